What follows belongs to an exercise in optimizing a design on an open flow for small area; a production flow would make more cautious choices. In this exercise RTL edits were held to simulation tests only and were not proved equivalent to the original. Order is by start time. A run may have started before the one above it ended, and the first run may already hold edits. Some runs may be left out. An edit can pass the tests and still lose a function that they never use. Power figures rest on the tool's default switching activity, not on a simulated workload.

### design/flow/design.v
module UC (opcode, onWriteReg,  writeDataMem, outputEnable, onop, onskip, muxEnd,
ctrlM5, selectSize, selectDado, selectD, HLT, endPCorReg, inputEnable, outmuxReg2,write_mem_inst, save_hd,
reset_pc, writeProcBuffer, flag_inst_type, zerarPC, flagCmd, emit, regType, selectRegFRST, selectReg, onWriteBuf, interrupt);
input [5:0] opcode;
output reg onWriteReg, writeDataMem, outputEnable, onop, onskip, muxEnd, outmuxReg2;
output reg [1:0] ctrlM5, selectSize;
output reg [2:0] selectDado;
output reg selectD, HLT, endPCorReg, inputEnable, write_mem_inst,save_hd, reset_pc, writeProcBuffer ;
output reg [1:0] flag_inst_type;
output reg zerarPC, onWriteBuf;  
output reg flagCmd, emit, regType, selectRegFRST, selectReg, interrupt;
parameter adc = 6'b0, sub = 6'b1, adci = 6'b10, subi = 6'b00011, storePage = 6'b100, loadPage = 6'b101, countPC = 6'b110,
lowo = 6'b00111, stwo = 6'b01000, loi = 6'b1001, mov = 6'b01010, insereInst = 6'b01011, sril = 6'b1100, jump = 6'b1101,
jmpr = 6'b01110, saveProc = 6'b01111, bneq = 6'b10000, blz = 6'b10001, slet = 6'b10010, sgrt = 6'b10011, in = 6'b10100,
out = 6'b10101, nop = 6'b10110, hlt = 6'b10111, mult = 6'b11000, multi = 6'b11001, jal = 6'b11010, div = 6'b11011,
copy = 6'b11100, storeRegister = 6'b011110 , loadRegister = 6'b011101, reset = 6'b11111, inCMD = 6'b100000, emitCMD = 6'b100001,
loi6bits = 6'b100010, savePC = 6'b100011, saveadd_buffer = 6'b100100, renameProg = 6'b100101, troca_contexto = 6'b100110, 
renameProgReg = 6'b100111, interrupCPC  = 6'b101000;
always @ (*) begin
	{onWriteReg, writeDataMem, outputEnable, onop, onskip, muxEnd, outmuxReg2, ctrlM5, selectSize, selectDado, selectD, HLT, endPCorReg, inputEnable, write_mem_inst, save_hd, reset_pc, writeProcBuffer, flag_inst_type, zerarPC, onWriteBuf, flagCmd, emit, regType, selectRegFRST, selectReg, interrupt} = 0;
	case (opcode)
		adc: begin
			onWriteReg = 1;
			writeDataMem = 0;
			outputEnable = 0;
			onop = 1;
			outmuxReg2 = 0;
			onskip = 0;
			muxEnd = 1;
			ctrlM5 = 2'b10;
			selectSize = 2'b0;
			selectDado = 0;
			selectD = 0;
			inputEnable = 0;
			HLT = 0;
			endPCorReg = 0;
			write_mem_inst= 0;
			save_hd = 0;
			reset_pc = 0;
			writeProcBuffer = 0;
			flag_inst_type = 2'b11;
			zerarPC = 0;
			flagCmd = 0;
			emit = 0;
			regType = 0;
			selectRegFRST = 0;
			selectReg = 0;
			onWriteBuf = 0;
			interrupt = 0;
		end
		sub:  begin
			onWriteReg = 1;
			writeDataMem = 0;
			outputEnable = 0;
			outmuxReg2 = 0;
			onop = 1;
			onskip = 0;
			muxEnd = 1;
			ctrlM5 = 2'b10;
			selectSize = 2'b0;
			selectDado = 0;
			inputEnable = 0;
			selectD = 0;
			HLT = 0;
			endPCorReg = 0;
			write_mem_inst= 0;
			save_hd = 0;
			reset_pc = 0;
			writeProcBuffer = 0;
			flag_inst_type = 2'b11;
			zerarPC = 0;
			flagCmd = 0;
			emit = 0;
			regType = 0;
			selectRegFRST = 0;
			selectReg = 0;
			onWriteBuf = 0;
			interrupt = 0;
		end
		adci:  begin
			onWriteReg = 1;
			writeDataMem = 0;
			outputEnable = 0;
			onop = 1;
			onskip = 0;
			outmuxReg2 = 0;
			muxEnd = 1;
			inputEnable = 0;
			ctrlM5 = 2'b01;
			selectSize = 2'b0;
			selectDado = 0;
			selectD = 1;
			HLT = 0;
			endPCorReg = 0;
			write_mem_inst= 0;
			save_hd = 0;
			reset_pc = 0;
			writeProcBuffer = 0;
			flag_inst_type = 2'b11;
			zerarPC = 0;
			flagCmd = 0;
			emit = 0;
			regType = 0;
			selectRegFRST = 0;
			selectReg = 0;
			onWriteBuf = 0;
			interrupt = 0;
		end
		subi:
		begin
			onWriteReg = 1;
			writeDataMem = 0;
			inputEnable = 0;
			outputEnable = 0;
			onop = 1;
			outmuxReg2 = 0;
			onskip = 0;
			muxEnd = 1;
			ctrlM5 = 2'b01;
			selectSize = 2'b0;
			selectDado = 0;
			selectD = 1;
			HLT = 0;
			endPCorReg = 0;
			write_mem_inst= 0;
			save_hd = 0;
			reset_pc = 0;
			writeProcBuffer = 0;
			flag_inst_type = 2'b11;
			zerarPC = 0;
			flagCmd = 0;
			emit = 0;
			regType = 0;
			selectRegFRST = 0;
			selectReg = 0;
			onWriteBuf = 0;
			interrupt = 0;
		end
		storePage: begin
			onWriteReg = 1;
			writeDataMem = 0;
			outputEnable = 0;
			onop = 1;
			onskip = 0;
			outmuxReg2 = 0;
			muxEnd = 1;
			ctrlM5 = 2'b10;
			inputEnable = 0;
			selectSize = 2'b0;
			selectDado = 0;
			selectD = 0;	
			writeProcBuffer = 0;
			HLT = 0;
			endPCorReg = 0;
			write_mem_inst= 0;
			save_hd = 0;
			reset_pc = 0;
			writeProcBuffer = 0;
			flag_inst_type = 2'b11;
			zerarPC = 0;
			flagCmd = 0;
			emit = 0;
			regType = 0;
			selectRegFRST = 0;
			selectReg = 0;
			onWriteBuf = 0;
			interrupt = 0;
		end
		loadPage:  begin
			onWriteReg = 1;
			writeDataMem = 0;
			outputEnable = 0;
			onop = 1;
			onskip = 0;
			inputEnable = 0;
			outmuxReg2 = 0;
			muxEnd = 1;
			ctrlM5 = 2'b10;
			selectSize = 2'b0;
			selectDado = 0;
			selectD = 0;
			HLT = 0;
			endPCorReg = 0;
			write_mem_inst= 0;
			save_hd = 0;
			reset_pc = 0;
			writeProcBuffer = 0;
			flag_inst_type = 2'b10;
			zerarPC = 0;
			flagCmd = 0;
			emit = 0;
			regType = 0;
			selectRegFRST = 0;
			selectReg = 0;		
		   onWriteBuf = 0;	
			interrupt = 0;
		end
	countPC: begin  
			onWriteReg = 0;
			writeDataMem = 0;
			outputEnable = 0;
			onop = 0;
			outmuxReg2 = 0;
			onskip = 0;
			muxEnd = 1;
			ctrlM5 = 2'b01;
			selectSize = 2'b0;
			inputEnable = 0;
			selectDado = 0;
			selectD = 1'b0;
			HLT = 0;
			endPCorReg = 0;
			write_mem_inst= 0;
			save_hd = 0;
			reset_pc = 0;
			writeProcBuffer = 0;
			flag_inst_type = 2'b11;
			zerarPC = 1;
			flagCmd = 0;
			emit = 0;
			regType = 0;
			selectRegFRST = 0;
			selectReg = 0;	
			onWriteBuf = 0;
			interrupt = 0;
		end
	lowo: begin
			writeProcBuffer = 0;
			onWriteReg = 1;
			writeDataMem = 0;
			outputEnable = 0;
			onop = 1;
			onskip = 0;
			inputEnable = 0;
			outmuxReg2 = 1;
			muxEnd = 1;
			ctrlM5 = 2'b10;
			selectSize = 2'b0;
			selectDado = 3'b10;
			selectD = 0;
			HLT = 0;
			endPCorReg = 0;
			write_mem_inst= 0;
			save_hd = 0;
			reset_pc = 0;
			writeProcBuffer = 0;
			flag_inst_type = 2'b11;
			zerarPC = 0;
			flagCmd = 0;
			emit = 0;
			regType = 0;
			selectRegFRST = 0;
			selectReg = 0;	
			onWriteBuf = 0;
			interrupt = 0;
		end
		stwo: begin
			onWriteReg = 0;
			writeDataMem = 1;
			outputEnable = 0;
			onop = 1;
			onskip = 0;
			outmuxReg2 = 1;
			inputEnable = 0;
			muxEnd = 1;
			ctrlM5 = 2'b0;
			selectSize = 2'b0;
			selectDado = 2'b0;
			selectD = 0;
			HLT = 0;
			endPCorReg = 0;
			write_mem_inst= 0;
			save_hd = 0;
			reset_pc = 0;
			writeProcBuffer = 0;
			flag_inst_type = 2'b11;
			zerarPC = 0;
			flagCmd = 0;
			emit = 0;
			regType = 0;
			selectRegFRST = 0;
			selectReg = 0;	
			onWriteBuf = 0;
			interrupt = 0;
		end
		loi: begin
			onWriteReg = 1;
			writeDataMem = 0;
			outputEnable = 0;
			onop = 0;
			onskip = 0;
			outmuxReg2 = 0;
			inputEnable = 0;
			muxEnd = 1;
			ctrlM5 = 0;
			selectSize = 2'b01;
			selectDado = 3'b11;
			selectD = 1'b0;
			HLT = 0;
			endPCorReg = 0;
			write_mem_inst= 0;
			save_hd = 0;
			reset_pc = 0;
			writeProcBuffer = 0;
			flag_inst_type = 2'b11;
			zerarPC = 0;
			flagCmd = 0;
			emit = 0;
			regType = 0;
			selectRegFRST = 0;
			selectReg = 0;	
			onWriteBuf = 0;
			interrupt = 0;
		end
		mov: begin
			onWriteReg = 1;
			writeDataMem = 0;
			outputEnable = 0;
			outmuxReg2 = 0;
			onop = 0;
			onskip = 0;
			muxEnd = 1;
			inputEnable = 0;
			ctrlM5 = 2'b01;
			selectSize = 2'b0;
			selectDado = 3'b01;
			selectD = 1'b0;
			HLT = 0;
			endPCorReg = 0;
			write_mem_inst= 0;
			save_hd = 0;
			reset_pc = 0;
			writeProcBuffer = 0;
			flag_inst_type = 2'b11;
			zerarPC = 0;
			flagCmd = 0;
			emit = 0;
			regType = 0;
			selectRegFRST = 0;
			selectReg = 0;	
			onWriteBuf = 0;
			interrupt = 0;
		end
		insereInst: begin
			onWriteReg = 1;
			writeDataMem = 0;
			outputEnable = 0;
			onop = 1;
			onskip = 0;
			outmuxReg2 = 0;
			muxEnd = 1;
			ctrlM5 = 2'b01;
			inputEnable = 0;
			selectSize = 2'b0;
			selectDado = 0;
			selectD = 1;
			HLT = 0;
			endPCorReg = 0;
			write_mem_inst= 0;
			save_hd = 0;
			reset_pc = 0;
			writeProcBuffer = 0;
			flag_inst_type = 2'b11;
			zerarPC = 0;
			flagCmd = 0;
			emit = 0;
			regType = 0;
			selectRegFRST = 0;
			selectReg = 0;	
			onWriteBuf = 0;
			interrupt = 0;
		end
		sril: begin
			onWriteReg = 1;
			writeDataMem = 0;
			outputEnable = 0;
			onop = 1;
			onskip = 0;
			muxEnd = 1;
			inputEnable = 0;
			outmuxReg2 = 0;
			ctrlM5 = 1;
			selectSize = 2'b0;
			selectDado = 0;
			selectD = 1;
			HLT = 0;
			endPCorReg = 0;
			write_mem_inst= 0;
			save_hd = 0;
			reset_pc = 0;
			writeProcBuffer = 0;
			flag_inst_type = 2'b11;
			zerarPC = 0;
			flagCmd = 0;
			emit = 0;
			regType = 0;
			selectRegFRST = 0;
			selectReg = 0;	
			onWriteBuf = 0;
			interrupt = 0;
		end
		jump: begin
			onWriteReg = 0;
			writeDataMem = 0;
			outputEnable = 0;
			outmuxReg2 = 0;
			inputEnable = 0;
			onop = 0;
			onskip = 1;
			muxEnd = 0;
			ctrlM5 = 2'b0;
			selectSize = 2'b0;
			selectDado = 3'b0;
			selectD = 1'b0;
			HLT = 0;
			endPCorReg = 0;
			write_mem_inst= 0;
			save_hd = 0;
			reset_pc = 0;
			writeProcBuffer = 0;
			flag_inst_type = 2'b11;
			zerarPC = 0;
			flagCmd = 0;
			emit = 0;
			regType = 0;
			selectRegFRST = 0;
			selectReg = 0;	
			onWriteBuf = 0;
			interrupt = 0;
		end
		jmpr: begin
			onWriteReg = 0;
			writeDataMem = 0;
			outputEnable = 0;
			onop = 0;
			onskip = 1;
			muxEnd = 0;
			outmuxReg2 = 0;
			ctrlM5 = 0;
			selectSize = 0;
			selectDado = 0;
			selectD = 0;
			inputEnable = 0;
			HLT = 0;
			endPCorReg = 1;
			write_mem_inst= 0;
			save_hd = 0;
			reset_pc = 0;
			writeProcBuffer = 0;
			flag_inst_type = 2'b11;
			zerarPC = 0;
			flagCmd = 0;
			emit = 0;
			regType = 0;
			selectRegFRST = 0;
			selectReg = 0;	
			onWriteBuf = 0;
			interrupt = 0;
		end
		saveProc: begin
			onWriteReg = 0;
			writeDataMem = 0;
			outputEnable = 0;
			onop = 0;
			outmuxReg2 = 0;
			onskip = 0;
			muxEnd = 0;
			ctrlM5 = 2'b0;
			inputEnable = 0;
			selectSize = 2'b0;
			selectDado = 2'b0;
			selectD = 0;
			HLT = 0;
			endPCorReg = 0;
			write_mem_inst= 0;
			save_hd = 0;
			reset_pc = 0;
			writeProcBuffer = 1;
			flag_inst_type = 2'b11;
			zerarPC = 0;
			flagCmd = 0;
			emit = 0;
			regType = 0;
			selectRegFRST = 0;
			selectReg = 0;	
			onWriteBuf = 0;
			interrupt = 0;
		end
		bneq: begin
			onWriteReg = 0;
			writeDataMem = 0;
			outputEnable = 0;
			outmuxReg2 = 0;
			onop = 1;
			onskip = 1;
			muxEnd = 0;
			ctrlM5 = 2'b0;
			inputEnable = 0;
			selectSize = 2'b0;
			selectDado = 2'b0;
			selectD = 0;
			HLT = 0;
			endPCorReg = 0;
			write_mem_inst= 0;
			save_hd = 0;
			reset_pc = 0;
			writeProcBuffer = 0;
			flag_inst_type = 2'b11;
			zerarPC = 0;
			flagCmd = 0;
			emit = 0;
			regType = 0;
			selectRegFRST = 0;
			selectReg = 0;	
			onWriteBuf = 0;
			interrupt = 0;
		end
		blz: begin
			onWriteReg = 0;
			writeDataMem = 0;
			outputEnable = 0;
			onop = 1;
			outmuxReg2 = 0;
			inputEnable = 0;
			onskip = 1;
			muxEnd = 0;
			ctrlM5 = 2'b0;
			selectSize = 2'b0;
			selectDado = 2'b0;
			selectD = 1'b0;
			HLT = 0;
			endPCorReg = 0;
			write_mem_inst= 0;
			save_hd = 0;
			reset_pc = 0;
			writeProcBuffer = 0;
			flag_inst_type = 2'b11;
			zerarPC = 0;
			flagCmd = 0;
			emit = 0;
			regType = 0;
			selectRegFRST = 0;
			selectReg = 0;	
			onWriteBuf = 0;
			interrupt = 0;
		end
		slet: begin
			onWriteReg = 1;
			writeDataMem = 0;
			outputEnable = 0;
			onop = 1;
			inputEnable = 0;
			outmuxReg2 = 0;
			onskip = 0;
			muxEnd = 1;
			ctrlM5 = 2'b10;
			selectSize = 2'b0;
			selectDado = 0;
			selectD = 0;
			HLT = 0;
			endPCorReg = 0;
			write_mem_inst= 0;
			save_hd = 0;
			reset_pc = 0;
			writeProcBuffer = 0;
			flag_inst_type = 2'b11;
			zerarPC = 0;
			flagCmd = 0;
			emit = 0;
			regType = 0;
			selectRegFRST = 0;
			selectReg = 0;	
			onWriteBuf = 0;
			interrupt = 0;
		end
		sgrt: begin
			onWriteReg = 1;
			writeDataMem = 0;
			outputEnable = 0;
			onop = 1;
			inputEnable = 0;
			onskip = 0;
			outmuxReg2 = 0;
			muxEnd = 1;
			ctrlM5 = 2'b10;
			selectSize = 2'b0;
			selectDado = 0;
			selectD = 0;
			HLT = 0;
			endPCorReg = 0;
			write_mem_inst= 0;
			save_hd = 0;
			reset_pc = 0;
			writeProcBuffer = 0;
			flag_inst_type = 2'b11;
			zerarPC = 0;
			flagCmd = 0;
			emit = 0;
			regType = 0;
			selectRegFRST = 0;
			selectReg = 0;	
			onWriteBuf = 0;
			interrupt = 0;
		end
		in: begin
			onWriteReg = 1;
			writeDataMem = 0;
			outputEnable = 0;
			inputEnable = 1;
			onop = 0;
			onskip = 0;
			muxEnd = 1;
			outmuxReg2 = 0;
			ctrlM5 = 2'b0;
			selectSize = 2'b11;
			selectDado = 3'b11;
			selectD = 1;
			HLT = 1;
			endPCorReg = 0;
			write_mem_inst= 0;
			save_hd = 0;
			reset_pc = 0;
			writeProcBuffer = 0;
			flag_inst_type = 2'b11;
			zerarPC = 0;
			flagCmd = 0;
			emit = 0;
			regType = 0;
			selectRegFRST = 0;
			selectReg = 0;	
			onWriteBuf = 0;
			interrupt = 0;
		end
		out: begin
			onWriteReg = 0;
			writeDataMem = 0;
			outputEnable = 1;
			outmuxReg2 = 0;
			onop = 0;
			onskip = 0;
			muxEnd = 1;
			ctrlM5 = 2'b0;
			selectSize = 2'b0;
			inputEnable = 0;
			selectDado = 3'b0;
			selectD = 1'b0;
			HLT = 1;
			endPCorReg = 0;
			write_mem_inst= 0;
			save_hd = 0;
			reset_pc = 0;
			writeProcBuffer = 0;
			flag_inst_type = 2'b11;
			zerarPC = 0;
			flagCmd = 0;
			emit = 0;
			regType = 0;
			selectRegFRST = 0;
			selectReg = 0;	
			onWriteBuf = 0;
			interrupt = 0;
		end
		nop:
		begin
			onWriteReg = 0;
			writeDataMem = 0;
			inputEnable = 0;
			outmuxReg2 = 0;
			outputEnable = 0;
			onop = 0;
			onskip = 0;
			muxEnd = 1;
			ctrlM5 = 0;
			selectSize = 2'b0;
			selectDado = 0;
			selectD = 0;
			HLT = 0;
			endPCorReg = 0;
			write_mem_inst= 0;
			save_hd = 0;
			reset_pc = 0;
			writeProcBuffer = 0;
			flag_inst_type = 2'b11;
			zerarPC = 0;
			flagCmd = 0;
			emit = 0;
			regType = 0;
			selectRegFRST = 0;
			selectReg = 0;	
			onWriteBuf = 0;
			interrupt = 0;
		end
		hlt: begin
			onWriteReg = 0;
			writeDataMem = 0;
			outputEnable = 0;
			onop = 0;
			outmuxReg2 = 0;
			onskip = 0;
			muxEnd = 1;
			inputEnable = 0;
			ctrlM5 = 2'b0;
			selectSize = 2'b0;
			selectDado = 2'b0;
			selectD = 1'b0;
			HLT = 1;
			endPCorReg = 0;
			write_mem_inst= 0;
			save_hd = 0;
			reset_pc = 0;
			writeProcBuffer = 0;
			flag_inst_type = 2'b11;
			zerarPC = 0;
			flagCmd = 0;
			emit = 0;
			regType = 0;
			selectRegFRST = 0;
			selectReg = 0;	
			onWriteBuf = 0;
			interrupt = 0;
		end
		mult: begin
			onWriteReg = 1;
			writeDataMem = 0;
			outputEnable = 0;
			onop = 1;
			onskip = 0;
			muxEnd = 1;
			outmuxReg2 = 0;
			ctrlM5 = 2'b10;
			selectSize = 2'b0;
			inputEnable = 0;
			selectDado = 0;
			selectD = 0;
			HLT = 0;
			endPCorReg = 0;
			write_mem_inst= 0;
			save_hd = 0;
			reset_pc = 0;
			writeProcBuffer = 0;
			flag_inst_type = 2'b11;
			zerarPC = 0;
			flagCmd = 0;
			emit = 0;
			regType = 0;
			selectRegFRST = 0;
			selectReg = 0;	
			onWriteBuf = 0;
			interrupt = 0;
		end
			multi: begin
			onWriteReg = 1;
			writeDataMem = 0;
			inputEnable = 0;
			outputEnable = 0;
			onop = 1;
			onskip = 0;
			muxEnd = 1;
			ctrlM5 = 2'b01;
			outmuxReg2 = 0;
			selectSize = 2'b0;
			selectDado = 0;
			selectD = 1;
			HLT = 0;
			endPCorReg = 0;
			write_mem_inst= 0;
			save_hd = 0;
			reset_pc = 0;
			writeProcBuffer = 0;
			flag_inst_type = 3'b11;
			zerarPC = 0;
			flagCmd = 0;
			emit = 0;
			regType = 0;
			selectRegFRST = 0;
			selectReg = 0;	
			onWriteBuf = 0;
			interrupt = 0;
			end
			jal: begin
			onWriteReg = 1;
			writeDataMem = 0;
			outputEnable = 0;
			onop = 0;
			onskip = 1;
			muxEnd = 0;
			ctrlM5 = 2'b00;
			selectSize = 2'b10;
			outmuxReg2 = 0;
			inputEnable = 0;
			selectDado = 3'b11;
			selectD = 1'b0;
			HLT = 0;
			endPCorReg = 0;
			write_mem_inst= 0;
			save_hd = 0;
			reset_pc = 0;
			writeProcBuffer = 0;
			flag_inst_type = 2'b11;
			zerarPC = 0;
			flagCmd = 0;
			emit = 0;
			regType = 0;
			selectRegFRST = 0;
			selectReg = 0;	
			onWriteBuf = 0;
			interrupt = 0;
		end
		div: begin
			onWriteReg = 1;
			writeDataMem = 0;
			outputEnable = 0;
			onop = 1;
			onskip = 0;
			muxEnd = 1;
			outmuxReg2 = 0;
			ctrlM5 = 2'b10;
			selectSize = 2'b0;
			inputEnable = 0;
			selectDado = 0;
			selectD = 0;
			HLT = 0;
			endPCorReg = 0;
			write_mem_inst= 0;
			save_hd = 0;
			reset_pc = 0;
			writeProcBuffer = 0;
			flag_inst_type = 2'b11;
			zerarPC = 0;
			flagCmd = 0;
			emit = 0;
			regType = 0;
			selectRegFRST = 0;
			selectReg = 0;	
			onWriteBuf = 0;
			interrupt = 0;
		end
		copy: begin
			onWriteReg = 0;
			writeDataMem = 0;
			outputEnable = 0;
			onop = 0;
			onskip = 0;
			muxEnd = 1;
			outmuxReg2 = 0;
			ctrlM5 = 2'b10;
			selectSize = 2'b0;
			inputEnable = 0;
			selectDado = 0;
			selectD = 0;
			HLT = 0;
			endPCorReg = 0;
			write_mem_inst= 1;
			save_hd = 0;
			reset_pc = 0;
			writeProcBuffer = 0;
			flag_inst_type = 2'b0;
			zerarPC = 0;
			flagCmd = 0;
			emit = 0;
			regType = 0;
			selectRegFRST = 0;
			selectReg = 0;	
			onWriteBuf = 0;
			interrupt = 0;
		end
		storeRegister: begin
			onWriteReg = 0;
			writeDataMem = 0;
			outputEnable = 0;
			onop = 0;
			onskip = 0;
			muxEnd = 1;
			outmuxReg2 = 0;
			ctrlM5 = 2'b10;
			selectSize = 2'b0;
			inputEnable = 0;
			selectDado = 0;
			selectD = 0;
			HLT = 0;
			endPCorReg = 0;
			write_mem_inst= 0;
			save_hd = 1;
			reset_pc = 0;
			writeProcBuffer = 0;
			flag_inst_type = 2'b1;
			zerarPC = 0;
			flagCmd = 0;
			emit = 0;
			regType = 0;
			selectRegFRST = 1;
			selectReg = 0;	
			onWriteBuf = 0;
			interrupt = 0;
		end
		loadRegister: begin
			onWriteReg = 1;
			writeDataMem = 0;
			outputEnable = 0;
			onop = 0;
			onskip = 0;
			muxEnd = 1;
			outmuxReg2 = 0;
			ctrlM5 = 2'b11;
			selectSize = 2'b0;
			inputEnable = 0;
			selectDado = 3'b100;
			selectD = 0;
			HLT = 0;
			endPCorReg = 0;
			write_mem_inst= 0;
			save_hd = 0;
			reset_pc = 0;
			writeProcBuffer = 0;
			flag_inst_type = 2'b1;
			zerarPC = 0;
			flagCmd = 0;
			emit = 0;
			regType = 0;
			selectRegFRST = 1;
			selectReg = 0;	
			onWriteBuf = 0;
			interrupt = 0;
		end
		reset: begin
			onWriteReg = 0;
			writeDataMem = 0;
			outputEnable = 0;
			onop = 0;
			onskip = 0;
			muxEnd = 1;
			outmuxReg2 = 0;
			ctrlM5 = 2'b10;
			selectSize = 2'b0;
			inputEnable = 0;
			selectDado = 0;
			selectD = 0;
			HLT = 0;
			endPCorReg = 0;
			write_mem_inst= 0;
			save_hd = 0;
			reset_pc = 1;
			writeProcBuffer = 0;
			flag_inst_type = 2'b11;
			zerarPC = 0;
			flagCmd = 0;
			emit = 0;
			regType = 0;
			selectRegFRST = 0;
			selectReg = 0;	
			onWriteBuf = 0;
			interrupt = 0;
		end
		inCMD: begin
			onWriteReg = 1;
			writeDataMem = 0;
			outputEnable = 0;
			onop = 0;
			onskip = 0;
			muxEnd = 1;
			outmuxReg2 = 0;
			ctrlM5 = 2'b10;
			selectSize = 2'b11;
			inputEnable = 1;
			selectDado = 3'b11;
			selectD = 1;
			HLT = 1;
			endPCorReg = 0;
			write_mem_inst= 0;
			save_hd = 0;
			reset_pc = 0;
			writeProcBuffer = 0;
			flag_inst_type = 2'b11;
			zerarPC = 0;
			flagCmd = 1;
			emit = 0;
			regType = 0;
			selectRegFRST = 0;
			selectReg = 0;	
			onWriteBuf = 0;
			interrupt = 0;
		end
		emitCMD: begin
			onWriteReg = 0;
			writeDataMem = 0;
			outputEnable = 0;
			onop = 0;
			onskip = 0;
			muxEnd = 1;
			outmuxReg2 = 0;
			ctrlM5 = 2'b10;
			selectSize = 2'b0;
			inputEnable = 0;
			selectDado = 0;
			selectD = 0;
			HLT = 0;
			endPCorReg = 0;
			write_mem_inst= 0;
			save_hd = 0;
			reset_pc = 0;
			writeProcBuffer = 0;
			flag_inst_type = 2'b11;
			zerarPC = 0;
			flagCmd = 0;
			emit = 1;
			regType = 0;
			selectRegFRST = 0;
			selectReg = 0;	
			onWriteBuf = 0;
			interrupt = 0;
		end
		loi6bits: begin
			onWriteReg = 1;
			writeDataMem = 0;
			outputEnable = 0;
			onop = 0;
			onskip = 0;
			outmuxReg2 = 0;
			inputEnable = 0;
			muxEnd = 1;
			ctrlM5 = 0;
			selectSize = 2'b0;
			selectDado = 3'b11;
			selectD = 1'b0;
			HLT = 0;
			endPCorReg = 0;
			write_mem_inst= 0;
			save_hd = 0;
			reset_pc = 0;
			writeProcBuffer = 0;
			flag_inst_type = 2'b11;
			zerarPC = 0;
			flagCmd = 1;
			emit = 0;
			regType = 1;
			selectRegFRST = 0;
			selectReg = 0;	
			onWriteBuf = 0;
			interrupt = 0;
		end
		renameProgReg: begin
			onWriteReg = 0;
			writeDataMem = 0;
			outputEnable = 0;
			onop = 0;
			onskip = 0;
			outmuxReg2 = 0;
			inputEnable = 0;
			muxEnd = 1;
			ctrlM5 = 0;
			selectSize = 2'b0;
			selectDado = 3'b11;
			selectD = 1'b0;
			HLT = 0;
			endPCorReg = 0;
			write_mem_inst= 0;
			save_hd = 0;
			reset_pc = 0;
			writeProcBuffer = 0;
			flag_inst_type = 2'b11;
			zerarPC = 0;
			flagCmd = 0;
			emit = 0;
			regType = 0;
			selectRegFRST = 0;
			selectReg = 0;	
			onWriteBuf = 1;
			interrupt = 0;
		end 
		troca_contexto: begin
			onWriteReg = 1;
			writeDataMem = 0;
			outputEnable = 0;
			onop = 0;
			onskip = 0;
			outmuxReg2 = 0;
			inputEnable = 0;
			muxEnd = 1;
			ctrlM5 = 2'b1;
			selectSize = 2'b0;
			selectDado = 3'b101;
			selectD = 1'b0;
			HLT = 0;
			endPCorReg = 0;
			write_mem_inst= 0;
			save_hd = 0;
			reset_pc = 0;
			writeProcBuffer = 0;
			flag_inst_type = 2'b11;
			zerarPC = 0;
			flagCmd = 0;
			emit = 0;
			regType = 0;
			selectRegFRST = 0;
			selectReg = 0;	
			onWriteBuf = 0;
			interrupt = 0;
		end 
		interrupCPC: begin
			onWriteReg = 0;
			writeDataMem = 0;
			outputEnable = 0;
			onop = 0;
			onskip = 0;
			outmuxReg2 = 0;
			inputEnable = 0;
			muxEnd = 1;
			ctrlM5 = 2'b1;
			selectSize = 2'b0;
			selectDado = 3'b101;
			selectD = 1'b0;
			HLT = 0;
			endPCorReg = 0;
			write_mem_inst= 0;
			save_hd = 0;
			reset_pc = 0;
			writeProcBuffer = 0;
			flag_inst_type = 2'b11;
			zerarPC = 0;
			flagCmd = 0;
			emit = 0;
			regType = 0;
			selectRegFRST = 0;
			selectReg = 0;	
			onWriteBuf = 0;
			interrupt = 1;
		end 
		default: begin
			onWriteReg = 0;
			writeDataMem = 0;
			outputEnable = 0;
			onop = 0;
			onskip = 0;
			muxEnd = 1;
			outmuxReg2 = 0;
			ctrlM5 = 2'b10;
			selectSize = 2'b0;
			inputEnable = 0;
			selectDado = 0;
			selectD = 0;
			HLT = 0;
			endPCorReg = 0;
			write_mem_inst= 0;
			save_hd = 0;
			reset_pc = 0;
			writeProcBuffer = 0;
			flag_inst_type = 2'b11;
			zerarPC = 0;
			flagCmd = 0;
			emit = 0;
			regType = 0;
			selectRegFRST = 0;
			selectReg = 0;	
			onWriteBuf = 0;
			interrupt = 0;
		end
	endcase
end
endmodule
module ULA  (controle, DA, DB, ULAresult, negativo, zero, overflow);
  input [3:0] controle;
  input [31:0] DA;
  input [31:0] DB;
  output reg [31:0] ULAresult;
  output zero;
  output negativo;
  reg [63:0] multResult;
  output reg overflow;
  reg [32:0] resultOF;
	parameter adc = 4'b0, sub = 4'b1, e = 4'b10, ou = 4'b11, n = 4'b100, 
	slel = 4'b101, sril = 4'b110, beq = 4'b111, bneq = 4'b1000, 
	blz = 4'b1001, slet =4'b1010, sgrt = 4'b1011, mult = 4'b1100, div = 4'b1101;
  always @ (*) begin
    multResult = 0;
    resultOF = 0;
    case(controle)
      adc: begin 
		resultOF = DA + DB;  
		overflow = 0;
		if(resultOF[32] == 1) begin
			overflow = 1;
			resultOF = 0;
		end
		ULAresult = resultOF;
		end
      sub: begin  
			if(DA>DB)
				ULAresult = DA - DB;	
			else
				ULAresult = DB - DA;	
			overflow = 0;
			end
      e: begin ULAresult = DA & DB;  
			overflow = 0;
			end
      ou: begin ULAresult = DA | DB;  
			overflow = 0;
			end
      n: begin ULAresult = !DA;
			overflow = 0;
			end
		sril: begin ULAresult = DA >> DB;  
				overflow = 0;
				end
      slel: begin 
			ULAresult = DA << DB;
			overflow = 0;
		end
      beq: begin 
				if (DA == DB) ULAresult = 0;  
				else ULAresult = 1;
				overflow = 0;
			 end
      bneq: begin
					if(DA != DB) ULAresult = 1;  
					else ULAresult = 0;
					overflow = 0;
				end
      blz: begin 
			  ULAresult = DA;
			  overflow = 0;
			  end
      sgrt: begin if (DA > DB) ULAresult = 1;  
				else ULAresult =0;
				overflow = 0;
				end
      slet:  begin if (DA < DB) ULAresult = 1;  
				else ULAresult =0;
				overflow = 0;
				end
		mult: begin
			overflow = 0;
				multResult = DA * DB;
				if (|multResult[63:32]) begin
					overflow = 1;
					multResult = 0;
				end
				ULAresult = multResult [31:0];
		end
		div: begin
			if (DB == 0) ULAresult = 0;
			else ULAresult = DA/DB;
			overflow = 0;
		end
		default: begin
			ULAresult = 0;
			overflow = 0;
		end
    endcase
    end
	assign zero = (ULAresult==0);
	assign negativo = ($signed (ULAresult) < 0);
endmodule
module controle1 (ONcontrole1, controle, jump, pc, endereco, zero, negativo, endout);
	input ONcontrole1;
	input [5:0] controle;
	input [11:0] endereco, pc;
	input zero, negativo;
	output reg jump;
	output reg [11:0] endout;
	reg [11:0] add;
	parameter beq = 6'b01111, bneq = 6'b10000, blz = 6'b10001, jmp = 6'b01101, jmpr = 6'b01110, jal = 6'b11010;
	always @ (*) begin 
		add = pc;
		if (ONcontrole1) begin
		case (controle)
			beq:
				if(zero==1) begin
					endout = add + endereco;
					jump =1;
				end
				else begin 
					endout = add;
					jump = 0;
				end
			bneq:
				if(zero == 0) begin
					endout = endereco;
					jump =1;
				end
				else begin 
					endout = add;
					jump = 0;
				end
			blz:
				if(negativo==1) begin
					endout = add + endereco;
					jump = 1;
				end
				else begin 
					endout = add;
					jump = 0;
				end
			jmp: begin
				endout = endereco;
				jump = 1;
			end
			jmpr: begin
				endout = endereco +1;
				jump = 1;
			end
			jal: begin
				endout = endereco;
				jump = 1;
			end
			default: begin
				endout = endereco;
				jump = 1;
			end
		endcase	
	end
	else begin
		endout = 0;
		jump = 0;
	end 
	end
endmodule 
module controle2(nfuncao, onOP, controle);
	input [5:0] nfuncao;
	input onOP;
	output reg [3:0] controle;
	parameter adc = 6'b00000, sub = 6'b00001, adci = 6'b00010, subi = 6'b00011, e = 6'b00100,
	ou = 6'b00101, n = 6'b00110, lowo = 6'b00111 , stwo = 6'b01000, slel = 6'b01011,
	sril = 6'b01100, beq = 6'b01111, bneq = 6'b10000, blz = 6'b10001, slet = 6'b10010,
	sgrt = 6'b10011, mult = 6'b11000, multi = 6'b11001, div = 6'b11011;
	always @(*) begin
		if(onOP) begin
			case (nfuncao)
				adc: controle = 4'b0;
				sub: controle = 4'b1;
				adci: controle = 4'b0;
				subi: controle = 4'b1;
				e: controle = 4'b10;
				ou: controle = 4'b11;
				n: controle = 4'b100;
				lowo: controle = 4'b0;
				stwo: controle = 4'b0;
				slel: controle = 4'b101;
				sril: controle = 4'b110;
				beq: controle = 4'b111;
				bneq: controle = 4'b1000;
				blz: controle = 4'b1001;
				slet: controle = 4'b1010;
				sgrt: controle = 4'b1011;
				mult: controle = 4'b1100;
				multi: controle = 4'b1100;
				div: controle = 4'b1101;
				default: controle = 4'b0;
				endcase
			end
		else controle = 5'b0;
	end
endmodule 
module extensorSinal (selectSize, imm17, imm22, imm9, imm18, out32);
	input [1:0]selectSize;
	input [15:0] imm17;
	input [21:0] imm22;
	input [11:0] imm9;
	input [17:0] imm18;
	output reg [31:0] out32;
	parameter i17 = 2'b0, i22 = 2'b01, i9 = 2'b10, i18 = 2'b11;
	always @ (*) begin
		case (selectSize)
			i17: out32 = {16'b0, imm17};
			i22: out32 = {9'b0, imm22};
			i9: out32 = {20'b0, imm9};
			i18: out32 = {14'b0, imm18};
		endcase
	end
endmodule
module mux5bits (ctl, DA, DB, DC, DD, outD);
	input [1:0] ctl;
	input [5:0] DA, DB, DC, DD;
	output reg [5:0] outD;
	always @ (*) begin
		case (ctl) 
			2'b00: outD = DA;
			2'b01: outD = DB;
			2'b10: outD = DC;
			2'b11: outD = DD;
		endcase
	end
endmodule
module RegSizeSelector (DA, DB, controle, dataOut);
	input [5:0] DA, DB;
	output reg [5:0] dataOut;
	input controle;
	always @ (*) begin
		case (controle) 
			0: dataOut = DA;
			1:dataOut = DB;
		endcase
	end
endmodule 
module MUX(select, DA, DB, outMUX);
	input [31:0] DA, DB;
	input select;
	output reg[31:0] outMUX;
	always @ (*) begin
		case (select)
			1'b0: outMUX = DA;
			1'b1: outMUX = DB;
		endcase
	end
endmodule
module mux4 (select, DA, DB,DC, DD, DE, DF, outD);
input [2:0] select;
input [31:0] DA, DB, DC, DD, DE, DF;
output reg [31:0] outD;
always @ (*) begin
 case (select)
	3'b0: outD = DA;	
	3'b01: outD = DB;
	3'b10: outD = DC;
	3'b11: outD = DD;
	3'b100: outD = DE;
	3'b101: outD = DF;
	default: outD = 0;
 endcase
end
endmodule
module muxEndereco (ctrl, jIN, EA,EB, jOUT, Eout);
	input ctrl, jIN;
	input [11:0] EA, EB;
	output reg jOUT;
	output reg [11:0] Eout;
	always @(*) begin
		case (ctrl)
			1'b0: begin Eout = EA;	
							jOUT = jIN;
					end
			1'b1: begin Eout = EB;
							jOUT = 0;
					end
		endcase
	end
endmodule
module muxEnd (ctrl,EA,EB,Eout);
	input ctrl;
	input [11:0] EA, EB;
	output reg [11:0] Eout;
	always @(*) begin
		case (ctrl)
			1'b0: Eout = EA;				
			1'b1:  Eout = EB;
		endcase
	end
endmodule
module somadorADDR (index, pid_buffer, flag_inst_type, saida);
	input [13:0]pid_buffer;  
	input [7:0] index;  
	input [1:0] flag_inst_type;  
	output reg [13:0] saida;  
	always @(*) begin	
		case(flag_inst_type)
			2'b0: begin  
				saida = pid_buffer; 
			end 
			2'b1: begin  
				saida = 500 + 40*pid_buffer + index;
			end 
			2'b10: begin  
				saida =  800 + 40*pid_buffer + index;                 
			end 
			default: saida = 0;
		endcase
	end 
endmodule
module outputController (outputEnable, data, out);
	input outputEnable;
	input [31:0] data;
	output reg [31:0] out;
	always @ (*) begin
		if(outputEnable)
			out = data;
		else 
			out = 0;
	end
endmodule
module binToBCD(outputEnable, endereco, inputEnable, dataBin, dmilhao, milhao, cmilhar, dmilhar, milhar, centesimal, decimal, unidade);
	input [31:0] dataBin;
	input [11:0] endereco;
	input outputEnable, inputEnable;
	output reg [3:0] dmilhao , milhao, cmilhar, dmilhar, centesimal, milhar, decimal, unidade;
	integer i, j;
	always @(*) begin
	dmilhao = 4'd0;
	milhao = 4'd0;
	cmilhar =  4'd0;
	dmilhar =  4'd0;
		for(i = 11; i>=0; i = i-1 ) begin
		if(dmilhao > 4)
			dmilhao = dmilhao + 3;
		if(milhao > 4)
			milhao = milhao + 3;
		if(cmilhar > 4)
			cmilhar = cmilhar + 3;
		if(dmilhar > 4)
			dmilhar = dmilhar + 3;
		dmilhao = dmilhao << 1;
		dmilhao [0] = milhao [3];
		milhao = milhao << 1;
		milhao [0] = cmilhar [3];
		cmilhar = cmilhar << 1;
		cmilhar [0] =  dmilhar [3];
		dmilhar = dmilhar << 1;
		dmilhar [0] =  endereco[i];
		end
	end
	always @(*) begin
	j = 0;
	milhar = 4'd0;
	centesimal = 4'd0;
	decimal = 4'd0;
	unidade = 4'd0;
		if (outputEnable == 0)
			begin
			if(inputEnable ==1) begin
				unidade = 4'b1011;
				decimal = 4'b1011;
				centesimal = 4'b1011;
				milhar = 4'b1011;
			end
		else
			begin
				unidade = 4'b1010;
				decimal = 4'b1010;
				centesimal = 4'b1010;
				milhar = 4'b1010;
			 end
	end
	else
		begin
	for(j = 31; j>=0; j = j-1 ) begin
		if(milhar > 4)
			milhar = milhar + 3;
		if(centesimal > 4)
			centesimal = centesimal + 3;
		if(decimal > 4)
			decimal = decimal + 3;
		if (unidade > 4)
			unidade = unidade + 3;
		milhar = milhar << 1;
		milhar [0] = centesimal [3];
		centesimal = centesimal << 1;
		centesimal [0] = decimal [3];
		decimal = decimal << 1;
		decimal [0] = unidade [3];
		unidade = unidade <<1;
		unidade [0] = dataBin[j];
		end
	end
end	
endmodule
module display7segmentos(numero, outDisplay);	
	input [3:0] numero;
	output reg [6:0] outDisplay;
	always@(*)
		case(numero)
			4'b0000 : outDisplay = ~7'b1111110;
			4'b0001 : outDisplay = ~7'b0110000;
			4'b0010 : outDisplay = ~7'b1101101;
			4'b0011 : outDisplay = ~7'b1111001;
			4'b0100 : outDisplay = ~7'b0110011;
			4'b0101 : outDisplay = ~7'b1011011;
			4'b0110 : outDisplay = ~7'b1011111;
			4'b0111 : outDisplay = ~7'b1110000;
			4'b1000 : outDisplay = ~7'b1111111;
			4'b1001 : outDisplay = ~7'b1111011;
			4'b1011 : outDisplay = ~7'b0000001; 
			default : outDisplay = ~7'b0000000;
		endcase
endmodule 
module programCounter (ck, rst, jump, countPC, endereco, hlt, nHLT, OUTendereco, CPCin, output_cpc,interrupt, stored, stored_OK, returnMenu);
	input ck, rst, jump, hlt, nHLT, countPC, stored_OK, returnMenu,interrupt;
	input [11:0] endereco;
	reg [11:0] address;
	output reg[11:0] OUTendereco;
	input [11:0] CPCin;
	reg [11:0] CPCout;
	output reg [11:0] output_cpc;
	reg lastState;
	output reg stored;
	always @ (posedge ck) begin
		if(rst) begin
			address = 0;
			CPCout = 0;
			stored <= 0;
			output_cpc <= 0;
			lastState <= 0;
			OUTendereco <= 0;
		end
		else begin
		if(interrupt) begin
			CPCout = 12'b111111111111;
			stored <= 0;
			address = endereco + 1;
		end
	  else if (CPCin == 12'b110010) begin
			address = endereco;
			stored <= 1;
			CPCout = CPCin + 1;
		end 
		else if (stored_OK)  begin
			address = 12'b110101001; 
			CPCout = 12'b1111111111;
			stored <= 0;
		end
		 else if(countPC) begin
			CPCout = 0;
			address = endereco + 1;
			stored <= 0;
		end 
		else if(returnMenu) begin
			address = 12'b100010; 
			CPCout = CPCin + 1;
			stored <= 0;
		end
	else if(jump) begin
			address = endereco;
			stored <= 0;
			CPCout = CPCin + 1;
		end 
		else if(nHLT && !lastState) begin
			address = endereco + 1;
			CPCout = CPCin + 1;
			stored <= 0;
		end 
		else if(hlt) begin
			stored <= 0;
		end
		else  begin
			address = endereco + 1;
			CPCout = CPCin + 1;
			stored <= 0;
		end
			output_cpc <= CPCout;
			lastState<= nHLT;
			OUTendereco <= address;	
		end
	end
endmodule
module regFile(rst, readReg1, readReg2, readReg3, writeReg, writeData, writeAddress, readData1, readData2, readData3, inCMD, ck, emit,
stored, endereco, stored_OK);
	input [5:0] readReg1, readReg2, readReg3;
	input [31:0] writeData;
	input [5:0] writeAddress;
	input stored;
	output reg stored_OK;
	input [31:0] endereco;
	input rst, ck, writeReg, inCMD, emit;
	output reg [31:0] readData1, readData2, readData3;
	reg [31:0] registers[63:0];
	integer k;
	always @ (posedge ck) begin
		if(rst) begin
			for (k = 0; k < 64; k = k + 1)
				registers[k] = 0;
			stored_OK <= 0;
		end
		else if(stored==1) begin
			registers[8] = endereco - 1;
			stored_OK <= 1;
		end
		else if (writeReg) begin
			if(inCMD)
				registers[40] = writeData;
			else
				registers[writeAddress] = writeData;
			stored_OK <= 0;
		end 
		else stored_OK <= 0;
	end
always@(*) begin
	readData1 = registers[readReg1];
	readData2 = registers[readReg2];
	readData3 = registers[readReg3];
	if(emit)
		readData1 = registers[40];
end
endmodule
module mips_os_core (
	input  wire        clk,
	input  wire        rst,
	input  wire [31:0] instr,
	input  wire [31:0] dmem_rdata,
	input  wire [31:0] hd_rdata,
	input  wire [31:0] pbuf_rdata,
	input  wire [16:0] switches,
	input  wire        nHLT,
	input  wire        returnMenu,
	output wire [11:0] endereco,
	output wire [31:0] result,
	output wire        zero,
	output wire        neg,
	output wire        overflow,
	output wire        dmem_we,
	output wire [6:0]  dmem_addr,
	output wire [31:0] dmem_wdata,
	output wire        hd_we,
	output wire [10:0] hd_addr,
	output wire [31:0] hd_wdata,
	output wire        imem_we,
	output wire [10:0] imem_waddr,
	output wire [31:0] imem_wdata,
	output wire        pbuf_we,
	output wire [5:0]  pbuf_addr,
	output wire [31:0] pbuf_wdata,
	output wire [6:0]  sdmilhao,
	output wire [6:0]  smilhao,
	output wire [6:0]  scmilhar,
	output wire [6:0]  sdmilhar,
	output wire [6:0]  smilhar,
	output wire [6:0]  scentesimal,
	output wire [6:0]  sdecimal,
	output wire [6:0]  sunidade
);
	wire [11:0] cpc;
	wire reset_pc, stored;
	wire outmuxReg2;
	wire [31:0] DA, DB, DC;
	wire [31:0] instrucao, wd, outIM;
	wire [13:0] endereco_efetivo_HD;
	wire [1:0] flag_inst_type;
	wire zerarPC, emit;
	wire onWriteReg, writeDataMem, outputEnable, onop, onskip, muxEnd;
	wire hlt, endPCorReg, flagCmd;
	wire [1:0] ctrlM5, selectSize;
	wire [2:0] selectDado;
	wire selectD;
	wire [5:0] gravaEnd, reg1_select, reg2_select;
	wire [31:0] outmux;
	wire [11:0] outskip, skipEnd, pcin;
	wire j, jmp, interrupt;
	wire inputEnable, selectRegFRST;
	wire [3:0] controle;
	wire [31:0] outOC;
	wire [3:0] dmilhao, milhao, cmilhar, dmilhar, centesimal, milhar, decimal, unidade;
	wire save_hd, writeProcBuffer, onWriteBuf, selectReg;
	wire write_mem_inst, regType, stored_OK;
	assign instrucao = instr;
	UC controlUnit(.opcode(instrucao[31:26]),
		.onWriteReg(onWriteReg), .writeDataMem(writeDataMem), .outputEnable(outputEnable),
		.onop(onop), .outmuxReg2(outmuxReg2), .onskip(onskip), .muxEnd(muxEnd),
		.ctrlM5(ctrlM5), .zerarPC(zerarPC), .selectSize(selectSize), .selectDado(selectDado),
		.selectD(selectD), .HLT(hlt), .flagCmd(flagCmd), .inputEnable(inputEnable),
		.endPCorReg(endPCorReg), .write_mem_inst(write_mem_inst), .save_hd(save_hd),
		.reset_pc(reset_pc), .writeProcBuffer(writeProcBuffer), .emit(emit), .regType(regType),
		.selectReg(selectReg), .selectRegFRST(selectRegFRST), .onWriteBuf(onWriteBuf),
		.flag_inst_type(flag_inst_type), .interrupt(interrupt));
	programCounter pc (.ck(clk), .rst(rst), .jump(jmp), .endereco(pcin), .hlt(hlt),
		.countPC(zerarPC), .CPCin(cpc), .output_cpc(cpc), .nHLT(~nHLT),
		.OUTendereco(endereco), .stored(stored), .stored_OK(stored_OK),
		.returnMenu(~returnMenu), .interrupt(interrupt));
	muxEndereco mux_add(.ctrl(muxEnd), .jIN(j), .EA(outskip), .EB(endereco), .jOUT(jmp), .Eout(pcin));
	mux5bits mux_save_reg (.ctl(ctrlM5), .DA({1'b0, instrucao[25:21]}), .DB({1'b0, instrucao[20:16]}),
		.DC({1'b0, instrucao[15:11]}), .DD(instrucao[5:0]), .outD(gravaEnd));
	RegSizeSelector selector (.DA({1'b0, instrucao[25:21]}), .DB(instrucao[25:20]),
		.controle(selectReg), .dataOut(reg1_select));
	RegSizeSelector selectorREG2 (.DA({1'b0, instrucao[20:16]}), .DB(instrucao[5:0]),
		.controle(selectRegFRST), .dataOut(reg2_select));
	regFile Banco_de_Registradores(.rst(rst), .readReg1(reg1_select), .readReg2(reg2_select),
		.readReg3({1'b0, instrucao[15:11]}), .emit(emit), .writeReg(onWriteReg),
		.writeData(outmux), .writeAddress(gravaEnd), .readData1(DA), .readData2(DB),
		.readData3(DC), .inCMD(flagCmd), .ck(clk), .stored(stored),
		.endereco({20'b0, endereco}), .stored_OK(stored_OK));
	extensorSinal Extensor_de_Sinal(.selectSize(selectSize), .imm17(instrucao[15:0]),
		.imm22({1'b0, instrucao[20:0]}), .imm9(endereco), .imm18({1'b0, switches}), .out32(wd));
	MUX mux1(.select(selectD), .DA(DB), .DB(wd), .outMUX(outIM));
	controle2 OPcontrol(.nfuncao(instrucao[31:26]), .onOP(onop), .controle(controle));
	ULA Unidade_Logica_Aritmetica(.controle(controle), .DA(DA), .DB(outIM), .ULAresult(result),
		.negativo(neg), .zero(zero), .overflow(overflow));
	muxEnd PCorREG(.ctrl(endPCorReg), .EA(instrucao[11:0]), .EB(DA[11:0]), .Eout(skipEnd));
	controle1 opControl(.ONcontrole1(onskip), .controle(instrucao[31:26]), .jump(j),
		.pc(endereco), .endereco(skipEnd), .zero(zero), .negativo(neg), .endout(outskip));
	mux4 RAMorImm (.select(selectDado), .DA(result), .DB(DA), .DC(dmem_rdata), .DD(wd),
		.DE(hd_rdata), .DF(pbuf_rdata), .outD(outmux));
	outputController outcontrol (.outputEnable(outputEnable), .data(DA), .out(outOC));
	somadorADDR sum(.index(instrucao[7:0]), .pid_buffer(DA[13:0]),
		.flag_inst_type(flag_inst_type), .saida(endereco_efetivo_HD));
	binToBCD BCDconversor(.dataBin(outOC), .endereco(pcin), .inputEnable(inputEnable),
		.outputEnable(outputEnable), .dmilhao(dmilhao), .milhao(milhao), .cmilhar(cmilhar),
		.dmilhar(dmilhar), .milhar(milhar), .centesimal(centesimal), .decimal(decimal),
		.unidade(unidade));
	display7segmentos H (.numero(dmilhao), .outDisplay(sdmilhao));
	display7segmentos G (.numero(milhao), .outDisplay(smilhao));
	display7segmentos F (.numero(cmilhar), .outDisplay(scmilhar));
	display7segmentos E (.numero(dmilhar), .outDisplay(sdmilhar));
	display7segmentos D (.numero(milhar), .outDisplay(smilhar));
	display7segmentos C (.numero(centesimal), .outDisplay(scentesimal));
	display7segmentos B (.numero(decimal), .outDisplay(sdecimal));
	display7segmentos A (.numero(unidade), .outDisplay(sunidade));
	assign dmem_we    = writeDataMem;
	assign dmem_addr  = result[6:0];
	assign dmem_wdata = DC;
	assign hd_we      = save_hd;
	assign hd_addr    = endereco_efetivo_HD[10:0];
	assign hd_wdata   = DB;
	assign imem_we    = write_mem_inst;
	assign imem_waddr = instrucao[10:0];
	assign imem_wdata = hd_rdata;
	assign pbuf_we    = onWriteBuf;
	assign pbuf_addr  = DA[5:0];
	assign pbuf_wdata = DB;
endmodule
### design/flow/run.sh
#!/bin/bash
# synth_recipe.tcl (not shown) runs the flow's synth.tcl, then flattens the netlist and writes it again
# the make line also repeats each setting of config.mk as NAME=value (left out here)
make -C /OpenROAD-flow-scripts/flow DESIGN_CONFIG=/design/flow/config.mk WORK_HOME=/design/flow/orfs CLKGATE_MAP_FILE= SYNTH_SCRIPT=/design/flow/synth_recipe.tcl finish
### design/flow/config.mk
export PLATFORM = sky130hd
export DESIGN_NAME = mips_os_core
export DESIGN_NICKNAME = mips_os_core
export VERILOG_FILES = /design/flow/design.v
export SDC_FILE = /design/flow/constraint.sdc
export NUM_CORES = 4
export LEC_CHECK = 0
export ABC_CLOCK_PERIOD_IN_PS = 150000
export CAP_MARGIN = 20
export CORE_MARGIN = 2
export CORE_UTILIZATION = 45
export SLEW_MARGIN = 20
### design/flow/constraint.sdc
create_clock -name core_clock -period 250.0 [get_ports {clk}]
set_input_delay 50.0000 -clock core_clock [delete_from_list [all_inputs] [get_ports {clk}]]
set_output_delay 50.0000 -clock core_clock [all_outputs]
set_load 0.01 [all_outputs]
==> impl_results.md, run 1 <==
- Clk Latency, worst-skew pair: 940 ps
- Compound-Gate Fraction of Synth Area: 12.4%
- Vias per cell: 6.61
- Sequential cell power: 402 uW
- Worst-margin pin slew: 1350 ps
- CTS Buf Count: 217
- CP Class: in2out
- CP Max Fanout: 66
- Setup_tns: 0 ps
- Synth Instances: 21.2k
- Die height: 661 um
- Max-slew violations: 0
- Reg2Reg Depth: 598
- Hold Path Sink: pc.output_cpc[11]
- Pwr top: combinational cells
- Placement Rows: 241
- Yosys reg bits: 2075
- Achievable Freq: 0.00415 GHz
- Worst setup path endpoint: sdmilhar[2]
- IO buf count: 418
- Routed WL: 899000 um
- FF-to-FF setup slack: 122560 ps
- Final ANT Viol Nets: 0
- FF-to-FF End: pc.OUTendereco[8]
- Largest stage delay, worst path: 800 ps
- Clock Power: 330 uW
- Worst slew margin: 9.99%
- DR pass1 iterations: 9
- Leak Pwr: 84.1 nW
- Post-Synth Adder-Cell Area: 17.3%
- Post-synth top flop: edfxtp_1
- Pint: 25.3 mW
- Clock Sinks: 2075
- Hold Vio Cnt, Final: 0
- Ports: 419
- Period utilization: 96.3%
- Sw Ratio: 55.5%
- Worst clock skew: 75.7 ps
- Die W: 661 um
- Critical path depth in cells: 648
- Comb pwr: 56.2 mW
- DP HPWL: 615000 um
- Critical Path AT: 190760 ps
- Largest family of logic cells by synthesized area: simple AND/OR/NAND/NOR gates
- Core footprint: 0.431 mm^2
- Clk pwr share: 0.6%
- First-pass GRT wire length: 1260000 um
- Avg Cell Area, Syn: 9.19 um^2
- Ys Warns: 17
- Worst R2R Start: Banco_de_Registradores.registers[18][20]
- Commonest non-fill, non-tap cells in the layout: 3306 x nor2_1, 3085 x nand2_1, 2048 x edfxtp_1, 1374 x inv_1, 1238 x ha_1
- Most used cell, CP: o21a_1
- Synth cell types: 147
- Placer Congestion: 1.05
- Root buf cell: clkbuf_16
- Drt drc: 0
- Hold_sp: pc.output_cpc[11]
- P&R area growth vs syn: 9.59%
- Synth Area in XOR/XNOR: 1.19%
- Post-synth EDFFs: 2048
- Fraction of synthesized area in multiplexers: 11.8%
- Net Switching: 31.6 mW
- Flop pwr share: 0.7%
- WHS: 518 ps
- Share of cells above drive strength 1: 11.7%
- DRT iter0 DRCs: 24.9k
- Power per cell area: 267 mW/mm^2
- CP bufs+invs: 34
- Crit. End Element: primary output
- Sequential area share after synthesis: 31.9%
- Initial Utilization: 45.2%
- Crit path from: instr[27]
- Total global-route track usage: 40.1%
- Min cycle time layout: 240760 ps
- CP required: 200000 ps
- Hold Crit Depth: 2
- Via Count: 177k
- Combinational share of power: 98.7%
- Asr flop ratio synth: 0%
- Final setup viols: 0
- Slowest CP cell: clkdlybuf4s50_1
- Simple-Gate Fraction of Synth Area: 19.3%
- Syn nets: 23.5k
- RSZ-0062 raised after global routing: false
- H-tree Lvls: 4
- GRT overflow: 0
- Cts hold-fix bufs: 0
- Full die area: 0.437 mm^2
- Clock slew at reported path FFs: 60 ps
- Status: no timing/DRC/antenna violations
- Min-delay worst type: reg2reg
- Routed length per instance: 33.6 um
- CP top delay family: compound AO/OA/AOI/OAI gates
- Antenna violations before repair: 69
- Setup crit start kind: input pin
- Largest net degree at the start of global routing: 136
- CTS tree: built
- Mapped Area: 0.194 mm^2
- Max IR drop VDD: 0.00319 V
- Vias in the first global route: 167k
- # Max-Cap Violations: 0
- Commonest non-fill, non-tap cell in the layout: nor2_1
- Final Net Count: 23.1k
- Clock Path Buffers: 4
final cells by class:
| cell class | instances | area, um^2 |
|---|---|---|
| Antenna cell | 38 | 95.1 |
| Sequential cell | 2075 | 62000 |
| Tap cell | 5710 | 7140 |
| Fill cell | 40147 | 217000 |
| Clock inverter | 121 | 1220 |
| Clock buffer | 257 | 5620 |
| Inverter | 1416 | 5320 |
| Multi-Input combinational cell | 16104 | 123000 |
| Timing Repair Buffer | 1009 | 8890 |
stage by stage:
step	instance area [um^2]	cells	setup WS [ps]	util (%)	power [mW]
2_1_floorplan	194000	21160	20010	-	52.9
3_3_place_gp	206000	26299	11430	47.8	56.0
3_5_place_dp	206000	26300	9620	47.8	56.4
4_1_cts	213000	26678	8830	49.4	56.9
5_1_grt	213000	26703	15.3	49.5	59.1
6_report	213000	26730	9240	49.5	57.0
state kept, by name (all words and copies together) (netlist names):
register,flops
pc.output_cpc,12
Banco_de_Registradores.registers,2048
Banco_de_Registradores.stored_OK,1
pc.lastState,1
pc.OUTendereco,12
pc.stored,1
cells by family (layout without fill, tap and decap cells):
group | Yosys count | after routing
muxes | 1416 | 1416
other | 0 | 38
buffers and inverters | 2982 | 2803
DFF | 2075 | 2075
and+or+nand+nor | 8842 | 8842
xor gates and xnor gates | 259 | 259
AOI/OAI and AO/OA | 3444 | 3445
adders and majority gates | 2142 | 2142
what timing repair did:
action                     4_1_cts  5_1_grt
setup buffers                    0        5
gates resized for setup          0       17
setup endpoints to repair        0       28
routing by layer:
layer  vias up  global-route usage, %  wire, um
met5         -                 0.0332       309
met3      3133                   11.4    114000
met1     86831                   50.0    323000
met2     12382                   58.7    377000
li1      74307                      -         -
met4        42                   31.1     85600
Yosys cell counts, types with 56 or more instances:
cell type | instances | area [um^2]
a211oi_1 | 77 | 578
a21o_1 | 153 | 1150
a21oi_1 | 630 | 3150
a221oi_1 | 60 | 526
a22oi_1 | 57 | 428
a311oi_1 | 308 | 2700
a31oi_1 | 137 | 857
and2_1 | 77 | 482
and3_1 | 185 | 1160
buf_1 | 244 | 916
buf_2 | 122 | 611
buf_4 | 90 | 676
clkbuf_1 | 1098 | 4120
edfxtp_1 | 2048 | 61500
fa_1 | 903 | 18100
ha_1 | 1238 | 15500
inv_1 | 1384 | 5190
mux2_2 | 366 | 4120
mux2i_1 | 371 | 3710
mux4_2 | 655 | 14800
nand2_1 | 3144 | 11800
nand2b_1 | 150 | 938
nand3_1 | 982 | 4910
nand4_1 | 85 | 532
nor2_1 | 3315 | 12400
nor2b_1 | 60 | 375
nor3_1 | 544 | 2720
o211ai_1 | 107 | 803
o21a_1 | 470 | 3530
o21ai_0 | 495 | 2480
o21ai_1 | 56 | 280
o221ai_1 | 70 | 613
o22ai_1 | 88 | 551
o31ai_1 | 199 | 1490
or2_2 | 60 | 375
xnor2_1 | 204 | 1790
==> run 2, diff against run 1 <==
==> design/flow/design.v (replaced) <==
module mips_os_core (
	input  wire        clk,
	input  wire        rst,
	input  wire [31:0] instr,
	input  wire [31:0] dmem_rdata,
	input  wire [31:0] hd_rdata,
	input  wire [31:0] pbuf_rdata,
	input  wire [16:0] switches,
	input  wire        nHLT,
	input  wire        returnMenu,
	output wire [11:0] endereco,
	output wire [31:0] result,
	output wire        zero,
	output wire        neg,
	output wire        overflow,
	output wire        dmem_we,
	output wire [6:0]  dmem_addr,
	output wire [31:0] dmem_wdata,
	output wire        hd_we,
	output wire [10:0] hd_addr,
	output wire [31:0] hd_wdata,
	output wire        imem_we,
	output wire [10:0] imem_waddr,
	output wire [31:0] imem_wdata,
	output wire        pbuf_we,
	output wire [5:0]  pbuf_addr,
	output wire [31:0] pbuf_wdata,
	output wire [6:0]  sdmilhao,
	output wire [6:0]  smilhao,
	output wire [6:0]  scmilhar,
	output wire [6:0]  sdmilhar,
	output wire [6:0]  smilhar,
	output wire [6:0]  scentesimal,
	output wire [6:0]  sdecimal,
	output wire [6:0]  sunidade
);
	genvar k, kb;
	localparam integer DIV_RIPPLE = 12;
	wire [5:0] op = instr[31:26];
	wire [63:0] od = 64'd1 << op;
	wire o_sub   = od[1]  | od[3];
	wire o_and   = od[4];
	wire o_or    = od[5];
	wire o_shl   = od[11];
	wire o_shr   = od[12];
	wire o_neq   = od[16];
	wire o_pass  = od[17];
	wire o_slt   = od[18];
	wire o_sgt   = od[19];
	wire o_mul   = od[24] | od[25];
	wire o_div   = od[27];
	wire o_add   = ~(o_sub | o_and | o_or | o_shl | o_shr | o_neq | o_pass |
	                 o_slt | o_sgt | o_mul | o_div);
	wire wr      = od[0] | od[1] | od[2] | od[3] | od[4] | od[5] | od[7] | od[9] |
	               od[10] | od[11] | od[12] | od[18] | od[19] | od[20] | od[24] |
	               od[25] | od[26] | od[27] | od[29] | od[32] | od[34] | od[38];
	wire m5_0    = od[9] | od[20] | od[26];
	wire m5_1    = od[2] | od[3] | od[10] | od[11] | od[12] | od[25] | od[38];
	wire m5_3    = od[29];
	wire cmd     = od[32] | od[34];
	wire hlt     = od[20] | od[21] | od[23] | od[32];
	wire in_en   = od[20] | od[32];
	wire out_en  = od[21];
	wire emit    = od[33];
	wire sel_rf  = od[29] | od[30];
	wire imm_b   = od[2] | od[3] | od[11] | od[12] | od[25];
	reg [11:0] pc, cpc;
	reg stored, stored_ok, last;
	assign endereco = pc;
	wire [31:0] r [0:63];
	wire [31:0] wdata;
	wire [5:0]  waddr = cmd  ? 6'd40 :
	                    m5_0 ? {1'b0, instr[25:21]} :
	                    m5_1 ? {1'b0, instr[20:16]} :
	                    m5_3 ? instr[5:0] : {1'b0, instr[15:11]};
	wire [63:0] wdec = {63'd0, wr} << waddr;
	wire [31:0] wdata_g = wdata & {32{~rst}};
	wire [31:0] pcm1 = {20'd0, pc} - 32'd1;
	wire [31:0] wdata8 = rst ? 32'd0 : stored ? pcm1 : wdata;
	generate for (k = 0; k < 64; k = k + 1) begin: R
		reg [31:0] q;
		wire we = rst | (stored ? (k == 8) : wdec[k]);
		always @(posedge clk)
			if (we) q <= (k == 8) ? wdata8 : wdata_g;
		assign r[k] = q;
	end endgenerate
	wire [31:0] rlo [0:31];
	generate for (k = 0; k < 32; k = k + 1) begin: L
		assign rlo[k] = r[k];
	end endgenerate
	wire [31:0] DA = emit ? r[40] : rlo[instr[25:21]];
	wire [5:0]  ra2 = sel_rf ? instr[5:0] : {1'b0, instr[20:16]};
	wire [31:0] DB = r[ra2];
	wire [31:0] DC = rlo[instr[15:11]];
	wire [31:0] B = imm_b ? {16'd0, instr[15:0]} : in_en ? {15'd0, switches} : DB;
	wire subm = o_sub | o_neq | o_slt | o_sgt;
	wire [32:0] s33 = {1'b0, DA} + {1'b0, B ^ {32{subm}}};
	wire [31:0] s = s33[31:0];
	wire c = s33[32];
	wire eq = &s;                      
	wire [31:0] r_add = c ? 32'd0 : s;
	wire [31:0] r_sub = c ? s + 32'd1 : ~s;
	wire [31:0] da_rev, sh_rev, sh;
	generate for (k = 0; k < 32; k = k + 1) begin: REV
		assign da_rev[k] = DA[31 - k];
		assign sh_rev[k] = sh[31 - k];
	end endgenerate
	wire [31:0] shin = o_shl ? da_rev : DA;
	assign sh = shin >> B[4:0];
	wire [31:0] r_sh = (|B[31:5]) ? 32'd0 : (o_shl ? sh_rev : sh);
	wire [35:0] yb = {3'b000, B, 1'b0};
	reg [32:0] p33, brow;
	reg bs1, bs2, bng;
	integer br, bi;
	always @(*) begin
		p33 = 33'd0;
		for (br = 0; br < 17; br = br + 1) begin
			bng = yb[2*br+2];
			bs1 = yb[2*br+1] ^ yb[2*br];
			bs2 = (yb[2*br+2] & ~yb[2*br+1] & ~yb[2*br]) | (~yb[2*br+2] & yb[2*br+1] & yb[2*br]);
			for (bi = 0; bi < 33; bi = bi + 1)
				brow[bi] = ((bs1 & ((bi < 32) ? DA[(bi < 32) ? bi : 0] : 1'b0)) |
				            (bs2 & ((bi > 0) ? DA[(bi > 0) ? bi - 1 : 0] : 1'b0))) ^ bng;
			p33 = p33 + (brow << (2*br)) + ({32'd0, bng} << (2*br));
		end
	end
	wire [31:0] apf, bpf;
	assign apf[31] = DA[31];
	assign bpf[31] = B[31];
	generate for (k = 30; k >= 0; k = k - 1) begin: PF
		assign apf[k] = apf[k + 1] | DA[k];
		assign bpf[k] = bpf[k + 1] | B[k];
	end endgenerate
	wire [31:1] big;
	generate for (k = 1; k < 32; k = k + 1) begin: BG
		assign big[k] = apf[k] & bpf[32 - k];
	end endgenerate
	wire ovm = p33[32] | (|big);
	wire [31:0] r_mul = ovm ? 32'd0 : p33[31:0];
	wire [31:0] qq;
	generate for (k = 31; k >= 0; k = k - 1) begin: DV
		localparam integer W = 32 - k;
		wire [W-1:0] T, Rm;
		if (W == 1) begin: F
			assign T = DA[31];
		end else begin: N
			assign T = {DV[k + 1].Rm[W-2:0], DA[k]};
		end
		wire [W:0] D;
		if (W <= DIV_RIPPLE) begin: RP
			wire [W:0] cy;
			assign cy[0] = 1'b1;
			for (kb = 0; kb < W; kb = kb + 1) begin: C
				assign D[kb] = T[kb] ^ ~B[kb] ^ cy[kb];
				assign cy[kb + 1] = (T[kb] & ~B[kb]) | (T[kb] & cy[kb]) | (~B[kb] & cy[kb]);
			end
			assign D[W] = ~cy[W];
		end else begin: KS
			assign D = {1'b0, T} - {1'b0, B[W-1:0]};
		end
		wire hz;
		if (W == 32) begin: H1
			assign hz = 1'b1;
		end else begin: H0
			assign hz = ~bpf[W];
		end
		assign qq[k] = hz & ~D[W];
		assign Rm = qq[k] ? D[W-1:0] : T;
	end endgenerate
	wire [31:0] r_div = qq & {32{bpf[0]}};
	assign result =
		({32{o_add}}  & r_add) |
		({32{o_sub}}  & r_sub) |
		({32{o_and}}  & (DA & B)) |
		({32{o_or}}   & (DA | B)) |
		({32{o_shl | o_shr}} & r_sh) |
		({32{o_neq}}  & {31'd0, ~eq}) |
		({32{o_pass}} & DA) |
		({32{o_slt}}  & {31'd0, ~c & ~eq}) |
		({32{o_sgt}}  & {31'd0, c}) |
		({32{o_mul}}  & r_mul) |
		({32{o_div}}  & r_div);
	assign overflow = (o_add & c) | (o_mul & ovm);
	assign zero = ~|result;
	assign neg = result[31];
	assign wdata = od[10] ? DA :
	               od[7]  ? dmem_rdata :
	               od[9]  ? {11'd0, instr[20:0]} :
	               in_en  ? {15'd0, switches} :
	               od[26] ? {20'd0, pc} :
	               od[34] ? {16'd0, instr[15:0]} :
	               od[29] ? hd_rdata :
	               od[38] ? pbuf_rdata : result;
	wire tk16 = od[16] & ~eq;
	wire tk17 = od[17] & DA[31];
	wire jmp = od[13] | od[14] | od[26] | tk16 | tk17;
	wire [11:0] pcin = (od[13] | od[26] | tk16) ? instr[11:0] :
	                   od[14] ? DA[11:0] + 12'd1 :
	                   tk17 ? pc + instr[11:0] :
	                   od[15] ? 12'd0 : pc;
	wire [11:0] pcin1 = pcin + 12'd1;
	wire [11:0] cpc1 = cpc + 12'd1;
	always @(posedge clk) begin
		if (rst) begin
			pc <= 12'd0;
			cpc <= 12'd0;
			stored <= 1'b0;
			stored_ok <= 1'b0;
			last <= 1'b0;
		end else begin
			stored_ok <= stored;
			last <= ~nHLT;
			stored <= 1'b0;
			if (od[40]) begin
				cpc <= 12'hfff;
				pc <= pcin1;
			end else if (cpc == 12'd50) begin
				pc <= pcin;
				stored <= 1'b1;
				cpc <= cpc1;
			end else if (stored_ok) begin
				pc <= 12'b000110101001;
				cpc <= 12'b001111111111;
			end else if (od[6]) begin
				cpc <= 12'd0;
				pc <= pcin1;
			end else if (~returnMenu) begin
				pc <= 12'd34;
				cpc <= cpc1;
			end else if (jmp) begin
				pc <= pcin;
				cpc <= cpc1;
			end else if (~nHLT & ~last) begin
				pc <= pcin1;
				cpc <= cpc1;
			end else if (!hlt) begin
				pc <= pcin1;
				cpc <= cpc1;
			end
		end
	end
	wire [7:0] m5 = DA[7:0] + {DA[5:0], 2'b00};
	wire [10:0] hsum = {m5, 3'b000} + {3'b000, instr[7:0]} + (od[5] ? 11'd800 : 11'd500);
	assign hd_addr = od[28] ? DA[10:0] : (od[29] | od[30] | od[5]) ? hsum : 11'd0;
	assign dmem_we    = od[8];
	assign dmem_addr  = result[6:0];
	assign dmem_wdata = DC;
	assign hd_we      = od[30];
	assign hd_wdata   = DB;
	assign imem_we    = od[28];
	assign imem_waddr = instr[10:0];
	assign imem_wdata = hd_rdata;
	assign pbuf_we    = od[39];
	assign pbuf_addr  = DA[5:0];
	assign pbuf_wdata = DB;
	function [3:0] a3(input [3:0] v);
		a3 = {v[3] | v[2] & (v[1] | v[0]),
		      v[2] & ~v[1] & ~v[0] | v[3] & v[0],
		      ~v[2] & v[1] | v[1] & v[0] | v[3] & ~v[0],
		      ~v[3] & ~v[2] & v[0] | v[2] & v[1] & ~v[0] | v[3] & ~v[0]};
	endfunction
	function [6:0] seg(input [3:0] n);
		case (n)
			4'd0: seg = ~7'b1111110;
			4'd1: seg = ~7'b0110000;
			4'd2: seg = ~7'b1101101;
			4'd3: seg = ~7'b1111001;
			4'd4: seg = ~7'b0110011;
			4'd5: seg = ~7'b1011011;
			4'd6: seg = ~7'b1011111;
			4'd7: seg = ~7'b1110000;
			4'd8: seg = ~7'b1111111;
			4'd9: seg = ~7'b1111011;
			default: seg = ~7'b0000000;
		endcase
	endfunction
	reg [15:0] bp, bd;
	integer i;
	always @(*) begin
		bp = 16'd0;
		for (i = 11; i >= 0; i = i - 1) begin
			bp = {a3(bp[15:12]), a3(bp[11:8]), a3(bp[7:4]), a3(bp[3:0])};
			bp = {bp[14:0], pcin[i]};
		end
		bd = 16'd0;
		for (i = 31; i >= 0; i = i - 1) begin
			bd = {a3(bd[15:12]), a3(bd[11:8]), a3(bd[7:4]), a3(bd[3:0])};
			bd = {bd[14:0], DA[i]};
		end
	end
	assign sdmilhao = seg(bp[15:12]);
	assign smilhao  = seg(bp[11:8]);
	assign scmilhar = seg(bp[7:4]);
	assign sdmilhar = seg(bp[3:0]);
	wire [6:0] nodig = in_en ? 7'b1111110 : 7'b1111111;
	assign smilhar     = out_en ? seg(bd[15:12]) : nodig;
	assign scentesimal = out_en ? seg(bd[11:8])  : nodig;
	assign sdecimal    = out_en ? seg(bd[7:4])   : nodig;
	assign sunidade    = out_en ? seg(bd[3:0])   : nodig;
endmodule
==> design/flow/flow/run.sh (new file) <==
#!/bin/bash
# The standard layout (standard.sh: standard synthesis, floorplan, tap
# cells, power grid, placement, CTS, routing) with two placement/CTS options:
#  - the port buffers that buffer_ports inserts use the smallest buffer,
#    sky130_fd_sc_hd__buf_1, instead of the default delay buffer;
#  - CTS clusters up to 20 sinks per leaf buffer and inserts no dummy loads.
# Every ORFS step keeps its own log under orfs/logs; make's output goes to
# standard.log in this folder.
set -euo pipefail
export BUFFER_PORTS_ARGS="-buffer_cell sky130_fd_sc_hd__buf_1"
export CTS_ARGS="-sink_clustering_enable -repair_clock_nets -sink_clustering_size 20 -sink_clustering_max_diameter 100 -dont_use_dummy_load"
bash standard.sh > standard.log 2>&1
==> design/flow/standard.sh (new file) <==
#!/bin/bash
# synth_recipe.tcl (not shown) runs the flow's synth.tcl, then flattens the netlist and writes it again
# the make line also repeats each setting of config.mk as NAME=value (left out here)
make -C /OpenROAD-flow-scripts/flow DESIGN_CONFIG=/design/flow/config.mk WORK_HOME=/design/flow/orfs CLKGATE_MAP_FILE= SYNTH_SCRIPT=/design/flow/synth_recipe.tcl "${@:-finish}"
--- a/design/flow/config.mk
+++ b/design/flow/config.mk
@@ -7,2 +7,3 @@
 export LEC_CHECK = 0
+export ABC_AREA = 1
 export ABC_CLOCK_PERIOD_IN_PS = 150000
@@ -11,2 +12,4 @@
 export CORE_UTILIZATION = 45
+export CTS_CLUSTER_DIAMETER = 100
+export CTS_CLUSTER_SIZE = 20
 export SLEW_MARGIN = 20
removed: design/flow/run.sh
==> run 2 against run 1 <==
Core utilization hardly changed. Largest cell class unchanged. Count of clock-buffer cells in the layout fell by 140. Die area down 22%. Highest routed layer unchanged. Sequential share of layout area up 8.4 points. Wire length rose by 4.6%. Clock skew is 65 ps higher. Critical path depth shrank 48. Global-route usage is 13 points higher. Via count decreased by 12%. Still clean on timing, DRC and antenna.
==> impl_results.md, run 2 <==
- Status: no timing/DRC/antenna violations (unchanged)
- Yosys reg bits: 2075 (unchanged)
- Comb pwr: 43.7 mW (was 56.2 mW)
- Placement Rows: 212 (was 241)
- # Max-Cap Violations: 0 (unchanged)
- Hold_sp: cpc[10] (was pc.output_cpc[11])
- Crit. End Element: primary output (unchanged)
- Setup crit start kind: input pin (unchanged)
- Post-synth top flop: edfxtp_1 (unchanged)
- Largest net degree at the start of global routing: 69 (was 136)
- RSZ-0062 raised after global routing: false (unchanged)
- WHS: 529 ps (was 518 ps)
- Clock Power: 201 uW
- Largest stage delay, worst path: 1200 ps (was 800 ps)
- Full die area: 0.340 mm^2 (was 0.437 mm^2)
- Drt drc: 0 (unchanged)
- Pint: 15.0 mW (was 25.3 mW)
- H-tree Lvls: 3 (was 4)
- Total setup buffers inserted after CTS: 0 (unchanged)
- Sequential cell power: 605 uW
- Clk Latency, worst-skew pair: 880 ps (was 940 ps)
- Critical Path AT: 176040 ps (was 190760 ps)
- Core footprint: 0.334 mm^2 (was 0.431 mm^2)
- Mapped Area: 0.151 mm^2 (was 0.194 mm^2)
- CP bufs+invs: 59 (was 34)
- Crit path from: instr[28] (was instr[27])
- Clk pwr share: 0.5% (was 0.6%)
- Most frequent cell after synthesis: nand2_1 (was nor2_1)
- Pwr top: combinational cells (unchanged)
- Worst-margin pin slew: 1440 ps (was 1350 ps)
- Via Count: 155k (was 177k)
- Synth cell types: 92 (was 147)
- Share of cells above drive strength 1: 9.53% (was 11.7%)
- CP top delay family: compound AO/OA/AOI/OAI gates (unchanged)
- DRT iter0 DRCs: 28.1k (was 24.9k)
- GRT overflow: 0 (unchanged)
- Ports: 419 (unchanged)
- CP Class: in2out (unchanged)
- Min cycle time layout: 226040 ps (was 240760 ps)
- Commonest non-fill, non-tap cell in the layout: nand2_1 (was nor2_1)
- DP HPWL: 679000 um (was 615000 um)
- Sw Ratio: 66.4% (was 55.5%)
- Setup_tns: 0 ps (unchanged)
- CP Max Fanout: 41 (was 66)
- Period utilization: 90.4% (was 96.3%)
- Max IR drop VDD: 0.00419 V (was 0.00319 V)
- Largest register FFs: 2048 (unchanged)
- Worst slew margin: 3.90% (was 9.99%)
- Die W: 583 um (was 661 um)
- Area leader, netlist: edfxtp_1 (unchanged)
- Most used cell, CP: nand2_1 (was o21a_1)
- Worst R2R Start: R[25].q[30] (was Banco_de_Registradores.registers[18][20])
- Layout Utilization: 49.5% (about the same)
- Ys Warns: 1 (was 17)
- Leak Pwr: 69.3 nW (was 84.1 nW)
- Asr flop ratio synth: 0% (unchanged)
- Hold Path Sink: cpc[10] (was pc.output_cpc[11])
- Flop pwr share: 1.4% (was 0.7%)
- Post-cts gate resize count: 0 (unchanged)
- P&R area growth vs syn: 9.34% (was 9.59%)
- Root buf cell: clkbuf_16 (unchanged)
- Syn nets: 18.7k (was 23.5k)
- Total global-route track usage: 53.6% (was 40.1%)
- FF-to-FF End: R[26].q[0] (was pc.OUTendereco[8])
- Net Switching: 29.5 mW (was 31.6 mW)
- CTS tree: built (unchanged)
- FF-to-FF setup slack: 125020 ps (was 122560 ps)
- Die height: 583 um (was 661 um)
- Vias per cell: 6.89 (was 6.61)
- Worst setup path endpoint: zero (was sdmilhar[2])
- Routed length per instance: 41.8 um (was 33.6 um)
- Hold Vio Cnt, Final: 0 (unchanged)
- Final ANT Viol Nets: 0 (unchanged)
- Area fraction of the dominant cell type after synthesis: 40.7% (was 31.6%)
- Antenna violations before repair: 153 (was 69)
- Worst clock skew: 141 ps (was 75.7 ps)
- IO buf count: 418 (unchanged)
- Clock Path Buffers: 3 (was 4)
- Commonest cells in the netlist: 3267 x nand2_1, 2196 x inv_1, 2048 x edfxtp_1 (was 3315 x nor2_1, 3144 x nand2_1, 2048 x edfxtp_1)
- Slowest CP cell: nor2_1 (was clkdlybuf4s50_1)
- DR pass1 iterations: 9 (unchanged)
- Avg Cell Area, Syn: 8.61 um^2 (was 9.19 um^2)
- Placer Congestion: 1.15 (was 1.05)
- Achievable Freq: 0.00442 GHz (was 0.00415 GHz)
- Final Net Count: 19.2k (was 23.1k)
- CP required: 200000 ps (about the same)
- Cts hold-fix bufs: 0 (unchanged)
- Largest cells by area after synthesis: edfxtp_1 41%, nand2_1 8.1%, ha_1 6.0%, inv_1 5.5%, fa_1 4.1% (was edfxtp_1 32%, fa_1 9.3%, ha_1 8.0%, mux4_2 7.6%, nor2_1 6.4%)
- CTS Buf Count: 117 (was 217)
- Final setup viols: 0 (unchanged)
- Hold Crit Depth: 2 (unchanged)
- Reg2Reg Depth: 596 (was 598)
- Clock slew at reported path FFs: 80 ps (was 60 ps)
- Vias in the first global route: 137k (was 167k)
- Min-delay worst type: reg2reg (unchanged)
- First-pass GRT wire length: 1230000 um (was 1260000 um)
- Clock Sinks: 2075 (unchanged)
- Combinational share of power: 98.2% (was 98.7%)
- Critical path depth in cells: 600 (was 648)
- Power per cell area: 269 mW/mm^2 (was 267 mW/mm^2)
- Commonest non-fill, non-tap cells in the layout: 3250 x nand2_1, 2173 x inv_1, 2048 x edfxtp_1, 1069 x nor2_1, 946 x o21ai_0 (was 3306 x nor2_1, 3085 x nand2_1, 2048 x edfxtp_1, 1374 x inv_1, 1238 x ha_1)
- Max-slew violations: 0 (unchanged)
- Synth Instances: 17.6k (was 21.2k)
- Sequential area share after synthesis: 41.1% (was 31.9%)
- Post-synth EDFFs: 2048 (unchanged)
- Routed WL: 941000 um (was 899000 um)
- Initial Utilization: 45.2% (about the same)
run 2: changes by cell type in the layout (fill, tap and decap cells not counted), moves of 460 or more:
cell	previous run	this run
nor2_1	3306	1069
inv_1	1374	2173
o22ai_1	87	882
mux4_2	655	0
fa_1	903	307
ha_1	1238	720
xor2_1	50	544
o21ai_0	480	946
o21a_1	469	9
run 2: layer usage:
| metal | vias up | global-route usage (%) | wire [um] |
|---|---|---|---|
| met5 | - | 2.34 | 1510 |
| met4 | 86 | 49.1 | 111000 |
| met3 | 4271 | 26.1 | 147000 |
| met2 | 13775 | 72.5 | 363000 |
| met1 | 74090 | 61.6 | 318000 |
| li1 | 62857 | - | - |
run 2: area by class of cell:
type	count	area [um^2]
Inverter	2337	8800
Antenna cell	118	295
Multi-Input combinational cell	12320	78600
Tap cell	4387	5490
Fill cell	31795	169000
Sequential cell	2075	62000
Timing Repair Buffer	1142	7080
Clock buffer	117	2930
run 2: per-stage QoR:
stage	instances	area (um^2)	setup WS, ps	power, mW
2_1_floorplan	17552	151000	45830	38.7
3_3_place_gp	22240	162000	25980	43.6
3_5_place_dp	22251	162000	25330	44.0
4_1_cts	22368	165000	25010	44.3
5_1_grt	22397	165000	12730	48.9
6_report	22496	165000	23960	44.5
run 2: cells by family (layout without fill, tap and decap cells):
kind of cell | Yosys count | in the layout | synth area share [%]
other | 0 | 118 | 0
muxes | 8 | 8 | 0.0530
AOI/OAI and AO/OA | 4353 | 4353 | 18.3
buffers and inverters | 3157 | 3596 | 8.34
DFF | 2075 | 2075 | 41.1
and+or+nand+nor | 6222 | 6222 | 18.1
adders and majority gates | 1027 | 1027 | 10.0
xor gates and xnor gates | 710 | 710 | 4.12

## port drivers added, routing unchanged
No port has a modelled driver above. Below, the same layouts with a new extraction and two added sets of constraints.
Step 1: set_driving_cell puts a clkbuf_16 on clk and a buf_2 on each other input, an assumption about the parent block.
Step 2 times the ports against the registers' clock, not the clock port: input delays grow and output delays shrink by t, the midpoint of the rising clock arrivals with the driver on.
Slacks: ideal ports / drivers / drivers and shift; pairs: ideal ports / drivers.
| run | t (ns) | setup slack, ns | hold slack, ns | clock arrival spread, ns |
|---|---|---|---|---|
| run 1 | 0.994 | 9.238 / 9.198 / 9.198 | 0.518 / 0.518 / 0.518 | 0.075 / 0.076 |
| run 2 | 0.918 | 23.960 / 23.911 / 23.911 | 0.529 / 0.529 / 0.529 | 0.141 / 0.141 |
After both steps setup and hold are still met in every run listed. The setup slack of run 2, which loses most, moves by -0.049 ns with the drivers and by -0.049 ns with both steps.
